Background: an optimization exercise with open tools, aiming at small area. Do not read the settings as production practice. RTL that was checked went through simulation tests only; none was proved equivalent to the original. The runs stand in the order in which they began. Some may have run side by side, so a run need not build on the results above it, and the first need not be the original design. Some runs may be left out. An edit can pass the tests and still lose a function that they never use. Only the layout flow was run in runs 3 to 9; the RTL was not checked for function there. The clock port is modelled as an ideal driver; clocking choices that lean on that would not hold on a real chip.

## config.mk

```make
export PLATFORM = sky130hd
export DESIGN_NAME = cpu
export DESIGN_NICKNAME = cpu
export VERILOG_FILES = /design/flow/design.v
export SDC_FILE = /design/flow/constraint.sdc
export NUM_CORES = 4
export LEC_CHECK = 0
export ABC_AREA = 1
export CAP_MARGIN = 20
export CORE_MARGIN = 2
export CORE_UTILIZATION = 40
export SLEW_MARGIN = 20
```

## constraint.sdc

```tcl
create_clock -name core_clock -period 10.0 [get_ports {clock_i}]
set_input_delay 2.0000 -clock core_clock [delete_from_list [all_inputs] [get_ports {clock_i}]]
set_output_delay 2.0000 -clock core_clock [all_outputs]
set_load 0.01 [all_outputs]
```

## design.v

```verilog
module cpu #(
    parameter unsigned CLOCK_DIVIDER = 12
) (
    input logic clock_i,
    input logic reset_i,
    input logic [7:0] data_i,
    input logic data_valid_i,
    output logic [7:0] data_o,
    output logic [15:0] address_o,
    output logic bus_read_o,
    output logic bus_write_o
);
  logic [3:0] cnt;
  logic step;
  assign step = cnt[3] & cnt[2];
  always_ff @(posedge clock_i) begin
    if (reset_i) cnt <= 4'd0;
    else if (step) cnt <= 4'd1;
    else cnt <= cnt + 4'd1;
  end
  localparam logic [5:0]
    S_FETCH  = 6'd0,
    S_NOP    = 6'd1,  S_SEC   = 6'd2,  S_CLC   = 6'd3,
    S_TAX    = 6'd4,  S_TAY   = 6'd5,  S_TXA   = 6'd6,  S_TYA  = 6'd7,
    S_TXS    = 6'd8,  S_TSX   = 6'd9,
    S_LDAI   = 6'd10, S_LDXI  = 6'd11, S_LDYI  = 6'd12,
    S_ADCI   = 6'd13, S_SBCI  = 6'd14, S_CMPI  = 6'd15,
    S_ANDI   = 6'd16, S_EORI  = 6'd17, S_ORAI  = 6'd18,
    S_STA1   = 6'd19, S_STA2  = 6'd20,
    S_LDAZ1  = 6'd21, S_LDXZ1 = 6'd22, S_LDYZ1 = 6'd23,
    S_LDAZ2  = 6'd24, S_LDXZ2 = 6'd25, S_LDYZ2 = 6'd26,
    S_ZPX1   = 6'd27, S_ZPX2  = 6'd28, S_ZPX3  = 6'd29,
    S_IDX1   = 6'd30, S_IDX2  = 6'd31, S_IDX3  = 6'd32, S_IDX4 = 6'd33, S_IDX5 = 6'd34,
    S_LDAA1  = 6'd35, S_ADCA1 = 6'd36, S_SBCA1 = 6'd37, S_CMPA1 = 6'd38,
    S_ANDA1  = 6'd39, S_EORA1 = 6'd40, S_ORAA1 = 6'd41,
    S_LDAA2  = 6'd42, S_ADCA2 = 6'd43, S_SBCA2 = 6'd44, S_CMPA2 = 6'd45,
    S_ANDA2  = 6'd46, S_EORA2 = 6'd47, S_ORAA2 = 6'd48,
    S_LDAA3  = 6'd49, S_ADCA3 = 6'd50, S_SBCA3 = 6'd51, S_CMPA3 = 6'd52,
    S_ANDA3  = 6'd53, S_EORA3 = 6'd54, S_ORAA3 = 6'd55,
    S_JMP1   = 6'd56, S_JMP2  = 6'd57,
    S_STUCK  = 6'd58;
  localparam logic [2:0] OP_ADD = 3'd0, OP_AND = 3'd1, OP_EOR = 3'd2, OP_ORA = 3'd3;
  localparam logic [1:0] CI_0 = 2'd0, CI_1 = 2'd1, CI_C = 2'd2, CI_NC = 2'd3;
  logic [5:0] st;
  logic pend;   
  logic [7:0] a, x, y, sp, t, h;
  logic c;
  logic [15:0] pc;
  logic upc;   
  logic zh;   
  logic [5:0] nst;
  logic npend, ld_pend;
  logic nrd, nwr, nupc, ld_upc;
  logic pc_inc, pc_jmp;
  logic ld_a, ld_x, ld_y, ld_sp, ld_t, ld_h, ld_zh, nzh;
  logic sa_a, sa_x, sa_y, sa_sp, sa_t, sa_h;   
  logic sb_d;   
  logic binv;
  logic [2:0] op;
  logic [1:0] ci;
  logic ld_c, c_alu, c_val;
  function automatic logic [5:0] decode(input logic [7:0] o);
    case (o)
      8'hEA: decode = S_NOP;
      8'h38: decode = S_SEC;
      8'h18: decode = S_CLC;
      8'hAA: decode = S_TAX;
      8'hA8: decode = S_TAY;
      8'h8A: decode = S_TXA;
      8'h98: decode = S_TYA;
      8'h9A: decode = S_TXS;
      8'hBA: decode = S_TSX;
      8'hA9: decode = S_LDAI;
      8'hA2: decode = S_LDXI;
      8'hA0: decode = S_LDYI;
      8'h69: decode = S_ADCI;
      8'hE9: decode = S_SBCI;
      8'hC9: decode = S_CMPI;
      8'h29: decode = S_ANDI;
      8'h49: decode = S_EORI;
      8'h09: decode = S_ORAI;
      8'h85: decode = S_STA1;
      8'hA5: decode = S_LDAZ1;
      8'hA6: decode = S_LDXZ1;
      8'hA4: decode = S_LDYZ1;
      8'hB5: decode = S_ZPX1;
      8'hA1: decode = S_IDX1;
      8'hAD: decode = S_LDAA1;
      8'h6D: decode = S_ADCA1;
      8'hED: decode = S_SBCA1;
      8'hCD: decode = S_CMPA1;
      8'h2D: decode = S_ANDA1;
      8'h4D: decode = S_EORA1;
      8'h0D: decode = S_ORAA1;
      8'h4C: decode = S_JMP1;
      default: decode = S_STUCK;
    endcase
  endfunction
  logic implied;
  assign implied = (data_i == 8'hEA) | (data_i == 8'h38) | (data_i == 8'h18) |
                   (data_i == 8'hAA) | (data_i == 8'hA8) | (data_i == 8'h8A) |
                   (data_i == 8'h98) | (data_i == 8'h9A) | (data_i == 8'hBA);
  always_comb begin
    nst = st;
    npend = 1'b0; ld_pend = 1'b0;
    nrd = 1'b0; nwr = 1'b0;
    nupc = 1'b1; ld_upc = 1'b0;
    pc_inc = 1'b0; pc_jmp = 1'b0;
    ld_a = 1'b0; ld_x = 1'b0; ld_y = 1'b0; ld_sp = 1'b0; ld_t = 1'b0; ld_h = 1'b0;
    ld_zh = 1'b0; nzh = 1'b0;
    sa_a = 1'b0; sa_x = 1'b0; sa_y = 1'b0; sa_sp = 1'b0; sa_t = 1'b0; sa_h = 1'b0;
    sb_d = 1'b0; binv = 1'b0; op = OP_ORA; ci = CI_0;
    ld_c = 1'b0; c_alu = 1'b0; c_val = 1'b0;
    case (st)
      S_FETCH: begin
        if (pend) begin
          ld_a = 1'b1; sa_t = 1'b1;
        end
        if (data_valid_i) begin
          nst = decode(data_i);
          if (!implied) begin
            nrd = 1'b1; pc_inc = 1'b1; ld_upc = 1'b1;
          end
        end
      end
      S_NOP, S_SEC, S_CLC, S_TAX, S_TAY, S_TXA, S_TYA, S_TXS, S_TSX: begin
        nst = S_FETCH; ld_pend = 1'b1;
        nrd = 1'b1; pc_inc = 1'b1; ld_upc = 1'b1;
        case (st)
          S_SEC: begin ld_c = 1'b1; c_val = 1'b1; end
          S_CLC: begin ld_c = 1'b1; c_val = 1'b0; end
          S_TAX: begin ld_x = 1'b1; sa_a = 1'b1; end
          S_TAY: begin ld_y = 1'b1; sa_a = 1'b1; end
          S_TXA: begin ld_a = 1'b1; sa_x = 1'b1; end
          S_TYA: begin ld_a = 1'b1; sa_y = 1'b1; end
          S_TXS: begin ld_sp = 1'b1; sa_x = 1'b1; end
          S_TSX: begin ld_x = 1'b1; sa_sp = 1'b1; end
          default: ;
        endcase
      end
      S_LDAI, S_LDXI, S_LDYI, S_LDAZ2, S_LDXZ2, S_LDYZ2, S_ZPX3: begin
        if (data_valid_i || st == S_LDAZ2 || st == S_LDXZ2 || st == S_LDYZ2 || st == S_ZPX3) begin
          nst = S_FETCH; ld_pend = 1'b1;
          nrd = 1'b1; pc_inc = 1'b1; ld_upc = 1'b1;
          sb_d = 1'b1;
          ld_c = 1'b1; c_val = 1'b0;
          case (st)
            S_LDAI, S_LDAZ2, S_ZPX3: ld_a = 1'b1;
            S_LDXI, S_LDXZ2: ld_x = 1'b1;
            default: ld_y = 1'b1;
          endcase
        end
      end
      S_ADCI, S_SBCI, S_CMPI, S_ANDI, S_EORI, S_ORAI,
      S_ADCA3, S_SBCA3, S_CMPA3, S_ANDA3, S_EORA3, S_ORAA3: begin
        if (data_valid_i) begin
          nst = S_FETCH; ld_pend = 1'b1; npend = (st != S_CMPI);
          nrd = 1'b1; pc_inc = 1'b1; ld_upc = 1'b1;
          ld_t = 1'b1; sa_a = 1'b1; sb_d = 1'b1;
          case (st)
            S_ADCI, S_ADCA3: begin op = OP_ADD; ci = CI_C; ld_c = 1'b1; c_alu = 1'b1; end
            S_SBCI, S_SBCA3: begin op = OP_ADD; ci = CI_NC; binv = 1'b1; ld_c = 1'b1; c_alu = 1'b1; end
            S_CMPI, S_CMPA3: begin op = OP_ADD; ci = CI_1; ld_c = 1'b1; c_alu = 1'b1; end
            S_ANDI, S_ANDA3: op = OP_AND;
            S_EORI, S_EORA3: op = OP_EOR;
            default: op = OP_ORA;
          endcase
        end
      end
      S_STA1: begin
        if (data_valid_i) begin
          nst = S_STA2;
          nwr = 1'b1; ld_upc = 1'b1; nupc = 1'b0;
          ld_t = 1'b1; sb_d = 1'b1; ld_zh = 1'b1; nzh = 1'b1;
        end
      end
      S_STA2: begin
        nst = S_FETCH; ld_pend = 1'b1;
        nrd = 1'b1; pc_inc = 1'b1; ld_upc = 1'b1;
      end
      S_LDAZ1, S_LDXZ1, S_LDYZ1: begin
        if (data_valid_i) begin
          nst = st + 6'd3;
          nrd = 1'b1; ld_upc = 1'b1; nupc = 1'b0;
          ld_t = 1'b1; sb_d = 1'b1; ld_zh = 1'b1; nzh = 1'b1;
        end
      end
      S_ZPX1, S_IDX1: begin
        if (data_valid_i) begin
          nst = st + 6'd1;
          ld_t = 1'b1; sa_x = 1'b1; sb_d = 1'b1; op = OP_ADD;
        end
      end
      S_ZPX2, S_IDX2: begin
        nst = st + 6'd1;
        nrd = 1'b1; ld_upc = 1'b1; nupc = 1'b0; ld_zh = 1'b1; nzh = 1'b1;
      end
      S_IDX3: begin
        nst = S_IDX4;
        nrd = 1'b1;
        ld_t = 1'b1; sa_t = 1'b1; op = OP_ADD; ci = CI_1;
        ld_h = 1'b1;   
      end
      S_IDX4: begin
        nst = S_IDX5;
        nrd = 1'b1;
        ld_t = 1'b1; sa_h = 1'b1;
        ld_h = 1'b1; ld_zh = 1'b1; nzh = 1'b0;
      end
      S_IDX5: begin
        nst = S_FETCH; ld_pend = 1'b1;
        nrd = 1'b1; pc_inc = 1'b1; ld_upc = 1'b1;
        ld_a = 1'b1; sb_d = 1'b1;
      end
      S_LDAA1, S_ADCA1, S_SBCA1, S_CMPA1, S_ANDA1, S_EORA1, S_ORAA1: begin
        if (data_valid_i) begin
          nst = st + 6'd7;
          nrd = 1'b1; pc_inc = 1'b1; ld_upc = 1'b1;
          ld_t = 1'b1; sb_d = 1'b1;
        end
      end
      S_LDAA2, S_ADCA2, S_SBCA2, S_CMPA2, S_ANDA2, S_EORA2, S_ORAA2: begin
        if (data_valid_i) begin
          nst = st + 6'd7;
          nrd = 1'b1; ld_upc = 1'b1; nupc = 1'b0;
          ld_h = 1'b1; ld_zh = 1'b1; nzh = 1'b0;
        end
      end
      S_LDAA3: begin
        if (data_valid_i) begin
          nst = S_FETCH; ld_pend = 1'b1;
          nrd = 1'b1; pc_inc = 1'b1; ld_upc = 1'b1;
          ld_a = 1'b1; sb_d = 1'b1;
        end
      end
      S_JMP1: begin
        if (data_valid_i) begin
          nst = S_JMP2;
          nrd = 1'b1; pc_inc = 1'b1; ld_upc = 1'b1;
          ld_t = 1'b1; sb_d = 1'b1;
        end
      end
      S_JMP2: begin
        if (data_valid_i) begin
          nst = S_FETCH; ld_pend = 1'b1;
          nrd = 1'b1; pc_jmp = 1'b1; ld_upc = 1'b1;
        end
      end
      default: ;
    endcase
    if (reset_i) begin
      nst = S_JMP1;
      npend = 1'b0; ld_pend = 1'b1;
      nrd = 1'b1; nwr = 1'b0;
      nupc = 1'b1; ld_upc = 1'b1;
      pc_inc = 1'b0; pc_jmp = 1'b1;
      ld_a = 1'b1; ld_x = 1'b1; ld_y = 1'b1; ld_sp = 1'b1; ld_t = 1'b0; ld_h = 1'b0;
      ld_zh = 1'b0;
      sa_a = 1'b0; sa_x = 1'b0; sa_y = 1'b0; sa_sp = 1'b0; sa_t = 1'b0; sa_h = 1'b0;
      sb_d = 1'b0; binv = 1'b0; op = OP_ORA;
      ld_c = 1'b1; c_alu = 1'b0; c_val = 1'b0;
    end
  end
  logic pc_rst;
  assign pc_rst = reset_i;
  logic [7:0] alu_a, alu_b, alu_z;
  logic [8:0] sum;
  logic cin;
  always_comb begin
    alu_a = ({8{sa_a}} & a) | ({8{sa_x}} & x) | ({8{sa_y}} & y) | ({8{sa_sp}} & sp) |
            ({8{sa_t}} & t) | ({8{sa_h}} & h);
    alu_b = ({8{sb_d}} & data_i) ^ {8{binv}};
    case (ci)
      CI_0: cin = 1'b0;
      CI_1: cin = 1'b1;
      CI_C: cin = c;
      default: cin = ~c;
    endcase
    sum = {1'b0, alu_a} + {1'b0, alu_b} + {8'd0, cin};
    case (op)
      OP_ADD: alu_z = sum[7:0];
      OP_AND: alu_z = alu_a & alu_b;
      OP_EOR: alu_z = alu_a ^ alu_b;
      default: alu_z = alu_a | alu_b;
    endcase
  end
  logic en;
  assign en = step | reset_i;
  always_ff @(posedge clock_i) begin
    if (en) begin
      st <= nst;
      if (ld_pend) pend <= npend;
      bus_read_o <= nrd;
      bus_write_o <= nwr;
      if (ld_upc) upc <= nupc;
      if (ld_zh) zh <= nzh;
      if (ld_a) a <= alu_z;
      if (ld_x) x <= alu_z;
      if (ld_y) y <= alu_z;
      if (ld_sp) sp <= alu_z;
      if (ld_t) t <= alu_z;
      if (ld_h) h <= data_i;
      if (ld_c) c <= c_alu ? sum[8] : c_val;
      if (pc_inc) pc <= pc + 16'd1;
      else if (pc_jmp) pc <= pc_rst ? 16'hFFFC : {data_i, t};
    end
  end
  assign address_o = upc ? pc : {zh ? 8'd0 : h, t};
  assign data_o = a;
endmodule
```

## run.sh

```bash
#!/bin/bash
# synth_recipe.tcl (not shown) runs the flow's synth.tcl, then flattens the netlist and writes it again
# the make line also repeats each setting of config.mk as NAME=value (left out here)
make -C /OpenROAD-flow-scripts/flow DESIGN_CONFIG=/design/flow/config.mk WORK_HOME=/design/flow/orfs CLKGATE_MAP_FILE= SYNTH_SCRIPT=/design/flow/synth_recipe.tcl finish
```

==> results.yml, run 1 <==
timing:
  rsz0062_at_grt: "false"
  finalHoldViolations: 0
  final.setup.tns_ns: 0
  clock.fmax_mhz: 155
  setup_viol: 0
  fin_crit_sh: 0.643
  worst_slew_pin_slew_ns: 1.09
  whs_ns: 0.457
  clock_skew_ns: 0.0115
  min_period_ns: 6.43
  slew_headroom: 0.270
  drv_slew: 0
critical_path:
  crit_chain: "clkdlybuf4s50_1 > clkinv_1 > nor2_1 > nor2_1 > nand2_1 > nand2_1 > inv_1 > nand2_1 > nand2_1 > nand2_1 > fa_1 > fa_1 > o21ai_0 > a21oi_1 > o21bai_1 > xnor2_1 > inv_1 > nand4_1 > nand4_1"
  crit_path_top_delay_cell: "clkdlybuf4s50_1"
  path_buf_inv: 4
  cp.arrival_ns: 6.46
  critPathKind: "input port to flop"
  critPathLaunchType: "input port"
  crit_fanout: 16
  crit_required_ns: 10.03
  r2r_end: "a[6]"
  slowest_delay_ns: 0.80
  timing.rr.start: "st[4]"
  crit_family: "buffers and inverters"
  path_common_cell: "nand2_1"
  critPathCaptureType: "flop"
  r2r_cells: 24
  rrSetupSlack_ns: 4.82
floorplan:
  die_h_um: 134
  dieArea_um2: 18000
  ios: 37
  std_cell_rows: 47
  start_util: 0.409
  dieWidth_um: 134
  coreArea_um2: 16600
detailed_routing:
  wl_per_cell_um: 17.1
  ant_nets: 0
  wl_um: 20700
  num_vias: 6638
  drc: 0
  dr.first_iter.drc_count: 501
  via_per_inst: 5.48
  drt_pass1_iterations: 5
clock_tree:
  clk_latency_ns: 0.35
  path_clk_slew_ns: 0.06
  cts_hold_buf: 0
  cts_setup_buffers: 0
  cts_tree: "built"
  cts_root_buf: "clkbuf_16"
  cts_inserted_buffers: 9
  cts_resized: 0
  clockBufferDepth: 2
  htreeDepth: 3
  cts.sinks: 90
synth:
  yosysTopAreaCellShare: 0.336
  yosysUniqueCellTypes: 47
  yosysMostFrequentCell: "nand2_1"
  syn_nets: 983
  ys_async_sr_fraction: 0
  synth_area_um2: 6790
  synth_top_area_cell: "edfxtp_1"
  synthTopCellsByCount: "nand2_1 (286), nor2_1 (130), inv_1 (97)"
  yosysWarningCount: 1
  synthCells: 949
  yosys-top-cells-area: "edfxtp_1 (34%), nand2_1 (16%), nor2_1 (7.2%), inv_1 (5.4%), nand3_1 (4.7%)"
  ys.flop_type: "edfxtp_1"
  ys_ff_latch: 90
  avgSynthCellArea_um2: 7.16
  synth-edff-count: 76
  ys_seq_area_frac: 0.377
place:
  place_hpwl_um: 16400
  io_buffer_count: 36
  gp_congestion: 0.976
final_layout:
  drive_gt1_frac: 0.0636
  syn2layout_area_growth_pct: 13.7
  layout.nets: 1020
  antenna_cells: 0
hold_path:
  hold_class: "flop to flop"
  hp-start: "cnt[3]"
  min_to: "cnt[3]"
  holdPathStages: 2
job:
  drv_cap: 0
global_route:
  grt_usage: 0.233
  grt_overflow: 0
  grt_max_degree: 27
  grt_pass1_wl_um: 33000
  grt_pass1_vias: 6190
  antenna_found_initial: 0
status:
  outcome: "finished clean"
==> metal layers <==
metal / vias to the layer above / track usage / share of wire
met1: 3109 / 0.343 / 0.47
met2: 251 / 0.358 / 0.45
met4: 0 / 0.0678 / 0.019
met3: 27 / 0.0325 / 0.064
met5: - / 0 / 0
li1: 3251 / - / -
==> metrics by stage <==
stage / instances / instance area, um^2 / utilization / worst slack (ns)
after global placement: 1195 / 7400 / 0.446 / 3.53
after floorplan: 949 / 6790 / - / 4.60
after CTS: 1211 / 7720 / 0.466 / 3.71
after global routing: 1211 / 7720 / 0.466 / 3.15
final: 1211 / 7720 / 0.466 / 3.57
after detailed placement: 1195 / 7400 / 0.446 / 3.34
==> cells by family after synthesis <==
family,after synthesis,synth area share
AOI/OAI and AO/OA,114,0.0999
xor gates and xnor gates,23,0.0297
and+or+nand+nor,576,0.378
DFF,90,0.377
adders and majority gates,23,0.0457
buffers and inverters,123,0.0689
==> final cells by class <==
class | instances | area (um^2)
Tap cell | 220 | 275
Clock buffer | 10 | 229
Inverter | 109 | 409
Sequential cell | 90 | 2560
Clock inverter | 6 | 96.3
Multi-Input combinational cell | 736 | 3760
Fill cell | 1718 | 8860
Timing Repair Buffer | 40 | 390
==> layout by cell type (no fill, tap or decap), types with 15 or more instances in the layout <==
| cell | Yosys | final |
|---|---|---|
| xor2_1 | 15 | 15 |
| nand4_1 | 39 | 39 |
| inv_1 | 97 | 97 |
| nand3_1 | 64 | 64 |
| clkdlybuf4s50_1 | 0 | 36 |
| edfxtp_1 | 76 | 76 |
| nor2_1 | 130 | 130 |
| ha_1 | 20 | 20 |
| nand2_1 | 286 | 286 |
| a21oi_1 | 20 | 20 |
| o21ai_0 | 56 | 56 |
==> how the worst max path moves through the flow <==
stage | cells past startpoint | start | end | slack (ns)
final | 19 | data_valid_i | a[6] | 3.57
after global placement | 19 | data_valid_i | sp[6] | 3.53
after CTS | 19 | data_valid_i | a[6] | 3.71
after floorplan | 19 | data_valid_i | a[6] | 4.60
after global routing | 19 | data_valid_i | a[6] | 3.15
after detailed placement | 19 | data_valid_i | sp[6] | 3.34
==> worst register-to-register path: cells and delay by family (launching register included) <==
kind            cells  cell delay, ns
compound gates      3            0.67
xor+xnor            1            0.14
fa+ha+maj           2            0.88
simple gates       14            2.40
buf+inv             4            0.32
flops               1            0.45
Power of run 1 is not shown: the default activity estimate is doubtful for this run.
==> run 2, diff against run 1 <==
==> design.v (replaced) <==
module cpu #(
    parameter unsigned CLOCK_DIVIDER = 12
) (
    input logic clock_i,
    input logic reset_i,
    input logic [7:0] data_i,
    input logic data_valid_i,
    output logic [7:0] data_o,
    output logic [15:0] address_o,
    output logic bus_read_o,
    output logic bus_write_o
);
  logic [3:0] cnt;
  logic step, shift, first, last;
  assign step  = (cnt == 4'd3);
  assign shift = cnt[3];
  assign first = (cnt == 4'd8);
  assign last  = (cnt == 4'd15);
  always_ff @(posedge clock_i) begin
    if (reset_i) cnt <= 4'd7;
    else if (step) cnt <= 4'd8;
    else cnt <= cnt + 4'd1;
  end
  localparam logic [3:0]
    Q_F0    = 4'd0,    
    Q_F1    = 4'd1,    
    Q_EXD   = 4'd2,    
    Q_EXN   = 4'd3,    
    Q_ZP1   = 4'd4,    
    Q_ZX1   = 4'd5,    
    Q_ZX2   = 4'd6,    
    Q_I3    = 4'd7,    
    Q_I4    = 4'd8,    
    Q_AB1   = 4'd9,    
    Q_AB2   = 4'd10,   
    Q_RST   = 4'd11,   
    Q_STUCK = 4'd12;   
  logic [3:0] q;
  logic [7:0] ir;
  logic [7:0] a, x, y, sp, t, h;
  logic c, cy;
  logic [15:0] pc;
  logic upc;   
  logic zh;   
  function automatic logic [3:0] decode(input logic [7:0] o);
    if (o == 8'hEA || o == 8'h38 || o == 8'h18 || o == 8'hAA || o == 8'hA8 || o == 8'h8A ||
        o == 8'h98 || o == 8'h9A || o == 8'hBA)
      decode = Q_EXN;
    else if (o == 8'hA9 || o == 8'hA2 || o == 8'hA0 || o == 8'h69 || o == 8'hE9 ||
             o == 8'hC9 || o == 8'h29 || o == 8'h49 || o == 8'h09)
      decode = Q_EXD;
    else if (o == 8'h85 || o == 8'hA5 || o == 8'hA6 || o == 8'hA4)
      decode = Q_ZP1;
    else if (o == 8'hB5 || o == 8'hA1)
      decode = Q_ZX1;
    else if (o == 8'hAD || o == 8'h6D || o == 8'hED || o == 8'hCD || o == 8'h2D ||
             o == 8'h4D || o == 8'h0D || o == 8'h4C)
      decode = Q_AB1;
    else
      decode = Q_STUCK;
  endfunction
  logic implied;
  assign implied = (data_i == 8'hEA) | (data_i == 8'h38) | (data_i == 8'h18) |
                   (data_i == 8'hAA) | (data_i == 8'hA8) | (data_i == 8'h8A) |
                   (data_i == 8'h98) | (data_i == 8'h9A) | (data_i == 8'hBA);
  logic [3:0] nq;
  logic nrd, nwr, set_upc, clr_upc, set_zh, clr_zh;
  logic pc_inc, pc_jmp;
  logic ld_ir, t_d, t_h, h_d;
  logic c_ld, c_v;
  logic clr_c_op;   
  assign clr_c_op = (ir == 8'hA9) | (ir == 8'hA2) | (ir == 8'hA0) | (ir == 8'hA5) |
                    (ir == 8'hA6) | (ir == 8'hA4) | (ir == 8'hB5);
  always_comb begin
    nq = q;
    nrd = 1'b0;
    nwr = 1'b0;
    set_upc = 1'b0; clr_upc = 1'b0; set_zh = 1'b0; clr_zh = 1'b0;
    pc_inc = 1'b0; pc_jmp = 1'b0;
    ld_ir = 1'b0; t_d = 1'b0; t_h = 1'b0; h_d = 1'b0;
    c_ld = 1'b0; c_v = 1'b0;
    case (q)
      Q_F0, Q_F1: begin
        nq = Q_F0;
        if (data_valid_i) begin
          ld_ir = 1'b1;
          nq = decode(data_i);
          if (!implied) begin
            nrd = 1'b1; pc_inc = 1'b1;
          end
        end
      end
      Q_EXD, Q_EXN: begin
        if (data_valid_i || q == Q_EXN) begin
          nq = Q_F1;
          t_d = 1'b1;
          nrd = 1'b1; pc_inc = 1'b1; set_upc = 1'b1;
          if (clr_c_op) begin c_ld = 1'b1; c_v = 1'b0; end
          if (ir == 8'h38) begin c_ld = 1'b1; c_v = 1'b1; end
          if (ir == 8'h18) begin c_ld = 1'b1; c_v = 1'b0; end
        end
      end
      Q_ZP1: begin
        if (data_valid_i) begin
          nq = Q_EXN;
          t_d = 1'b1; clr_upc = 1'b1; set_zh = 1'b1;
          if (ir == 8'h85) nwr = 1'b1;
          else nrd = 1'b1;
        end
      end
      Q_ZX1: begin
        if (data_valid_i) begin
          nq = Q_ZX2;
          t_d = 1'b1;
        end
      end
      Q_ZX2: begin
        nq = (ir == 8'hA1) ? Q_I3 : Q_EXN;
        nrd = 1'b1; clr_upc = 1'b1; set_zh = 1'b1;
      end
      Q_I3: begin
        nq = Q_I4;
        nrd = 1'b1; t_h = 1'b1; h_d = 1'b1;
      end
      Q_I4: begin
        nq = Q_EXN;
        nrd = 1'b1; t_h = 1'b1; h_d = 1'b1; clr_zh = 1'b1;
      end
      Q_AB1, Q_RST: begin
        if (data_valid_i) begin
          nq = Q_AB2;
          t_d = 1'b1; nrd = 1'b1; pc_inc = 1'b1;
        end
      end
      Q_AB2: begin
        if (data_valid_i) begin
          nrd = 1'b1;
          if (!ir[0]) begin   
            nq = Q_F0;
            pc_jmp = 1'b1;
          end else begin
            nq = Q_EXD;
            h_d = 1'b1; clr_upc = 1'b1; clr_zh = 1'b1;
          end
        end
      end
      default: ;
    endcase
  end
  localparam logic [1:0] OP_ADD = 2'd0, OP_AND = 2'd1, OP_EOR = 2'd2, OP_ORA = 2'd3;
  logic sa_a, sa_x, sa_y, sa_sp, sa_h, sb_t, binv;
  logic [1:0] op;
  logic cin;
  logic d_a, d_x, d_y, d_sp, d_t, d_h;   
  logic r_a, r_x;   
  logic upd_c;
  always_comb begin
    sa_a = 1'b0; sa_x = 1'b0; sa_y = 1'b0; sa_sp = 1'b0; sa_h = 1'b0; sb_t = 1'b0;
    binv = 1'b0; op = OP_ORA; cin = 1'b0;
    d_a = 1'b0; d_x = 1'b0; d_y = 1'b0; d_sp = 1'b0; d_t = 1'b0; d_h = 1'b0;
    r_a = 1'b0; r_x = 1'b0;
    upd_c = 1'b0;
    case (q)
      Q_F1: begin
        case (ir)
          8'hA9, 8'hA5, 8'hB5, 8'hAD, 8'hA1: begin sb_t = 1'b1; d_t = 1'b1; d_a = 1'b1; end
          8'hA2, 8'hA6: begin sb_t = 1'b1; d_t = 1'b1; d_x = 1'b1; end
          8'hA0, 8'hA4: begin sb_t = 1'b1; d_t = 1'b1; d_y = 1'b1; end
          8'h69, 8'h6D: begin
            sa_a = 1'b1; sb_t = 1'b1; d_a = 1'b1; d_t = 1'b1;
            op = OP_ADD; cin = c; upd_c = 1'b1;
          end
          8'hE9, 8'hED: begin
            sa_a = 1'b1; sb_t = 1'b1; binv = 1'b1; d_a = 1'b1; d_t = 1'b1;
            op = OP_ADD; cin = ~c; upd_c = 1'b1;
          end
          8'hCD: begin
            sa_a = 1'b1; sb_t = 1'b1; d_a = 1'b1; d_t = 1'b1;
            op = OP_ADD; cin = 1'b1; upd_c = 1'b1;
          end
          8'hC9: begin
            sa_a = 1'b1; sb_t = 1'b1; r_a = 1'b1; d_t = 1'b1;
            op = OP_ADD; cin = 1'b1; upd_c = 1'b1;
          end
          8'h29, 8'h2D: begin sa_a = 1'b1; sb_t = 1'b1; d_a = 1'b1; d_t = 1'b1; op = OP_AND; end
          8'h49, 8'h4D: begin sa_a = 1'b1; sb_t = 1'b1; d_a = 1'b1; d_t = 1'b1; op = OP_EOR; end
          8'h09, 8'h0D: begin sa_a = 1'b1; sb_t = 1'b1; d_a = 1'b1; d_t = 1'b1; op = OP_ORA; end
          8'hAA: begin sa_a = 1'b1; d_a = 1'b1; d_x = 1'b1; end
          8'hA8: begin sa_a = 1'b1; d_a = 1'b1; d_y = 1'b1; end
          8'h8A: begin sa_x = 1'b1; d_x = 1'b1; d_a = 1'b1; end
          8'h98: begin sa_y = 1'b1; d_y = 1'b1; d_a = 1'b1; end
          8'h9A: begin sa_x = 1'b1; d_x = 1'b1; d_sp = 1'b1; end
          8'hBA: begin sa_sp = 1'b1; d_sp = 1'b1; d_x = 1'b1; end
          default: ;
        endcase
      end
      Q_ZX2: begin
        sa_x = 1'b1; r_x = 1'b1; sb_t = 1'b1; d_t = 1'b1; d_h = 1'b1; op = OP_ADD; cin = 1'b0;
      end
      Q_I3: begin
        sa_h = 1'b1; d_h = 1'b1; op = OP_ADD; cin = 1'b1;
      end
      Q_RST: begin
        d_a = 1'b1; d_x = 1'b1; d_y = 1'b1; d_sp = 1'b1;
      end
      default: ;
    endcase
  end
  logic ab, bb, z, ci, co;
  always_comb begin
    ab = (sa_a & a[0]) | (sa_x & x[0]) | (sa_y & y[0]) | (sa_sp & sp[0]) | (sa_h & h[0]);
    bb = (sb_t & t[0]) ^ binv;
    ci = first ? cin : cy;
    co = (ab & bb) | (ab & ci) | (bb & ci);
    case (op)
      OP_ADD: z = ab ^ bb ^ ci;
      OP_AND: z = ab & bb;
      OP_EOR: z = ab ^ bb;
      default: z = ab | bb;
    endcase
  end
  logic sh_a, sh_x, sh_y, sh_sp, sh_t, sh_h;
  assign sh_a  = shift & (d_a | r_a);
  assign sh_x  = shift & (d_x | r_x);
  assign sh_y  = shift & d_y;
  assign sh_sp = shift & d_sp;
  assign sh_t  = shift & d_t;
  assign sh_h  = shift & d_h;
  always_ff @(posedge clock_i) begin
    if (sh_a) a <= {r_a ? a[0] : z, a[7:1]};
    if (sh_x) x <= {r_x ? x[0] : z, x[7:1]};
    if (sh_y) y <= {z, y[7:1]};
    if (sh_sp) sp <= {z, sp[7:1]};
    if (shift) cy <= co;
    if (sh_t) t <= {z, t[7:1]};
    else if (step & t_d) t <= data_i;
    else if (step & t_h) t <= h;
    if (sh_h) h <= {z, h[7:1]};
    else if (step & h_d) h <= data_i;
  end
  always_ff @(posedge clock_i) begin
    if (reset_i) begin
      q <= Q_RST;
      ir[0] <= 1'b0;
      bus_read_o <= 1'b1;
      bus_write_o <= 1'b0;
      c <= 1'b0;
      pc <= 16'hFFFC;
      upc <= 1'b1;
    end else begin
      if (shift & last & upd_c) c <= co;
      if (step) begin
        q <= nq;
        if (ld_ir) ir <= data_i;
        bus_read_o <= nrd;
        bus_write_o <= nwr;
        if (set_upc) upc <= 1'b1;
        else if (clr_upc) upc <= 1'b0;
        if (set_zh) zh <= 1'b1;
        else if (clr_zh) zh <= 1'b0;
        if (c_ld) c <= c_v;
        if (pc_inc) pc <= pc + 16'd1;
        else if (pc_jmp) pc <= {data_i, t};
      end
    end
  end
  assign address_o = upc ? pc : {zh ? 8'd0 : h, t};
  assign data_o = a;
endmodule
--- a/config.mk
+++ b/config.mk
@@ -7,3 +7,2 @@
 export LEC_CHECK = 0
-export ABC_AREA = 1
 export CAP_MARGIN = 20
==> run 2 against run 1 <==
  * Still clean on timing, DRC and antenna
  * Die area decreased by 23%
  * Wire length decreased by 33%
  * Critical path depth decreased by 12
  * Synthesized area decreased by 24%
  * Worst hold slack got worse by 0.036 ns
==> results.yml, run 2 <==
final_layout:
  largest_reg_flops: 16
  stdcell_area_um2: 5890
  drive_gt1_frac: 0.115
  regMostFlops: "pc"
  antenna_cells: 0
  mostFrequentLayoutCell: "edfxtp_1"
  layout.nets: 560
  final.fill_count: 1202
  mostFrequentLayoutCells: "edfxtp_1 (57), nand2_1 (53), nor2_1 (37), clkdlybuf4s50_1 (36), o21ai_0 (32)"
  syn2layout_area_growth_pct: 14.1
synth:
  avgSynthCellArea_um2: 9.73
  synth_top_area_cell: "edfxtp_1"
  synth-edff-count: 57
  ys_async_sr_fraction: 0
  yosysWarningCount: 1
  synthCells: 530
  yosysMostFrequentCell: "edfxtp_1"
  yosys-top-cells-area: "edfxtp_1 (33%), dfxtp_1 (11%), nand2_1 (3.9%), mux2i_1 (3.5%), mux2_2 (3.3%)"
  ys.flop_type: "edfxtp_1"
  syn_nets: 547
  yosysTopAreaCellShare: 0.332
  ys_seq_area_frac: 0.444
  synthTopCellsByCount: "edfxtp_1 (57), nand2_1 (53), nor2_1 (37)"
  synth_area_um2: 5160
  ys_ff_latch: 86
  yosysUniqueCellTypes: 78
detailed_routing:
  drt_pass1_iterations: 6
  ant_nets: 0
  wl_um: 13900
  dr.first_iter.drc_count: 382
  wl_per_cell_um: 19.4
  via_per_inst: 5.90
  drc: 0
  num_vias: 4245
critical_path:
  crit_start: "data_i[4]"
  critPathKind: "input port to flop"
  slowest_delay_ns: 0.73
  critPathCaptureType: "flop"
  rrSetupSlack_ns: 6.15
  crit_chain: "clkdlybuf4s50_1 > nor2b_1 > o211ai_1 > a31oi_4 > a21oi_2 > mux2i_1 > a221oi_2"
  r2r_cells: 12
  cp.arrival_ns: 4.62
  critPathLaunchType: "input port"
  timing.rr.start: "q[1]"
  crit_family: "compound AO/OA/AOI/OAI gates"
  crit_required_ns: 10.25
  path_buf_inv: 1
  crit_fanout: 12
  r2r_end: "t[7]"
  crit_path_top_delay_cell: "clkdlybuf4s50_1"
floorplan:
  dieWidth_um: 118
  start_util: 0.409
  coreArea_um2: 12600
  ios: 37
  std_cell_rows: 41
  die_h_um: 118
  dieArea_um2: 13800
global_route:
  grt_max_degree: 29
  grt_pass1_wl_um: 22300
  grt_usage: 0.202
  grt_pass1_vias: 4013
  antenna_found_initial: 0
  grt_overflow: 0
place:
  gp_congestion: 0.915
  place_hpwl_um: 9800
  dpl_worst_slack_ns: 5.33
  io_buffer_count: 36
  postPlaceCellArea_um2: 5570
clock_tree:
  cts.sinks: 86
  cts_resized: 0
  clk_latency_ns: 0.35
  cts_hold_buf: 0
  htreeDepth: 3
  path_clk_slew_ns: 0.07
  cts_tree: "built"
  cts_root_buf: "clkbuf_16"
  cts_setup_buffers: 0
  clockBufferDepth: 2
  cts_inserted_buffers: 9
hold_path:
  hp-start: "x[7]"
  hold_class: "flop to flop"
  holdPathStages: 0
  min_to: "x[6]"
timing:
  slew_headroom: 0.392
  rsz0062_at_grt: "false"
  worst_slew_pin_slew_ns: 0.911
  drv_slew: 0
  fin_crit_sh: 0.436
  final.setup.tns_ns: 0
  setup_slack_ns: 5.64
  min_period_ns: 4.36
  setup_viol: 0
  finalHoldViolations: 0
  clock.fmax_mhz: 229
  clock_skew_ns: 0.00716
status:
  outcome: "finished clean"
job:
  drv_cap: 0
-- run 2: cell types whose count changed after synthesis, moves of 18 or more --
cell      before  now
edfxtp_1      76   57
inv_1         97   18
mux2i_1        0   18
nand2_1      286   53
nand3_1       64   12
nand4_1       39   10
nor2_1       130   37
o21ai_0       56   33
-- run 2: worst reg2reg max path, delay by kind of cell, from the launching register on --
family,cells,cell delay [ns]
and+or+nand+nor,3,1.01
AOI/OAI and AO/OA,4,0.98
DFF,1,0.80
adders and majority gates,1,0.28
xor gates and xnor gates,1,0.24
buffers and inverters,2,0.16
muxes,1,0.12
-- run 2: final cells by class --
class,count,area (um^2),share of cell area
inverter,19,71.3,0.0121
clock buffer,9,225,0.0383
clock inverter,7,92.6,0.0157
timing repair buffer,38,375,0.0638
multi-input combinational,389,2620,0.444
sequential,86,2290,0.389
tap,172,215,0.0366
-- run 2: how the worst max path moves through the flow --
stage | endpoint | slack (ns) | cells past startpoint
2_1_floorplan | t[7] | 6.45 | 7
3_3_place_gp | pc[2] | 5.47 | 7
5_1_grt | pc[2] | 5.47 | 7
6_report | pc[2] | 5.64 | 7
4_1_cts | pc[2] | 5.67 | 7
3_5_place_dp | pc[2] | 5.33 | 7
-- run 2: cell families after synthesis --
| family | count (synthesis) | synth area share |
|---|---|---|
| mux | 33 | 0.0677 |
| buf+inv | 55 | 0.0485 |
| compound gates | 153 | 0.216 |
| flops | 86 | 0.444 |
| fa+ha+maj | 7 | 0.0180 |
| xor+xnor | 4 | 0.00679 |
| simple gates | 192 | 0.198 |
-- run 2: per-layer routing --
| metal | vias to the layer above | global-route usage | wire (um) |
|---|---|---|---|
| met4 | 0 | 0.0678 | 237 |
| met2 | 204 | 0.279 | 6100 |
| met1 | 2018 | 0.309 | 6370 |
| met5 | - | 0 | 0 |
| met3 | 14 | 0.0446 | 1240 |
| li1 | 2009 | - | - |
-- run 2: per-stage QoR --
step           std cells  hold WS [ns]  utilization
3_3_place_gp         704         0.405        0.441
6_report             720         0.421        0.466
2_1_floorplan        530         0.400            -
3_5_place_dp         704         0.405        0.441
4_1_cts              720         0.422        0.466
5_1_grt              720         0.428        0.466
Power of run 2 is not shown: the default activity estimate is doubtful for this run.
==> run 3, diff against run 2 <==
--- a/design.v
+++ b/design.v
@@ -13,7 +13,4 @@
   logic [3:0] cnt;
-  logic step, shift, first, last;
-  assign step  = (cnt == 4'd3);
-  assign shift = cnt[3];
-  assign first = (cnt == 4'd8);
-  assign last  = (cnt == 4'd15);
+  logic step;
+  assign step = (cnt == 4'd3);
   always_ff @(posedge clock_i) begin
@@ -22,2 +19,20 @@
     else cnt <= cnt + 4'd1;
+  end
+  logic par;
+  always_ff @(posedge clock_i) begin
+    if (reset_i) par <= 1'b0;
+    else if (step) par <= ~par;
+  end
+  logic late;   
+  logic shift, first, last;
+  always_comb begin
+    if (late) begin
+      shift = (cnt[3] & cnt[2]) | (~cnt[3] & ~cnt[2]);
+      first = (cnt == 4'd12);
+      last  = (cnt == 4'd3);
+    end else begin
+      shift = cnt[3];
+      first = (cnt == 4'd8);
+      last  = (cnt == 4'd15);
+    end
   end
@@ -70,5 +85,23 @@
   logic c_ld, c_v;
-  logic clr_c_op;   
-  assign clr_c_op = (ir == 8'hA9) | (ir == 8'hA2) | (ir == 8'hA0) | (ir == 8'hA5) |
-                    (ir == 8'hA6) | (ir == 8'hA4) | (ir == 8'hB5);
+  logic f_sa_a, f_sa_x, f_sa_y, f_sa_sp, f_sb_t, f_binv, f_op0, f_op1, f_k1, f_kc, f_d_a, f_d_x, f_d_y, f_d_sp, f_d_t, f_upd_c, f_c_ld, f_c_v, f_is_sta, f_is_idx;
+  assign f_sa_a = (~ir[7]) | (ir[6]) | (ir[5] & ~ir[4] & ir[3] & ~ir[0]);
+  assign f_sa_x = (~ir[5] & ir[1]);
+  assign f_sa_y = (~ir[5] & ~ir[1] & ~ir[0]);
+  assign f_sa_sp = (ir[5] & ir[4] & ir[3]);
+  assign f_sb_t = (~ir[3]) | (ir[0]);
+  assign f_binv = (ir[7] & ir[6] & ir[5]);
+  assign f_op0 = (~ir[7] & ~ir[6]);
+  assign f_op1 = (~ir[7] & ~ir[5]);
+  assign f_k1 = (ir[7] & ~ir[5] & ir[0]);
+  assign f_kc = (ir[6] & ir[5]);
+  assign f_d_a = (ir[5] & ir[0]) | (~ir[7] & ir[0]) | (ir[6] & ir[2] & ir[0]) | (ir[7] & ir[4] & ~ir[1]) | (~ir[6] & ~ir[4] & ir[3]);
+  assign f_d_x = (~ir[6] & ir[1]);
+  assign f_d_y = (ir[7] & ~ir[1] & ~ir[0]);
+  assign f_d_sp = (ir[4] & ir[1]);
+  assign f_d_t = 1'b1;
+  assign f_upd_c = (ir[6] & ir[5] & ~ir[1]) | (ir[7] & ir[6] & ~ir[5]);
+  assign f_c_ld = (~ir[3] & ~ir[0]) | (ir[5] & ~ir[3] & ir[2]) | (ir[7] & ~ir[6] & ir[3] & ~ir[2] & ir[0]) | (~ir[7] & ir[4]);
+  assign f_c_v = (~ir[7] & ir[5]);
+  assign f_is_sta = (~ir[5]);
+  assign f_is_idx = (~ir[2]);
   always_comb begin
@@ -97,5 +130,3 @@
           nrd = 1'b1; pc_inc = 1'b1; set_upc = 1'b1;
-          if (clr_c_op) begin c_ld = 1'b1; c_v = 1'b0; end
-          if (ir == 8'h38) begin c_ld = 1'b1; c_v = 1'b1; end
-          if (ir == 8'h18) begin c_ld = 1'b1; c_v = 1'b0; end
+          c_ld = f_c_ld; c_v = f_c_v;
         end
@@ -106,3 +137,3 @@
           t_d = 1'b1; clr_upc = 1'b1; set_zh = 1'b1;
-          if (ir == 8'h85) nwr = 1'b1;
+          if (f_is_sta) nwr = 1'b1;
           else nrd = 1'b1;
@@ -117,3 +148,3 @@
       Q_ZX2: begin
-        nq = (ir == 8'hA1) ? Q_I3 : Q_EXN;
+        nq = f_is_idx ? Q_I3 : Q_EXN;
         nrd = 1'b1; clr_upc = 1'b1; set_zh = 1'b1;
@@ -154,3 +185,3 @@
   logic d_a, d_x, d_y, d_sp, d_t, d_h;   
-  logic r_a, r_x;   
+  logic r_x;   
   logic upd_c;
@@ -160,3 +191,3 @@
     d_a = 1'b0; d_x = 1'b0; d_y = 1'b0; d_sp = 1'b0; d_t = 1'b0; d_h = 1'b0;
-    r_a = 1'b0; r_x = 1'b0;
+    r_x = 1'b0;
     upd_c = 1'b0;
@@ -164,33 +195,9 @@
       Q_F1: begin
-        case (ir)
-          8'hA9, 8'hA5, 8'hB5, 8'hAD, 8'hA1: begin sb_t = 1'b1; d_t = 1'b1; d_a = 1'b1; end
-          8'hA2, 8'hA6: begin sb_t = 1'b1; d_t = 1'b1; d_x = 1'b1; end
-          8'hA0, 8'hA4: begin sb_t = 1'b1; d_t = 1'b1; d_y = 1'b1; end
-          8'h69, 8'h6D: begin
-            sa_a = 1'b1; sb_t = 1'b1; d_a = 1'b1; d_t = 1'b1;
-            op = OP_ADD; cin = c; upd_c = 1'b1;
-          end
-          8'hE9, 8'hED: begin
-            sa_a = 1'b1; sb_t = 1'b1; binv = 1'b1; d_a = 1'b1; d_t = 1'b1;
-            op = OP_ADD; cin = ~c; upd_c = 1'b1;
-          end
-          8'hCD: begin
-            sa_a = 1'b1; sb_t = 1'b1; d_a = 1'b1; d_t = 1'b1;
-            op = OP_ADD; cin = 1'b1; upd_c = 1'b1;
-          end
-          8'hC9: begin
-            sa_a = 1'b1; sb_t = 1'b1; r_a = 1'b1; d_t = 1'b1;
-            op = OP_ADD; cin = 1'b1; upd_c = 1'b1;
-          end
-          8'h29, 8'h2D: begin sa_a = 1'b1; sb_t = 1'b1; d_a = 1'b1; d_t = 1'b1; op = OP_AND; end
-          8'h49, 8'h4D: begin sa_a = 1'b1; sb_t = 1'b1; d_a = 1'b1; d_t = 1'b1; op = OP_EOR; end
-          8'h09, 8'h0D: begin sa_a = 1'b1; sb_t = 1'b1; d_a = 1'b1; d_t = 1'b1; op = OP_ORA; end
-          8'hAA: begin sa_a = 1'b1; d_a = 1'b1; d_x = 1'b1; end
-          8'hA8: begin sa_a = 1'b1; d_a = 1'b1; d_y = 1'b1; end
-          8'h8A: begin sa_x = 1'b1; d_x = 1'b1; d_a = 1'b1; end
-          8'h98: begin sa_y = 1'b1; d_y = 1'b1; d_a = 1'b1; end
-          8'h9A: begin sa_x = 1'b1; d_x = 1'b1; d_sp = 1'b1; end
-          8'hBA: begin sa_sp = 1'b1; d_sp = 1'b1; d_x = 1'b1; end
-          default: ;
-        endcase
+        sa_a = f_sa_a; sa_x = f_sa_x; sa_y = f_sa_y; sa_sp = f_sa_sp; sb_t = f_sb_t;
+        binv = f_binv; op = {f_op1, f_op0}; cin = f_k1 | (f_kc & (c ^ f_binv));
+        d_a = f_d_a; d_x = f_d_x; d_y = f_d_y; d_sp = f_d_sp; d_t = f_d_t;
+        upd_c = f_upd_c;
+      end
+      Q_ZP1: begin   
+        sa_a = 1'b1; d_h = 1'b1;
       end
@@ -221,7 +228,4 @@
   end
-  logic sh_a, sh_x, sh_y, sh_sp, sh_t, sh_h;
-  assign sh_a  = shift & (d_a | r_a);
-  assign sh_x  = shift & (d_x | r_x);
-  assign sh_y  = shift & d_y;
-  assign sh_sp = shift & d_sp;
+  assign late = par & (q != Q_I3);
+  logic sh_t, sh_h;
   assign sh_t  = shift & d_t;
@@ -229,6 +233,6 @@
   always_ff @(posedge clock_i) begin
-    if (sh_a) a <= {r_a ? a[0] : z, a[7:1]};
-    if (sh_x) x <= {r_x ? x[0] : z, x[7:1]};
-    if (sh_y) y <= {z, y[7:1]};
-    if (sh_sp) sp <= {z, sp[7:1]};
+    a <= {(shift & d_a) ? z : a[0], a[7:1]};
+    x <= {(shift & d_x & ~r_x) ? z : x[0], x[7:1]};
+    y <= {(shift & d_y) ? z : y[0], y[7:1]};
+    sp <= {(shift & d_sp) ? z : sp[0], sp[7:1]};
     if (shift) cy <= co;
@@ -267,3 +271,3 @@
   assign address_o = upc ? pc : {zh ? 8'd0 : h, t};
-  assign data_o = a;
+  assign data_o = h;
 endmodule
--- a/config.mk
+++ b/config.mk
@@ -10,2 +10,5 @@
 export CORE_UTILIZATION = 40
+export CTS_BUF_LIST = sky130_fd_sc_hd__clkbuf_8
+export CTS_CLUSTER_DIAMETER = 200
+export CTS_CLUSTER_SIZE = 50
 export SLEW_MARGIN = 20
==> run 3 against run 2 <==
  * Still clean
  * Wire length fell by 13%
  * Non-clock buffer count grew 1
  * Die area is 8.7% lower
  * Clock skew increased by 0.0056 ns
  * Global-route usage is 0.11 points lower
  * Synthesized cell count decreased by 4.5%
  * Core utilization fell by 0.28 points
  * Cell count fell by 6.5%
  * Worst setup slack gained 0.18 ns
  * Worst hold slack got worse by 0.091 ns
  * Flip-flop and latch count is 1 higher
  * Critical path type is now flop to output port
  * Critical endpoint is now address_o[7]
  * Largest cell class unchanged
==> results.yml, run 3 <==
status:
  outcome: "finished clean"
synth:
  ys_seq_area_frac: 0.424
  ys.flop_type: "dfxtp_1"
  yosysUniqueCellTypes: 81
  ys_ff_latch: 87
  yosysMostFrequentCell: "dfxtp_1"
  yosys-top-cells-area: "dfxtp_1 (26%), edfxtp_1 (16%), nand2_1 (3.8%), a21oi_1 (3.1%), nor2_1 (3.0%)"
  yosysTopAreaCellShare: 0.264
  syn_nets: 525
  synthCells: 506
  synth-edff-count: 25
  synth_area_um2: 4690
  yosysWarningCount: 1
  ys_async_sr_fraction: 0
  synth_top_area_cell: "dfxtp_1"
  synthTopCellsByCount: "dfxtp_1 (62), nand2_1 (47), nor2_1 (38)"
  avgSynthCellArea_um2: 9.28
final_layout:
  drive_gt1_frac: 0.102
  final.fill_count: 1134
  final_cells: 673
  finish.utilization: 0.464
  antenna_cells: 0
  largest_reg_flops: 16
  regMostFlops: "pc"
  syn2layout_area_growth_pct: 12.8
  mostFrequentLayoutCell: "dfxtp_1"
  layout.nets: 544
  mostFrequentLayoutCells: "dfxtp_1 (62), nand2_1 (47), nor2_1 (38), clkdlybuf4s50_1 (36), a21oi_1 (29)"
clock_tree:
  clockBufferDepth: 2
  cts_setup_buffers: 0
  cts_root_buf: "clkbuf_8"
  cts_resized: 0
  cts_tree: "built"
  cts_hold_buf: 0
  cts.sinks: 87
  path_clk_slew_ns: 0.10
  htreeDepth: 3
  clk_latency_ns: 0.39
  cts_inserted_buffers: 9
detailed_routing:
  drt_pass1_iterations: 5
  wl_um: 12200
  via_per_inst: 5.79
  num_vias: 3895
  drc: 0
  ant_nets: 0
  dr.first_iter.drc_count: 272
  wl_per_cell_um: 18.1
place:
  gp_congestion: 0.863
  place_hpwl_um: 8340
  dp_cells: 657
  io_buffer_count: 36
hold_path:
  hold_class: "flop to flop"
  hp-start: "x[1]"
  holdPathStages: 0
  min_to: "x[0]"
timing:
  setup_viol: 0
  final.setup.tns_ns: 0
  clock_skew_ns: 0.0128
  fin_crit_sh: 0.418
  finalHoldViolations: 0
  slew_headroom: 0.381
  whs_ns: 0.330
  clock.fmax_mhz: 239
  min_period_ns: 4.18
  drv_slew: 0
  worst_slew_pin_slew_ns: 0.921
  rsz0062_at_grt: "false"
global_route:
  grt_max_degree: 31
  grt_overflow: 0
  grt_usage: 0.201
  grt_pass1_wl_um: 19900
  antenna_found_initial: 0
  grt_pass1_vias: 3638
floorplan:
  coreArea_um2: 11400
  dieWidth_um: 112
  ios: 37
  start_util: 0.411
  die_h_um: 112
  std_cell_rows: 39
  dieArea_um2: 12600
critical_path:
  critPathLaunchType: "flop"
  crit_required_ns: 8.00
  critPathCaptureType: "output port"
  cp.arrival_ns: 2.18
  critPathKind: "flop to output port"
  crit_fanout: 25
  rrSetupSlack_ns: 6.41
  r2r_cells: 10
  timing.rr.start: "q[2]"
  r2r_end: "x[7]"
job:
  drv_cap: 0
==> run 3: cell types whose count changed after synthesis, moves of 7 or more <==
| cell | change |
|---|---|
| mux2_1 | +9 |
| o21ai_0 | -11 |
| nand4_1 | -7 |
| dfxtp_1 | +33 |
| edfxtp_1 | -32 |
| or3_1 | +7 |
| a21oi_1 | +9 |
==> run 3: worst max-delay path, cell delays in order, from the launching register on <==
cell and delay (ns):
dfxtp_1 0.90, mux2_2 0.41, clkdlybuf4s50_1 0.48
==> run 3: how the worst max path moves through the flow <==
stage	depth (start not counted)	slack, ns	start	endpoint
after global placement	5	5.57	data_valid_i	t[0]
final	2	5.82	upc	address_o[7]
after global routing	7	5.68	data_valid_i	pc[12]
after CTS	2	5.79	upc	address_o[1]
after detailed placement	5	5.49	data_valid_i	t[2]
after floorplan	4	6.47	data_valid_i	t[0]
==> run 3: per-stage QoR <==
step | instance area (um^2) | setup slack, ns
3_3_place_gp | 5110 | 5.57
2_1_floorplan | 4690 | 6.47
3_5_place_dp | 5110 | 5.49
6_report | 5300 | 5.82
4_1_cts | 5300 | 5.79
5_1_grt | 5300 | 5.68
==> run 3: cells by family after synthesis <==
group                      Yosys count  synth area share
adders and majority gates            9            0.0251
muxes                               33            0.0760
DFF                                 87             0.424
AOI/OAI and AO/OA                  139             0.209
and+or+nand+nor                    186             0.213
xor gates and xnor gates             5           0.00933
buffers and inverters               47            0.0432
==> run 3: layer usage <==
| metal | share of wire | vias up | GRT usage |
|---|---|---|---|
| met5 | 0 | - | 0 |
| met4 | 0.018 | 0 | 0.0724 |
| met3 | 0.063 | 14 | 0.0470 |
| met2 | 0.43 | 119 | 0.292 |
| met1 | 0.49 | 1852 | 0.291 |
| li1 | - | 1910 | - |
==> run 3: area by class of cell <==
cell class                      count  area (um^2)  share of cell area
Tap cell                          143          179              0.0338
Multi-Input combinational cell    372         2500               0.472
Clock inverter                      7         58.8              0.0111
Clock buffer                        9          124              0.0234
Sequential cell                    87         1990               0.376
Inverter                           16         60.1              0.0113
Timing Repair Buffer               39          383              0.0723
Power of run 3 is not shown: the default activity estimate is doubtful for this run.
==> run 4, diff against run 3 <==
==> flow/run.sh (new file) <==
#!/bin/bash
# The standard layout, with the smallest buffer on the ports and a clock
# tree built without dummy loads. The whole ORFS output goes to standard.log
# here; each ORFS step also keeps its own log under orfs/logs/.
set -euo pipefail
export BUFFER_PORTS_ARGS="-buffer_cell sky130_fd_sc_hd__buf_1"
export CTS_ARGS="-sink_clustering_enable -repair_clock_nets -buf_list sky130_fd_sc_hd__clkbuf_8 -dont_use_dummy_load"
bash standard.sh > standard.log 2>&1
==> standard.sh (new file) <==
#!/bin/bash
# synth_recipe.tcl (not shown) runs the flow's synth.tcl, then flattens the netlist and writes it again
# the make line also repeats each setting of config.mk as NAME=value (left out here)
make -C /OpenROAD-flow-scripts/flow DESIGN_CONFIG=/design/flow/config.mk WORK_HOME=/design/flow/orfs CLKGATE_MAP_FILE= SYNTH_SCRIPT=/design/flow/synth_recipe.tcl "${@:-finish}"
--- a/config.mk
+++ b/config.mk
@@ -9,6 +9,3 @@
 export CORE_MARGIN = 2
-export CORE_UTILIZATION = 40
-export CTS_BUF_LIST = sky130_fd_sc_hd__clkbuf_8
-export CTS_CLUSTER_DIAMETER = 200
-export CTS_CLUSTER_SIZE = 50
+export CORE_UTILIZATION = 55
 export SLEW_MARGIN = 20
removed: run.sh
==> run 4 against run 3 <==
  * Still clean on timing, DRC and antenna
  * Register-to-register slack better by 0.10 ns
  * Global-route usage up 6.1 points
  * First-iteration DRC count up 5.1%
  * Clock-buffer cell count unchanged
  * Non-clock buffer count down 1
  * Synthesized area unchanged
  * Clock skew up 0.027 ns
  * Fmax up 8.5%
  * Highest routed layer unchanged
==> results.yml, run 4 <==
timing:
  finalHoldViolations: 0
  clock.fmax_mhz: 260
  fin_crit_sh: 0.385
  slew_headroom: 0.357
  rsz0062_at_grt: "false"
  worst_slew_pin_slew_ns: 0.963
  drv_slew: 0
  min_period_ns: 3.85
  clock_skew_ns: 0.0396
  setup_viol: 0
  whs_ns: 0.314
  final.setup.tns_ns: 0
clock_tree:
  clockBufferDepth: 2
  cts_hold_buf: 0
  cts_root_buf: "clkbuf_8"
  clk_latency_ns: 0.36
  htreeDepth: 3
  cts_tree: "built"
  cts_inserted_buffers: 9
  cts_resized: 0
  path_clk_slew_ns: 0.11
  cts.sinks: 87
  cts_setup_buffers: 0
synth:
  synth_area_um2: 4690
  syn_nets: 525
  ys_ff_latch: 87
  synthTopCellsByCount: "dfxtp_1 (62), nand2_1 (47), nor2_1 (38)"
  synthCells: 506
  yosysTopAreaCellShare: 0.264
  ys.flop_type: "dfxtp_1"
  yosysMostFrequentCell: "dfxtp_1"
  synth-edff-count: 25
  yosys-top-cells-area: "dfxtp_1 (26%), edfxtp_1 (16%), nand2_1 (3.8%), a21oi_1 (3.1%), nor2_1 (3.0%)"
  ys_async_sr_fraction: 0
  yosysWarningCount: 1
  yosysUniqueCellTypes: 81
  synth_top_area_cell: "dfxtp_1"
  avgSynthCellArea_um2: 9.28
  ys_seq_area_frac: 0.424
detailed_routing:
  drt_pass1_iterations: 5
  wl_per_cell_um: 18.2
  ant_nets: 0
  dr.first_iter.drc_count: 286
  wl_um: 11400
  num_vias: 3895
  via_per_inst: 6.21
  drc: 0
critical_path:
  critPathKind: "input port to flop"
  path_buf_inv: 1
  critPathLaunchType: "input port"
  crit_fanout: 16
  crit_family: "simple AND/OR/NAND/NOR gates"
  slowest_delay_ns: 0.55
  crit_required_ns: 10.26
  crit_path_top_delay_cell: "nor2_2"
  critPathCaptureType: "flop"
  cp.arrival_ns: 4.12
  crit_chain: "buf_1 > nand3b_1 > or3_1 > nor2_2 > nor2_1 > and4_1 > a211oi_1"
final_layout:
  largest_reg_flops: 16
  seq_area_um2: 1990
  mostFrequentLayoutCell: "dfxtp_1"
  mostFrequentLayoutCells: "dfxtp_1 (62), nand2_1 (47), nor2_1 (38), buf_1 (36), a21oi_1 (29)"
  multiInputGateArea_um2: 2500
  drive_gt1_frac: 0.0900
  final.fill_count: 793
  layout.nets: 543
  antenna_cells: 0
  finish.utilization: 0.600
  regMostFlops: "pc"
  syn2layout_area_growth_pct: 5.60
global_route:
  grt_pass1_vias: 3514
  grt_overflow: 0
  grt_max_degree: 31
  grt_pass1_wl_um: 18600
  grt_usage: 0.261
  antenna_found_initial: 0
place:
  place_hpwl_um: 7970
  io_buffer_count: 36
  gp_congestion: 0.902
floorplan:
  std_cell_rows: 33
  ios: 37
  dieArea_um2: 9290
  dieWidth_um: 96.4
  start_util: 0.568
  die_h_um: 96.4
  coreArea_um2: 8260
status:
  outcome: "finished clean"
job:
  drv_cap: 0
hold_path:
  hold_class: "flop to flop"
run 4: layer usage:
metal,share of wire,up-vias,global-route usage,wire [um]
li1,-,1897,-,-
met1,0.50,1878,0.403,5740
met2,0.44,110,0.385,4990
met3,0.048,10,0.0349,549
met4,0.0085,0,0.0646,97
met5,0,-,0,0
run 4: layout make-up:
cell class / instances / share of cell area
multi-input combinational: 372 / 0.504
timing repair buffer: 38 / 0.0303
tap: 105 / 0.0265
inverter: 16 / 0.0121
sequential: 87 / 0.402
clock buffer: 9 / 0.0250
run 4: worst paths after layout:
path	start	endpoint	slack (ns)	cells past startpoint
worst min register to register	sp[4]	sp[3]	0.31	0
worst min-delay path	sp[4]	sp[3]	0.31	0
worst max register to register	q[3]	x[7]	6.51	10
worst max-delay path	data_valid_i	pc[14]	6.15	7
run 4: stage by stage:
step,cell area [um^2],worst slack [ns],instances
global placement,4830,5.90,618
finish,4960,6.15,627
detailed placement,4830,5.85,618
CTS,4960,6.20,627
floorplan,4690,6.47,506
global route,4960,5.98,627
run 4: kinds of logic after synthesis:
| logic type | synth area share |
|---|---|
| and+or+nand+nor | 0.213 |
| AOI/OAI and AO/OA | 0.209 |
| adders and majority gates | 0.0251 |
| buffers and inverters | 0.0432 |
| xor gates and xnor gates | 0.00933 |
| muxes | 0.0760 |
| DFF | 0.424 |
Power of run 4 is not shown: the default activity estimate is doubtful for this run.
==> run 5, diff against run 4 <==
--- a/config.mk
+++ b/config.mk
@@ -9,3 +9,3 @@
 export CORE_MARGIN = 2
-export CORE_UTILIZATION = 55
+export CORE_UTILIZATION = 40
 export SLEW_MARGIN = 20
==> run 5 against run 4 <==
  * Fmax is 0.76% lower
  * Synthesized cell count is the same
  * Flip-flop and latch count unchanged
  * Core utilization down 16 points
  * Worst setup slack worse by 0.030 ns
  * Worst hold slack lost 0.0059 ns
  * Via count is 0.18% lower
  * Critical path type unchanged
==> results.yml, run 5 <==
final_layout:
  drive_gt1_frac: 0.0900
  antenna_cells: 0
  finish.utilization: 0.438
  layout.nets: 543
  final.fill_count: 1146
  largest_reg_flops: 16
  multiInputGateArea_um2: 2500
  regMostFlops: "pc"
  seq_area_um2: 1990
  mostFrequentLayoutCells: "dfxtp_1 (62), nand2_1 (47), nor2_1 (38), buf_1 (36), a21oi_1 (29)"
  stdcell_area_um2: 5000
  mostFrequentLayoutCell: "dfxtp_1"
  syn2layout_area_growth_pct: 6.61
critical_path:
  slowest_delay_ns: 0.56
  crit_chain: "buf_1 > nand3b_1 > or3_1 > nor2_2 > nor2_1 > and4_1 > a211oi_1"
  critPathCaptureType: "flop"
  cp.arrival_ns: 4.16
  crit_required_ns: 10.28
  crit_path_top_delay_cell: "nor2_2"
  critPathLaunchType: "input port"
  crit_fanout: 16
  critPathKind: "input port to flop"
synth:
  synth_top_family_by_area: "simple AND/OR/NAND/NOR gates"
  yosys.area_share.xor_xnor: 0.00933
  syn_nets: 525
  ys_seq_area_frac: 0.424
  synth_fa_ha_area_frac: 0.0251
  synth_area_um2: 4690
  ys_async_sr_fraction: 0
  yosysWarningCount: 1
  synth-edff-count: 25
  yosys-top-cells-area: "dfxtp_1 (26%), edfxtp_1 (16%), nand2_1 (3.8%), a21oi_1 (3.1%), nor2_1 (3.0%)"
  avgSynthCellArea_um2: 9.28
  synthCells: 506
  yosysTopAreaCellShare: 0.264
  synthSimpleGateAreaFrac: 0.213
  ys_ff_latch: 87
  synth_top_area_cell: "dfxtp_1"
  yosysMostFrequentCell: "dfxtp_1"
  synthMuxAreaShare: 0.0760
  synthTopCellsByCount: "dfxtp_1 (62), nand2_1 (47), nor2_1 (38)"
  yosysUniqueCellTypes: 81
  synth_compound_area_frac: 0.209
  ys.flop_type: "dfxtp_1"
place:
  postPlaceCellArea_um2: 4880
  place_hpwl_um: 8150
  dpl_worst_slack_ns: 5.80
  io_buffer_count: 36
  gp_congestion: 0.851
timing:
  clock.fmax_mhz: 258
  min_period_ns: 3.88
  setup_viol: 0
  setup_slack_ns: 6.12
  fin_crit_sh: 0.388
  clock_skew_ns: 0.0265
  drv_slew: 0
  slew_headroom: 0.334
  worst_slew_pin_slew_ns: 0.998
  rsz0062_at_grt: "false"
  finalHoldViolations: 0
  final.setup.tns_ns: 0
detailed_routing:
  num_vias: 3888
  via_per_inst: 5.85
  dr.first_iter.drc_count: 244
  drc: 0
  drt_pass1_iterations: 5
  wl_um: 11700
  wl_per_cell_um: 17.6
  ant_nets: 0
global_route:
  grt_usage: 0.191
  grt_overflow: 0
  grt_max_degree: 31
  grt_pass1_vias: 3586
  grt_pass1_wl_um: 18900
  antenna_found_initial: 0
floorplan:
  dieWidth_um: 112
  coreArea_um2: 11400
  ios: 37
  start_util: 0.411
  die_h_um: 112
  dieArea_um2: 12600
  std_cell_rows: 39
clock_tree:
  clk_latency_ns: 0.38
  cts_tree: "built"
  cts_setup_buffers: 0
  clockBufferDepth: 2
  cts_inserted_buffers: 9
  cts_root_buf: "clkbuf_8"
  path_clk_slew_ns: 0.09
  htreeDepth: 3
  cts_resized: 0
  cts.sinks: 87
  cts_hold_buf: 0
job:
  drv_cap: 0
status:
  outcome: "finished clean"
hold_path:
  hold_class: "flop to flop"
run 5: cell counts after synthesis:
Identical to the previous run, type by type.
run 5: metal layers:
layer | routed length (um) | vias up | track usage
li1 | - | 1895 | -
met1 | 5550 | 1845 | 0.269
met2 | 5090 | 125 | 0.278
met3 | 750 | 23 | 0.0518
met4 | 284 | 0 | 0.0748
met5 | 0 | - | 0
run 5: kinds of logic after synthesis:
kind of cell | after synthesis
simple gates | 186
compound gates | 139
flops | 87
buf+inv | 47
mux | 33
fa+ha+maj | 9
xor+xnor | 5
run 5: through the flow:
stage                     instances  hold slack, ns
after detailed placement        656           0.312
final                           665           0.308
after global routing            665           0.310
after floorplan                 506           0.310
after global placement          656           0.311
after CTS                       665           0.313
run 5: layout make-up:
class,instances,area share
repair buffers,38,0.0300
flip-flops and latches,87,0.398
inverters,16,0.0120
well taps,143,0.0358
multi-input cells,372,0.499
clock buffers,9,0.0248
run 5: worst paths after layout:
path                start     end  slack [ns]  cells after the start
min reg2reg          x[2]    x[1]        0.31                      0
min                  x[2]    x[1]        0.31                      0
max reg2reg          q[0]    x[7]        6.48                     10
max          data_valid_i  pc[14]        6.12                      7
run 5: worst max-delay path, delay by kind of cell:
family / cells / cell delay, ns
AO/OA/AOI/OAI: 1 / 0.21
AND/OR/NAND/NOR: 5 / 1.50
buffers and inverters: 1 / 0.45
Power of run 5 is not shown: the default activity estimate is doubtful for this run.
==> run 6, diff against run 5 <==
==> flow/run.sh (replaced) <==
#!/bin/bash
# The standard layout (standard.sh) with three changes that only make the
# layout smaller: the smallest buffer on every port, a clock tree of clkbuf_8
# without dummy loads, and, after the floorplan, gates on paths with positive
# slack sized down (repair_timing -recover_power). Each tool's full output goes
# to a log of its own here; ORFS also keeps per-step logs under orfs/logs/.
set -euo pipefail
export BUFFER_PORTS_ARGS="-buffer_cell sky130_fd_sc_hd__buf_1"
export CTS_ARGS="-sink_clustering_enable -repair_clock_nets -buf_list sky130_fd_sc_hd__clkbuf_8 -dont_use_dummy_load"
bash standard.sh synth floorplan > standard_floorplan.log 2>&1
openroad -no_init -exit flow/downsize.tcl > downsize.log 2>&1
bash standard.sh > standard_finish.log 2>&1
==> flow/downsize.tcl (new file) <==
# Size down gates that have slack to spare, in the floorplan's database.
set res orfs/results/$::env(FLOW_PLATFORM)/cpu/base
read_db $res/2_floorplan.odb
read_liberty $::env(FLOW_HOME)/platforms/sky130hd/lib/sky130_fd_sc_hd__tt_025C_1v80.lib
read_sdc $res/2_floorplan.sdc
source $::env(FLOW_HOME)/platforms/sky130hd/setRC.tcl
report_design_area
report_worst_slack -max
repair_timing -recover_power 100 -verbose
report_design_area
report_worst_slack -max
write_db $res/2_floorplan.odb
--- a/config.mk
+++ b/config.mk
@@ -9,3 +9,3 @@
 export CORE_MARGIN = 2
-export CORE_UTILIZATION = 40
+export CORE_UTILIZATION = 55
 export SLEW_MARGIN = 20
==> run 6 against run 5 <==
  * Critical path depth did not move
  * Synthesized cell count did not move
  * Worst setup slack got worse by 0.47 ns
  * Sequential share of layout area rose by 0.81 points
  * Worst hold slack got worse by 0.00080 ns
  * Via count rose by 2.0%
  * Die area fell by 26%
  * Flip-flop and latch count did not move
  * Critical path type unchanged
  * Largest cell class unchanged
==> results.yml, run 6 <==
final_layout:
  drive_gt1_frac: 0.0593
  antenna_cells: 0
  mostFrequentLayoutCells: "dfxtp_1 (62), nand2_1 (47), nor2_1 (38), buf_1 (36), o21ai_0 (33)"
  layout.nets: 544
  mostFrequentLayoutCell: "dfxtp_1"
  regMostFlops: "pc"
  largest_reg_flops: 16
  stdcell_area_um2: 4900
  syn2layout_area_growth_pct: 4.48
clock_tree:
  clk_latency_ns: 0.37
  htreeDepth: 3
  cts_resized: 0
  cts.sinks: 87
  cts_hold_buf: 0
  clockBufferDepth: 2
  cts_root_buf: "clkbuf_8"
  cts_setup_buffers: 0
  cts_inserted_buffers: 9
  path_clk_slew_ns: 0.09
  cts_tree: "built"
floorplan:
  dieArea_um2: 9290
  dieWidth_um: 96.4
  coreArea_um2: 8260
  std_cell_rows: 33
  die_h_um: 96.4
  start_util: 0.568
  ios: 37
global_route:
  grt_use_met3: 0.0582
  met2_usage: 0.406
  grt_max_degree: 31
  grt_usage: 0.270
  grt_overflow: 0
  grt_pass1_wl_um: 19000
  groute.layer.met1.usage: 0.401
  grt_pass1_vias: 3565
  antenna_found_initial: 0
  grt.busiest_layer: "met2"
timing:
  slew_headroom: 0.325
  fin_crit_sh: 0.435
  setup_viol: 0
  clock.fmax_mhz: 230
  clock_skew_ns: 0.0408
  final.setup.tns_ns: 0
  finalHoldViolations: 0
  worst_slew_pin_slew_ns: 1.00
  setup_slack_ns: 5.65
  min_period_ns: 4.35
  rsz0062_at_grt: "false"
  drv_slew: 0
synth:
  yosysWarningCount: 1
  yosysMostFrequentCell: "dfxtp_1"
  ys_ff_latch: 87
  ys.flop_type: "dfxtp_1"
  yosysUniqueCellTypes: 81
  synth_area_um2: 4690
  ys_async_sr_fraction: 0
  yosys-top-cells-area: "dfxtp_1 (26%), edfxtp_1 (16%), nand2_1 (3.8%), a21oi_1 (3.1%), nor2_1 (3.0%)"
  synth-edff-count: 25
  syn_nets: 525
  ys_seq_area_frac: 0.424
  avgSynthCellArea_um2: 9.28
  synthCells: 506
  yosysTopAreaCellShare: 0.264
  synth_top_area_cell: "dfxtp_1"
  synthTopCellsByCount: "dfxtp_1 (62), nand2_1 (47), nor2_1 (38)"
critical_path:
  crit_fanout: 14
  cp.arrival_ns: 4.56
  crit_required_ns: 10.20
  critPathKind: "input port to flop"
  critPathCaptureType: "flop"
  critPathLaunchType: "input port"
detailed_routing:
  wl_per_cell_um: 18.7
  via_per_inst: 6.32
  dr.first_iter.drc_count: 239
  drc: 0
  num_vias: 3966
  wl_um: 11800
  drt_pass1_iterations: 5
  ant_nets: 0
job:
  drv_cap: 0
hold_path:
  hold_class: "flop to flop"
status:
  outcome: "finished clean"
place:
  gp_congestion: 0.871
  io_buffer_count: 36
  dpl_worst_slack_ns: 5.39
  postPlaceCellArea_um2: 4780
  place_hpwl_um: 8210
[run 6: cell counts after synthesis]
Identical to the previous run, type by type.
[run 6: layer usage]
layer	part of all wire	wire length (um)	vias up
met2	0.44	5160	147
met3	0.072	843	10
met5	0	0	-
met4	0.0093	109	0
met1	0.48	5660	1914
li1	-	-	1895
[run 6: cells by family after synthesis]
group | after synthesis | share of synthesized area
AOI/OAI and AO/OA | 139 | 0.209
xor gates and xnor gates | 5 | 0.00933
adders and majority gates | 9 | 0.0251
buffers and inverters | 47 | 0.0432
DFF | 87 | 0.424
muxes | 33 | 0.0760
and+or+nand+nor | 186 | 0.213
[run 6: through the flow]
step,cells,hold WS (ns),util
5_1_grt,628,0.309,0.594
3_5_place_dp,619,0.312,0.579
2_1_floorplan,506,0.310,-
4_1_cts,628,0.304,0.594
6_report,628,0.307,0.594
3_3_place_gp,619,0.311,0.579
[run 6: layout make-up]
cell class                      instances  area [um^2]
Inverter                               16         60.1
Timing Repair Buffer                   39          158
Multi-Input combinational cell        372         2440
Sequential cell                        87         1990
Clock buffer                            9          124
Tap cell                              105          131
Fill cell                             767         3350
[run 6: worst paths after layout]
path | from | end | slack [ns] | cells after the start
worst max register to register | q[0] | x[7] | 6.49 | 10
worst min register to register | a[1] | a[0] | 0.31 | 0
worst min-delay path | a[1] | a[0] | 0.31 | 0
worst max-delay path | data_valid_i | pc[10] | 5.65 | 7
[run 6: critical path, stage by stage]
cell and delay, ns:
buf_1 0.42, nor2b_1 0.37, nand2_4 0.11, nor4_1 0.84, o211ai_1 0.39, o211ai_1 0.26, o311ai_0 0.15
Power of run 6 is not shown: the default activity estimate is doubtful for this run.
==> run 7, diff against run 6 <==
--- a/flow/run.sh
+++ b/flow/run.sh
@@ -8,3 +8,3 @@
 export BUFFER_PORTS_ARGS="-buffer_cell sky130_fd_sc_hd__buf_1"
-export CTS_ARGS="-sink_clustering_enable -repair_clock_nets -buf_list sky130_fd_sc_hd__clkbuf_8 -dont_use_dummy_load"
+export CTS_ARGS="-sink_clustering_enable -repair_clock_nets -buf_list sky130_fd_sc_hd__clkbuf_16 -sink_clustering_size 100 -sink_clustering_max_diameter 500 -dont_use_dummy_load"
 bash standard.sh synth floorplan > standard_floorplan.log 2>&1
==> run 7 against run 6 <==
  * Still clean
  * Core utilization grew 1.2 points
  * Wire length grew 0.29%
  * Largest cell class unchanged
  * Register-to-register slack got worse by 0.07 ns
  * Global-route usage about the same
  * Sequential share of layout area shrank 0.82 points
  * Via count hardly changed
  * Synthesized area unchanged
  * Die area is the same
  * Fmax up 0.39%
==> results.yml, run 7 <==
status:
  outcome: "finished clean"
synth:
  ys_seq_area_frac: 0.424
  ys_ff_latch: 87
  synth_area_um2: 4690
  avgSynthCellArea_um2: 9.28
  yosysMostFrequentCell: "dfxtp_1"
  synth_top_area_cell: "dfxtp_1"
  syn_nets: 525
  yosys-top-cells-area: "dfxtp_1 (26%), edfxtp_1 (16%), nand2_1 (3.8%), a21oi_1 (3.1%), nor2_1 (3.0%)"
  yosysWarningCount: 1
  ys.flop_type: "dfxtp_1"
  ys_async_sr_fraction: 0
  synthTopCellsByCount: "dfxtp_1 (62), nand2_1 (47), nor2_1 (38)"
  synthCells: 506
  yosysUniqueCellTypes: 81
  synth-edff-count: 25
  yosysTopAreaCellShare: 0.264
final_layout:
  final.fill_count: 760
  mostFrequentLayoutCell: "dfxtp_1"
  syn2layout_area_growth_pct: 6.64
  mostFrequentLayoutCells: "dfxtp_1 (62), nand2_1 (47), nor2_1 (38), buf_1 (36), o21ai_0 (33)"
  antenna_cells: 0
  regMostFlops: "pc"
  seq_area_um2: 1990
  drive_gt1_frac: 0.0593
  largest_reg_flops: 16
  layout.nets: 544
  multiInputGateArea_um2: 2440
floorplan:
  dieArea_um2: 9290
  coreArea_um2: 8260
  die_h_um: 96.4
  std_cell_rows: 33
  start_util: 0.568
  dieWidth_um: 96.4
  ios: 37
critical_path:
  crit_family: "simple AND/OR/NAND/NOR gates"
  crit_fanout: 14
  cp.arrival_ns: 4.52
  critPathLaunchType: "input port"
  slowest_delay_ns: 0.84
  critPathCaptureType: "flop"
  path_common_cell: "o211ai_1"
  crit_path_top_delay_cell: "nor4_1"
  crit_required_ns: 10.19
  path_buf_inv: 1
  critPathKind: "input port to flop"
  crit_chain: "buf_1 > nor2b_1 > nand2_4 > nor4_1 > o211ai_1 > o211ai_1 > o311ai_0"
timing:
  slew_headroom: 0.329
  finalHoldViolations: 0
  whs_ns: 0.310
  final.setup.tns_ns: 0
  clock_skew_ns: 0.0266
  fin_crit_sh: 0.434
  min_period_ns: 4.34
  worst_slew_pin_slew_ns: 0.999
  clock.fmax_mhz: 231
  drv_slew: 0
  setup_viol: 0
  rsz0062_at_grt: "false"
place:
  place_hpwl_um: 8210
  io_buffer_count: 36
  gp_congestion: 0.871
job:
  drv_cap: 0
clock_tree:
  clk_latency_ns: 0.34
  clockBufferDepth: 2
  cts_resized: 0
  cts_inserted_buffers: 9
  htreeDepth: 3
  cts_hold_buf: 0
  cts_tree: "built"
  cts_root_buf: "clkbuf_16"
  cts.sinks: 87
  cts_setup_buffers: 0
  path_clk_slew_ns: 0.07
global_route:
  grt_overflow: 0
  grt_pass1_wl_um: 19000
  grt_usage: 0.270
  antenna_found_initial: 0
  grt_max_degree: 31
  grt_pass1_vias: 3600
detailed_routing:
  num_vias: 3968
  via_per_inst: 6.32
  dr.first_iter.drc_count: 200
  wl_per_cell_um: 18.8
  drc: 0
  ant_nets: 0
  drt_pass1_iterations: 7
  wl_um: 11800
hold_path:
  hold_class: "flop to flop"
[run 7: changes by cell type in the layout (fill, tap and decap cells not counted)]
cell | previous run | this run
clkbuf_8 | 9 | 0
clkbuf_16 | 0 | 9
[run 7: final cells by class]
class,instances,share of cell area
clock buffers,9,0.0450
inverters,16,0.0120
well taps,105,0.0263
multi-input cells,372,0.487
repair buffers,39,0.0315
flip-flops and latches,87,0.398
[run 7: path summary, 6_finish.rpt]
| path | start | endpoint | slack (ns) | depth (start not counted) |
|---|---|---|---|---|
| worst min-delay path | a[1] | a[0] | 0.31 | 0 |
| worst max register to register | q[0] | x[7] | 6.42 | 10 |
| worst max-delay path | data_valid_i | pc[10] | 5.66 | 7 |
| worst min register to register | a[1] | a[0] | 0.31 | 0 |
[run 7: logic make-up after synthesis]
group | Yosys count | synth area share
compound gates | 139 | 0.209
xor+xnor | 5 | 0.00933
fa+ha+maj | 9 | 0.0251
buf+inv | 47 | 0.0432
flops | 87 | 0.424
mux | 33 | 0.0760
simple gates | 186 | 0.213
[run 7: per-layer routing]
| metal | GRT usage | vias to the layer above | share of wire |
|---|---|---|---|
| met5 | 0 | - | 0 |
| li1 | - | 1896 | - |
| met4 | 0.0728 | 0 | 0.011 |
| met2 | 0.406 | 163 | 0.44 |
| met1 | 0.402 | 1896 | 0.48 |
| met3 | 0.0465 | 13 | 0.072 |
[run 7: stage by stage]
stage / utilization / cells / cell area, um^2 / setup slack (ns)
floorplan: - / 506 / 4690 / 6.47
global placement: 0.579 / 619 / 4780 / 5.55
detailed placement: 0.579 / 619 / 4780 / 5.39
CTS: 0.606 / 628 / 5000 / 5.71
global route: 0.606 / 628 / 5000 / 5.31
finish: 0.606 / 628 / 5000 / 5.66
Power of run 7 is not shown: the default activity estimate is doubtful for this run.
==> run 8, diff against run 7 <==
--- a/flow/run.sh
+++ b/flow/run.sh
@@ -8,3 +8,3 @@
 export BUFFER_PORTS_ARGS="-buffer_cell sky130_fd_sc_hd__buf_1"
-export CTS_ARGS="-sink_clustering_enable -repair_clock_nets -buf_list sky130_fd_sc_hd__clkbuf_16 -sink_clustering_size 100 -sink_clustering_max_diameter 500 -dont_use_dummy_load"
+export CTS_ARGS="-sink_clustering_enable -repair_clock_nets -root_buf sky130_fd_sc_hd__clkbuf_8 -buf_list sky130_fd_sc_hd__clkbuf_4 -dont_use_dummy_load"
 bash standard.sh synth floorplan > standard_floorplan.log 2>&1
==> run 8 against run 7 <==
  * Synthesized cell count is the same
  * Via count is essentially flat
  * Clock skew grew 0.014 ns
  * Flip-flop and latch count is the same
  * Clock-buffer cell count is the same
  * Synthesized area is the same
  * Core utilization shrank 1.2 points
  * Wire length shrank 0.29%
  * Worst hold slack lost 0.0033 ns
  * Sequential share of layout area grew 0.82 points
  * Design area shrank 2.0%
  * Cell count is the same
  * Critical path type unchanged
==> results.yml, run 8 <==
place:
  dpl_worst_slack_ns: 5.39
  postPlaceCellArea_um2: 4780
  gp_congestion: 0.871
  dp_cells: 619
  place_hpwl_um: 8210
  io_buffer_count: 36
synth:
  yosys.area_share.xor_xnor: 0.00933
  synth_compound_area_frac: 0.209
  synthTopCellsByCount: "dfxtp_1 (62), nand2_1 (47), nor2_1 (38)"
  yosys-top-cells-area: "dfxtp_1 (26%), edfxtp_1 (16%), nand2_1 (3.8%), a21oi_1 (3.1%), nor2_1 (3.0%)"
  synthSimpleGateAreaFrac: 0.213
  yosysMostFrequentCell: "dfxtp_1"
  ys_ff_latch: 87
  synth_top_area_cell: "dfxtp_1"
  avgSynthCellArea_um2: 9.28
  synthCells: 506
  synth-edff-count: 25
  synthMuxAreaShare: 0.0760
  yosysUniqueCellTypes: 81
  ys_async_sr_fraction: 0
  synth_area_um2: 4690
  ys.flop_type: "dfxtp_1"
  synth_fa_ha_area_frac: 0.0251
  syn_nets: 525
  yosysWarningCount: 1
  ys_seq_area_frac: 0.424
  synth_top_family_by_area: "simple AND/OR/NAND/NOR gates"
  yosysTopAreaCellShare: 0.264
clock_tree:
  cts.sinks: 87
  clk_latency_ns: 0.37
  cts_inserted_buffers: 9
  cts_resized: 0
  clockBufferDepth: 2
  path_clk_slew_ns: 0.09
  cts_hold_buf: 0
  cts_setup_buffers: 0
  htreeDepth: 3
  cts_tree: "built"
  cts_root_buf: "clkbuf_8"
final_layout:
  regMostFlops: "pc"
  layout.nets: 544
  antenna_cells: 0
  final.fill_count: 767
  final_cells: 628
  syn2layout_area_growth_pct: 4.48
  mostFrequentLayoutCells: "dfxtp_1 (62), nand2_1 (47), nor2_1 (38), buf_1 (36), o21ai_0 (33)"
  stdcell_area_um2: 4900
  drive_gt1_frac: 0.0593
  largest_reg_flops: 16
  mostFrequentLayoutCell: "dfxtp_1"
detailed_routing:
  via_per_inst: 6.32
  ant_nets: 0
  drc: 0
  drt_pass1_iterations: 5
  wl_per_cell_um: 18.7
  num_vias: 3966
  wl_um: 11800
  dr.first_iter.drc_count: 239
critical_path:
  crit_required_ns: 10.20
  cp.arrival_ns: 4.56
  critPathKind: "input port to flop"
  crit_start: "data_valid_i"
  crit_fanout: 14
  critPathLaunchType: "input port"
  critPathCaptureType: "flop"
  timing.rr.start: "q[0]"
floorplan:
  die_h_um: 96.4
  coreArea_um2: 8260
  dieArea_um2: 9290
  dieWidth_um: 96.4
  std_cell_rows: 33
  ios: 37
  start_util: 0.568
job:
  drv_cap: 0
hold_path:
  hold_class: "flop to flop"
  hp-start: "a[1]"
global_route:
  met2_usage: 0.406
  grt_overflow: 0
  groute.layer.met1.usage: 0.401
  grt_max_degree: 31
  grt.busiest_layer: "met2"
  antenna_found_initial: 0
  grt_use_met3: 0.0582
  grt_usage: 0.270
  grt_pass1_vias: 3565
  grt_pass1_wl_um: 19000
timing:
  drv_slew: 0
  rsz0062_at_grt: "false"
  clock_skew_ns: 0.0408
  fin_crit_sh: 0.435
  worst_slew_pin_slew_ns: 1.00
  setup_slack_ns: 5.65
  clock.fmax_mhz: 230
  final.setup.tns_ns: 0
  min_period_ns: 4.35
  slew_headroom: 0.325
  finalHoldViolations: 0
  setup_viol: 0
status:
  outcome: "finished clean"
==> run 8: cell counts after synthesis <==
Identical to the previous run, type by type.
==> run 8: final timing paths <==
check | endpoint | slack, ns | cells past startpoint
hold reg to reg | a[0] | 0.31 | 0
setup / recovery | pc[10] | 5.65 | 7
hold / removal | a[0] | 0.31 | 0
setup reg to reg | x[7] | 6.49 | 10
==> run 8: per-layer routing <==
metal  wire [um]  vias to the layer above
met4         109                        0
met3         843                       10
met5           0                        -
met2        5160                      147
met1        5660                     1914
li1            -                     1895
==> run 8: area by class of cell <==
cell class	instances	area, um^2	area share
inverters	16	60.1	0.0122
well taps	105	131	0.0268
multi-input cells	372	2440	0.497
flip-flops and latches	87	1990	0.406
repair buffers	39	158	0.0322
clock buffers	9	124	0.0253
==> run 8: cells by family (layout without fill, tap and decap cells) <==
group	Yosys count	in the layout
AOI/OAI and AO/OA	139	139
xor gates and xnor gates	5	5
adders and majority gates	9	9
buffers and inverters	47	64
DFF	87	87
muxes	33	33
and+or+nand+nor	186	186
==> run 8: per-stage QoR <==
stage	hold WS, ns	util
detailed placement	0.312	0.579
CTS	0.304	0.594
global placement	0.311	0.579
finish	0.307	0.594
global route	0.309	0.594
floorplan	0.310	-
==> run 8: critical path, cell delays in order <==
cell and delay, ns:
buf_1 0.42, nor2b_1 0.37, nand2_4 0.11, nor4_1 0.84
o211ai_1 0.39, o211ai_1 0.26, o311ai_0 0.15
Power of run 8 is not shown: the default activity estimate is doubtful for this run.
==> run 9, diff against run 8 <==
--- a/flow/run.sh
+++ b/flow/run.sh
@@ -8,3 +8,3 @@
 export BUFFER_PORTS_ARGS="-buffer_cell sky130_fd_sc_hd__buf_1"
-export CTS_ARGS="-sink_clustering_enable -repair_clock_nets -root_buf sky130_fd_sc_hd__clkbuf_8 -buf_list sky130_fd_sc_hd__clkbuf_4 -dont_use_dummy_load"
+export CTS_ARGS="-sink_clustering_enable -repair_clock_nets -root_buf sky130_fd_sc_hd__clkbuf_16 -buf_list sky130_fd_sc_hd__clkbuf_4 -dont_use_dummy_load"
 bash standard.sh synth floorplan > standard_floorplan.log 2>&1
==> run 9 against run 8 <==
  * Still clean on timing, DRC and antenna
  * First-iteration DRC count down 16%
  * Critical path depth unchanged
  * Register-to-register slack got worse by 0.07 ns
  * Flip-flop and latch count stayed put
  * Die area unchanged
  * Fmax up 0.39%
  * Synthesized area unchanged
  * Clock skew down 0.014 ns
  * Sequential share of layout area fell by 0.82 points
  * Synthesized cell count unchanged
  * Via count barely moved
  * Largest cell class unchanged
  * Highest routed layer unchanged
==> results.yml, run 9 <==
final_layout:
  antenna_cells: 0
  layout.nets: 544
  syn2layout_area_growth_pct: 6.64
  drive_gt1_frac: 0.0593
  mostFrequentLayoutCells: "dfxtp_1 (62), nand2_1 (47), nor2_1 (38), buf_1 (36), o21ai_0 (33)"
  regMostFlops: "pc"
  final.fill_count: 760
  largest_reg_flops: 16
  mostFrequentLayoutCell: "dfxtp_1"
timing:
  slew_headroom: 0.329
  final.setup.tns_ns: 0
  rsz0062_at_grt: "false"
  min_period_ns: 4.34
  fin_crit_sh: 0.434
  worst_slew_pin_slew_ns: 0.999
  setup_viol: 0
  drv_slew: 0
  finalHoldViolations: 0
  clock_skew_ns: 0.0266
  clock.fmax_mhz: 231
synth:
  synthCells: 506
  yosysMostFrequentCell: "dfxtp_1"
  synthTopCellsByCount: "dfxtp_1 (62), nand2_1 (47), nor2_1 (38)"
  synth-edff-count: 25
  ys_async_sr_fraction: 0
  yosysWarningCount: 1
  syn_nets: 525
  ys_ff_latch: 87
  yosys-top-cells-area: "dfxtp_1 (26%), edfxtp_1 (16%), nand2_1 (3.8%), a21oi_1 (3.1%), nor2_1 (3.0%)"
  synth_top_area_cell: "dfxtp_1"
  synth_area_um2: 4690
  yosysTopAreaCellShare: 0.264
  yosysUniqueCellTypes: 81
  ys.flop_type: "dfxtp_1"
  avgSynthCellArea_um2: 9.28
  ys_seq_area_frac: 0.424
critical_path:
  crit_start: "data_valid_i"
  crit_required_ns: 10.19
  r2r_cells: 10
  crit_path_top_delay_cell: "nor4_1"
  critPathKind: "input port to flop"
  path_common_cell: "o211ai_1"
  cp.arrival_ns: 4.52
  rrSetupSlack_ns: 6.42
  critPathCaptureType: "flop"
  timing.rr.start: "q[0]"
  crit_fanout: 14
  slowest_delay_ns: 0.84
  r2r_end: "x[7]"
  crit_chain: "buf_1 > nor2b_1 > nand2_4 > nor4_1 > o211ai_1 > o211ai_1 > o311ai_0"
  critPathLaunchType: "input port"
global_route:
  grt_max_degree: 31
  grt_usage: 0.270
  grt_pass1_wl_um: 19000
  grt_overflow: 0
  grt_pass1_vias: 3600
  antenna_found_initial: 0
clock_tree:
  cts_root_buf: "clkbuf_16"
  cts_inserted_buffers: 9
  path_clk_slew_ns: 0.07
  clockBufferDepth: 2
  clk_latency_ns: 0.34
  htreeDepth: 3
  cts_tree: "built"
  cts.sinks: 87
  cts_resized: 0
  cts_setup_buffers: 0
  cts_hold_buf: 0
hold_path:
  hp-start: "a[1]"
  min_to: "a[0]"
  hold_class: "flop to flop"
  holdPathStages: 0
detailed_routing:
  wl_um: 11800
  drt_pass1_iterations: 7
  num_vias: 3968
  dr.first_iter.drc_count: 200
  via_per_inst: 6.32
  ant_nets: 0
  wl_per_cell_um: 18.8
  drc: 0
place:
  gp_congestion: 0.871
  place_hpwl_um: 8210
  io_buffer_count: 36
floorplan:
  dieWidth_um: 96.4
  dieArea_um2: 9290
  start_util: 0.568
  die_h_um: 96.4
  ios: 37
  std_cell_rows: 33
  coreArea_um2: 8260
status:
  outcome: "finished clean"
job:
  drv_cap: 0
[run 9: how the worst max path moves through the flow]
stage | end | slack [ns]
3_5_place_dp | pc[10] | 5.39
3_3_place_gp | pc[10] | 5.55
6_report | pc[10] | 5.66
5_1_grt | pc[10] | 5.31
4_1_cts | pc[10] | 5.71
2_1_floorplan | t[0] | 6.47
[run 9: cell families after synthesis]
| logic type | share of synthesized area |
|---|---|
| simple gates | 0.213 |
| compound gates | 0.209 |
| flops | 0.424 |
| buf+inv | 0.0432 |
| mux | 0.0760 |
| fa+ha+maj | 0.0251 |
| xor+xnor | 0.00933 |
[run 9: worst max-delay path: cells and delay by family]
| kind | cells | cell delay (ns) |
|---|---|---|
| buffers and inverters | 1 | 0.41 |
| AO/OA/AOI/OAI | 3 | 0.79 |
| AND/OR/NAND/NOR | 3 | 1.32 |
[run 9: final cells by class]
cell class	count	area [um^2]	share of cell area
inverter	16	60.1	0.0120
timing repair buffer	39	158	0.0315
sequential	87	1990	0.398
multi-input combinational	372	2440	0.487
clock buffer	9	225	0.0450
tap	105	131	0.0263
[run 9: metal layers]
layer  vias to the layer above  GRT usage  part of all wire
li1                       1896          -                 -
met1                      1896      0.402              0.48
met2                       163      0.406              0.44
met3                        13     0.0465             0.072
met4                         0     0.0728             0.011
met5                         -          0                 0
[run 9: through the flow]
step / setup WS (ns) / hold WS, ns / instances / area (um^2) / utilization
after global routing: 5.31 / 0.320 / 628 / 5000 / 0.606
after global placement: 5.55 / 0.311 / 619 / 4780 / 0.579
after detailed placement: 5.39 / 0.312 / 619 / 4780 / 0.579
after CTS: 5.71 / 0.313 / 628 / 5000 / 0.606
after floorplan: 6.47 / 0.310 / 506 / 4690 / -
final: 5.66 / 0.310 / 628 / 5000 / 0.606
Power of run 9 is not shown: the default activity estimate is doubtful for this run.
==> run 10, diff against run 9 <==
--- a/design.v
+++ b/design.v
@@ -39,15 +39,15 @@
   localparam logic [3:0]
-    Q_F0    = 4'd0,    
-    Q_F1    = 4'd1,    
-    Q_EXD   = 4'd2,    
-    Q_EXN   = 4'd3,    
-    Q_ZP1   = 4'd4,    
-    Q_ZX1   = 4'd5,    
-    Q_ZX2   = 4'd6,    
-    Q_I3    = 4'd7,    
-    Q_I4    = 4'd8,    
-    Q_AB1   = 4'd9,    
-    Q_AB2   = 4'd10,   
-    Q_RST   = 4'd11,   
-    Q_STUCK = 4'd12;   
+    Q_F0    = 4'd3,   
+    Q_F1    = 4'd7,   
+    Q_EXD   = 4'd1,   
+    Q_EXN   = 4'd6,   
+    Q_ZP1   = 4'd12,   
+    Q_ZX1   = 4'd9,   
+    Q_ZX2   = 4'd13,   
+    Q_I3    = 4'd14,   
+    Q_I4    = 4'd4,   
+    Q_AB1   = 4'd5,   
+    Q_AB2   = 4'd0,   
+    Q_RST   = 4'd8,   
+    Q_STUCK = 4'd10;   
   logic [3:0] q;
--- a/flow/run.sh
+++ b/flow/run.sh
@@ -8,3 +8,3 @@
 export BUFFER_PORTS_ARGS="-buffer_cell sky130_fd_sc_hd__buf_1"
-export CTS_ARGS="-sink_clustering_enable -repair_clock_nets -root_buf sky130_fd_sc_hd__clkbuf_16 -buf_list sky130_fd_sc_hd__clkbuf_4 -dont_use_dummy_load"
+export CTS_ARGS="-sink_clustering_enable -repair_clock_nets -buf_list sky130_fd_sc_hd__clkbuf_8 -dont_use_dummy_load"
 bash standard.sh synth floorplan > standard_floorplan.log 2>&1
==> run 10 against run 9 <==
  * Flip-flop and latch count unchanged
  * Register-to-register slack got worse by 0.09 ns
  * Sequential share of layout area up 1.3 points
  * Worst setup slack gained 0.23 ns
  * Fmax is 5.7% higher
  * First-iteration DRC count rose by 96%
  * Critical endpoint is now t[7]
==> results.yml, run 10 <==
timing:
  rsz0062_at_grt: "false"
  slew_headroom: 0.332
  clock_skew_ns: 0.0358
  worst_slew_pin_slew_ns: 0.977
  finalHoldViolations: 0
  whs_ns: 0.310
  clock.fmax_mhz: 244
  fin_crit_sh: 0.410
  min_period_ns: 4.10
  setup_viol: 0
  drv_slew: 0
  final.setup.tns_ns: 0
clock_tree:
  clockBufferDepth: 2
  cts.sinks: 87
  cts_tree: "built"
  htreeDepth: 3
  clk_latency_ns: 0.37
  cts_setup_buffers: 0
  path_clk_slew_ns: 0.10
  cts_resized: 0
  cts_hold_buf: 0
  cts_inserted_buffers: 9
  cts_root_buf: "clkbuf_8"
synth:
  syn_nets: 522
  ys_seq_area_frac: 0.436
  yosysTopAreaCellShare: 0.272
  ys.flop_type: "dfxtp_1"
  yosysUniqueCellTypes: 70
  ys_async_sr_fraction: 0
  synth_top_area_cell: "dfxtp_1"
  avgSynthCellArea_um2: 9.07
  yosysMostFrequentCell: "nand2_1"
  yosys-top-cells-area: "dfxtp_1 (27%), edfxtp_1 (16%), o21ai_0 (5.6%), nand2_1 (5.4%), mux2_2 (5.4%)"
  synth-edff-count: 25
  synthTopCellsByCount: "nand2_1 (66), dfxtp_1 (62), o21ai_0 (51)"
  synth_area_um2: 4560
  synthCells: 503
  ys_ff_latch: 87
  yosysWarningCount: 1
final_layout:
  antenna_cells: 0
  syn2layout_area_growth_pct: 6.06
  largest_reg_flops: 16
  mostFrequentLayoutCell: "nand2_1"
  finish.utilization: 0.595
  regMostFlops: "pc"
  drive_gt1_frac: 0.0741
  mostFrequentLayoutCells: "nand2_1 (66), dfxtp_1 (62), o21ai_0 (53), nor2_1 (38), buf_1 (36)"
  layout.nets: 547
place:
  io_buffer_count: 36
  gp_congestion: 0.929
  place_hpwl_um: 8290
detailed_routing:
  ant_nets: 0
  wl_per_cell_um: 18.7
  drc: 0
  drt_pass1_iterations: 5
  wl_um: 11800
  dr.first_iter.drc_count: 391
  via_per_inst: 6.18
  num_vias: 3901
global_route:
  grt_usage: 0.272
  grt_max_degree: 30
  grt.busiest_layer: "met1"
  groute.layer.met1.usage: 0.422
  antenna_found_initial: 0
  grt_pass1_vias: 3397
  grt_overflow: 0
  grt_pass1_wl_um: 18600
  grt_use_met3: 0.0482
  met2_usage: 0.384
critical_path:
  critPathKind: "input port to flop"
  cp.arrival_ns: 4.19
  crit_required_ns: 10.09
  critPathCaptureType: "flop"
  crit_fanout: 12
  critPathLaunchType: "input port"
floorplan:
  std_cell_rows: 33
  start_util: 0.561
  dieWidth_um: 95.1
  ios: 37
  coreArea_um2: 8130
  dieArea_um2: 9040
  die_h_um: 95.1
hold_path:
  hold_class: "flop to flop"
status:
  outcome: "finished clean"
job:
  drv_cap: 0
-- run 10: worst max-delay path, cell delays in order --
cell	delay, ns
buf_1	0.45
nand2b_1	0.23
o21a_1	0.24
nor2_1	0.60
mux2_2	0.41
mux2_2	0.26
-- run 10: layout make-up --
type	count	area, um^2
Fill cell	746	3290
Inverter	18	67.6
Tap cell	105	131
Multi-Input combinational cell	373	2370
Timing Repair Buffer	39	155
Clock buffer	9	124
Sequential cell	87	1990
-- run 10: kinds of logic after synthesis --
logic type               share of synthesized area
AND/OR/NAND/NOR                              0.207
AO/OA/AOI/OAI                                0.214
flip-flops                                   0.436
buffers and inverters                       0.0397
multiplexers                                0.0740
adder cells (fa/ha/maj)                     0.0236
XOR/XNOR                                   0.00576
-- run 10: worst paths after layout --
| path | from | endpoint | slack, ns | depth (start not counted) |
|---|---|---|---|---|
| max | data_valid_i | t[7] | 5.90 | 6 |
| min | x[5] | x[4] | 0.31 | 0 |
| max reg2reg | q[3] | t[7] | 6.33 | 11 |
| min reg2reg | x[5] | x[4] | 0.31 | 0 |
-- run 10: stage by stage --
step	instance area [um^2]	setup slack, ns	std cells
floorplan	4560	6.43	503
global placement	4710	5.65	621
detailed placement	4710	5.56	621
CTS	4840	5.91	630
global route	4840	5.76	631
finish	4840	5.90	631
-- run 10: per-layer routing --
metal,share of wire,up-vias
li1,-,1888
met1,0.50,1847
met2,0.42,156
met3,0.075,10
met4,0.0090,0
met5,0,-
Power of run 10 is not shown: the default activity estimate is doubtful for this run.
==> run 11, diff against run 10 <==
==> flow/run.sh (replaced) <==
#!/bin/bash
# The standard layout (standard.sh) with changes that only make the layout
# smaller: the smallest buffer on every port; gates with slack to spare sized
# down after the floorplan (repair_timing -recover_power); and a clock net
# buffered by a single clkbuf_16 at the registers' centroid instead of an
# H-tree. Each tool's full output goes to a log of its own here; ORFS also keeps
# per-step logs under orfs/logs/.
set -euo pipefail
export BUFFER_PORTS_ARGS="-buffer_cell sky130_fd_sc_hd__buf_1"
export POST_FLOORPLAN_TCL="$PWD/flow/downsize_hook.tcl"
export PRE_CTS_TCL="$PWD/flow/clock.tcl"
bash standard.sh > standard.log 2>&1
==> flow/clock.tcl (new file) <==
# PRE_CTS hook: drive every register's clock pin from one clkbuf_16 placed at
# the registers' centroid; the clock port then feeds only that buffer.
set block [ord::get_db_block]
set clknet [$block findNet clock_i]
set master [[ord::get_db] findMaster sky130_fd_sc_hd__clkbuf_16]
set buf [odb::dbInst_create $block $master clkroot]
set net [odb::dbNet_create $block clkroot_net]
$net setSigType CLOCK
set sx 0
set sy 0
set n 0
foreach it [$clknet getITerms] {
  set inst [$it getInst]
  if { [$inst getName] eq "clkroot" } { continue }
  set b [$inst getBBox]
  set sx [expr {$sx + ([$b xMin] + [$b xMax]) / 2}]
  set sy [expr {$sy + ([$b yMin] + [$b yMax]) / 2}]
  incr n
  $it disconnect
  $it connect $net
}
[$buf findITerm A] connect $clknet
[$buf findITerm X] connect $net
$buf setLocation [expr {$sx / $n}] [expr {$sy / $n}]
$buf setPlacementStatus PLACED
puts "clock.tcl: clkroot drives $n clock pins"
==> flow/downsize_hook.tcl (new file) <==
# POST_FLOORPLAN hook: size down gates that have slack to spare.
repair_timing -recover_power 100 -verbose
removed: flow/downsize.tcl
==> run 11 against run 10 <==
  * Critical path depth did not move
  * Flip-flop and latch count did not move
  * Core utilization rose by 1.4 points
  * Global-route usage fell by 0.22 points
  * Via count rose by 1.3%
  * Worst setup slack improved by 0.15 ns
  * Design area rose by 2.4%
  * Die area did not move
  * Synthesized area did not move
  * Highest routed layer unchanged
==> results.yml, run 11 <==
place:
  gp_congestion: 0.929
  io_buffer_count: 36
  dpl_worst_slack_ns: 5.56
  postPlaceCellArea_um2: 4710
  place_hpwl_um: 8290
timing:
  fin_crit_sh: 0.395
  clock_skew_ns: 0.0191
  setup_viol: 0
  clock.fmax_mhz: 253
  slew_headroom: 0.337
  rsz0062_at_grt: "false"
  setup_slack_ns: 6.05
  drv_slew: 0
  worst_slew_pin_slew_ns: 0.970
  min_period_ns: 3.95
  finalHoldViolations: 0
  final.setup.tns_ns: 0
final_layout:
  mostFrequentLayoutCells: "nand2_1 (66), dfxtp_1 (62), o21ai_0 (53), nor2_1 (38), buf_1 (36)"
  mostFrequentLayoutCell: "nand2_1"
  stdcell_area_um2: 4950
  finish.utilization: 0.609
  largest_reg_flops: 16
  antenna_cells: 0
  regMostFlops: "pc"
  layout.nets: 548
  drive_gt1_frac: 0.0880
  syn2layout_area_growth_pct: 8.55
floorplan:
  coreArea_um2: 8130
  ios: 37
  die_h_um: 95.1
  dieWidth_um: 95.1
  start_util: 0.561
  std_cell_rows: 33
  dieArea_um2: 9040
synth:
  avgSynthCellArea_um2: 9.07
  ys_ff_latch: 87
  synth_top_area_cell: "dfxtp_1"
  synth_area_um2: 4560
  yosysTopAreaCellShare: 0.272
  synth-edff-count: 25
  syn_nets: 522
  yosysUniqueCellTypes: 70
  synthTopCellsByCount: "nand2_1 (66), dfxtp_1 (62), o21ai_0 (51)"
  ys_seq_area_frac: 0.436
  ys_async_sr_fraction: 0
  ys.flop_type: "dfxtp_1"
  yosys-top-cells-area: "dfxtp_1 (27%), edfxtp_1 (16%), o21ai_0 (5.6%), nand2_1 (5.4%), mux2_2 (5.4%)"
  yosysMostFrequentCell: "nand2_1"
  synthCells: 503
  yosysWarningCount: 1
critical_path:
  endpoint: "t[7]"
  timing.rr.start: "q[1]"
  critPathKind: "input port to flop"
  crit_start: "data_valid_i"
  critPathCaptureType: "flop"
  r2r_cells: 10
  crit_fanout: 12
  cp.arrival_ns: 4.18
  rrSetupSlack_ns: 6.31
  critPathLaunchType: "input port"
  crit_required_ns: 10.23
  r2r_end: "t[7]"
clock_tree:
  cts_tree: "built"
  cts_inserted_buffers: 9
  cts.sinks: 87
  clk_latency_ns: 0.48
  cts_resized: 0
  cts_setup_buffers: 0
  cts_hold_buf: 0
  path_clk_slew_ns: 0.11
global_route:
  antenna_found_initial: 0
  grt_max_degree: 30
  grt_pass1_wl_um: 18600
  grt_overflow: 0
  grt_pass1_vias: 3428
  grt_usage: 0.270
hold_path:
  hp-start: "a[6]"
  hold_class: "flop to flop"
detailed_routing:
  drt_pass1_iterations: 5
  met2_length_um: 5070
  ant_nets: 0
  top_layer: "met4"
  wl_um: 11900
  wl_met3_um: 878
  drc: 0
  num_vias: 3951
  wl_met1_um: 5800
  wl_per_cell_um: 18.6
  via_per_inst: 6.18
  dr.first_iter.drc_count: 318
job:
  drv_cap: 0
status:
  outcome: "finished clean"
==> run 11: cell families after synthesis <==
family	synth area share
buffers and inverters	0.0397
muxes	0.0740
and+or+nand+nor	0.207
xor gates and xnor gates	0.00576
DFF	0.436
AOI/OAI and AO/OA	0.214
adders and majority gates	0.0236
==> run 11: final cells by class, without the clock buffers <==
type                       instances  area [um^2]
sequential                        87         1990
timing repair buffer              39          155
fill                             735         3180
buffer                             1         25.0
multi-input combinational        373         2370
inverter                          18         67.6
clock inverter                     7         88.8
tap                              105          131
==> run 11: through the flow <==
stage | hold slack (ns) | cells
2_1_floorplan | 0.310 | 503
3_3_place_gp | 0.310 | 621
3_5_place_dp | 0.314 | 621
4_1_cts | 0.324 | 638
5_1_grt | 0.328 | 639
6_report | 0.323 | 639
==> run 11: worst min path at each step <==
stage / endpoint / slack [ns] / depth (start not counted)
floorplan: a[0] / 0.31 / 0
global placement: a[0] / 0.31 / 0
detailed placement: y[2] / 0.31 / 0
CTS: x[1] / 0.32 / 0
global route: x[1] / 0.33 / 0
finish: a[5] / 0.32 / 0
==> run 11: layer usage <==
layer | up-vias | global-route usage
met5 | - | 0
met4 | 0 | 0.0700
met3 | 10 | 0.0411
met2 | 173 | 0.387
met1 | 1867 | 0.421
li1 | 1901 | -
==> run 11: worst max-delay path: stages <==
cell	delay, ns
buf_1	0.43
nand2b_1	0.23
o21a_1	0.24
nor2_1	0.60
mux2_2	0.42
mux2_2	0.26
Power of run 11 is not shown: the default activity estimate is doubtful for this run.
==> run 12, diff against run 11 <==
--- a/design.v
+++ b/design.v
@@ -39,15 +39,13 @@
   localparam logic [3:0]
-    Q_F0    = 4'd3,   
-    Q_F1    = 4'd7,   
-    Q_EXD   = 4'd1,   
-    Q_EXN   = 4'd6,   
-    Q_ZP1   = 4'd12,   
-    Q_ZX1   = 4'd9,   
-    Q_ZX2   = 4'd13,   
-    Q_I3    = 4'd14,   
-    Q_I4    = 4'd4,   
+    Q_F0    = 4'd15,   
+    Q_F1    = 4'd1,   
+    Q_EXN   = 4'd14,   
+    Q_ZP1   = 4'd4,   
+    Q_ZX2   = 4'd0,   
+    Q_I3    = 4'd6,   
+    Q_I4    = 4'd2,   
     Q_AB1   = 4'd5,   
-    Q_AB2   = 4'd0,   
-    Q_RST   = 4'd8,   
-    Q_STUCK = 4'd10;   
+    Q_AB2   = 4'd9,   
+    Q_RST   = 4'd3,   
+    Q_STUCK = 4'd12;   
   logic [3:0] q;
@@ -65,7 +63,5 @@
              o == 8'hC9 || o == 8'h29 || o == 8'h49 || o == 8'h09)
-      decode = Q_EXD;
-    else if (o == 8'h85 || o == 8'hA5 || o == 8'hA6 || o == 8'hA4)
+      decode = Q_EXN;
+    else if (o == 8'h85 || o == 8'hA5 || o == 8'hA6 || o == 8'hA4 || o == 8'hB5 || o == 8'hA1)
       decode = Q_ZP1;
-    else if (o == 8'hB5 || o == 8'hA1)
-      decode = Q_ZX1;
     else if (o == 8'hAD || o == 8'h6D || o == 8'hED || o == 8'hCD || o == 8'h2D ||
@@ -106,2 +102,6 @@
   assign f_is_idx = (~ir[2]);
+  logic f_is_zx;   
+  assign f_is_zx = ir[4] | ~ir[2];
+  logic f_needdv;   
+  assign f_needdv = (~ir[3] & ~ir[2] & ~ir[0]) | (ir[3] & ir[0]);
   always_comb begin
@@ -125,4 +125,4 @@
       end
-      Q_EXD, Q_EXN: begin
-        if (data_valid_i || q == Q_EXN) begin
+      Q_EXN: begin
+        if (data_valid_i || !f_needdv) begin
           nq = Q_F1;
@@ -135,12 +135,11 @@
         if (data_valid_i) begin
-          nq = Q_EXN;
-          t_d = 1'b1; clr_upc = 1'b1; set_zh = 1'b1;
-          if (f_is_sta) nwr = 1'b1;
-          else nrd = 1'b1;
-        end
-      end
-      Q_ZX1: begin
-        if (data_valid_i) begin
-          nq = Q_ZX2;
           t_d = 1'b1;
+          if (f_is_zx) begin   
+            nq = Q_ZX2;
+          end else begin
+            nq = Q_EXN;
+            clr_upc = 1'b1; set_zh = 1'b1;
+            if (f_is_sta) nwr = 1'b1;
+            else nrd = 1'b1;
+          end
         end
@@ -172,3 +171,3 @@
           end else begin
-            nq = Q_EXD;
+            nq = Q_EXN;
             h_d = 1'b1; clr_upc = 1'b1; clr_zh = 1'b1;
==> flow/run.sh (replaced) <==
#!/bin/bash
# The standard layout (standard.sh) with three changes that only make the
# layout smaller: the smallest buffer on every port, a clock tree of clkbuf_8
# without dummy loads, and, after the floorplan, gates on paths with positive
# slack sized down (repair_timing -recover_power). Each tool's full output goes
# to a log of its own here; ORFS also keeps per-step logs under orfs/logs/.
set -euo pipefail
export BUFFER_PORTS_ARGS="-buffer_cell sky130_fd_sc_hd__buf_1"
export CTS_ARGS="-sink_clustering_enable -repair_clock_nets -buf_list sky130_fd_sc_hd__clkbuf_8 -dont_use_dummy_load"
bash standard.sh synth floorplan > standard_floorplan.log 2>&1
openroad -no_init -exit flow/downsize.tcl > downsize.log 2>&1
bash standard.sh > standard_finish.log 2>&1
==> flow/downsize.tcl (new file) <==
# Size down gates that have slack to spare, in the floorplan's database.
set res orfs/results/$::env(FLOW_PLATFORM)/cpu/base
read_db $res/2_floorplan.odb
read_liberty $::env(FLOW_HOME)/platforms/sky130hd/lib/sky130_fd_sc_hd__tt_025C_1v80.lib
read_sdc $res/2_floorplan.sdc
source $::env(FLOW_HOME)/platforms/sky130hd/setRC.tcl
report_design_area
report_worst_slack -max
repair_timing -recover_power 100 -verbose
report_design_area
report_worst_slack -max
write_db $res/2_floorplan.odb
removed: flow/clock.tcl
removed: flow/downsize_hook.tcl
==> run 12 against run 11 <==
  * Still clean on timing, DRC and antenna
  * Fmax decreased by 13%
  * Global-route usage increased by 0.13 points
  * Register-to-register slack improved by 0.05 ns
  * Critical path depth increased by 2
  * Die area decreased by 2.8%
  * Cell count decreased by 4.1%
  * Synthesized cell count decreased by 3.2%
  * Flip-flop and latch count unchanged
  * First-iteration DRC count increased by 22%
  * Worst setup slack got worse by 0.58 ns
  * Critical path type unchanged
  * Critical endpoint is now pc[6]
==> results.yml, run 12 <==
timing:
  fin_crit_sh: 0.454
  worst_slew_pin_slew_ns: 1.00
  clock.fmax_mhz: 220
  final.setup.tns_ns: 0
  min_period_ns: 4.54
  slew_headroom: 0.331
  clock_skew_ns: 0.0394
  setup_viol: 0
  finalHoldViolations: 0
  rsz0062_at_grt: "false"
  drv_slew: 0
  whs_ns: 0.305
final_layout:
  antenna_cells: 0
  layout.nets: 532
  syn2layout_area_growth_pct: 5.51
  final.fill_count: 723
  mostFrequentLayoutCells: "dfxtp_1 (62), nand2_1 (54), o21ai_0 (45), nor2_1 (41), buf_1 (36)"
  drive_gt1_frac: 0.0509
  regMostFlops: "pc"
  mostFrequentLayoutCell: "dfxtp_1"
  largest_reg_flops: 16
detailed_routing:
  drc: 0
  ant_nets: 0
  num_vias: 3795
  drt_pass1_iterations: 5
  wl_per_cell_um: 18.3
  wl_um: 11200
  dr.first_iter.drc_count: 389
  via_per_inst: 6.19
global_route:
  antenna_found_initial: 0
  grt_usage: 0.271
  grt_overflow: 0
  grt_pass1_vias: 3477
  grt_pass1_wl_um: 18400
  grt_max_degree: 26
status:
  outcome: "finished clean"
hold_path:
  hold_class: "flop to flop"
place:
  io_buffer_count: 36
  place_hpwl_um: 8000
  gp_congestion: 0.930
synth:
  synthSimpleGateAreaFrac: 0.185
  ys_async_sr_fraction: 0
  ys.flop_type: "dfxtp_1"
  yosysTopAreaCellShare: 0.280
  synth_compound_area_frac: 0.211
  synth_top_family_by_area: "compound AO/OA/AOI/OAI gates"
  syn_nets: 506
  yosysMostFrequentCell: "dfxtp_1"
  synthCells: 487
  yosysWarningCount: 1
  synth_area_um2: 4430
  yosysUniqueCellTypes: 69
  yosys-top-cells-area: "dfxtp_1 (28%), edfxtp_1 (17%), o21ai_0 (4.6%), nand2_1 (4.6%), mux2_2 (4.3%)"
  synth-edff-count: 25
  ys_seq_area_frac: 0.449
  synth_fa_ha_area_frac: 0.0265
  synth_top_area_cell: "dfxtp_1"
  ys_ff_latch: 87
  synthTopCellsByCount: "dfxtp_1 (62), nand2_1 (54), o21ai_0 (41)"
  avgSynthCellArea_um2: 9.10
  synthMuxAreaShare: 0.0703
  yosys.area_share.xor_xnor: 0.00988
clock_tree:
  cts_inserted_buffers: 9
  cts.sinks: 87
  htreeDepth: 3
  cts_setup_buffers: 0
  clockBufferDepth: 2
  cts_root_buf: "clkbuf_8"
  cts_tree: "built"
  clk_latency_ns: 0.37
  cts_hold_buf: 0
  cts_resized: 0
  path_clk_slew_ns: 0.11
floorplan:
  std_cell_rows: 32
  coreArea_um2: 7770
  dieArea_um2: 8790
  dieWidth_um: 93.8
  ios: 37
  die_h_um: 93.8
  start_util: 0.571
critical_path:
  critPathCaptureType: "flop"
  critPathKind: "input port to flop"
  crit_chain: "buf_1 > inv_1 > a2111oi_1 > o311ai_0 > a21oi_2 > nor2_1 > a311oi_1 > a21oi_1"
  critPathLaunchType: "input port"
  crit_family: "compound AO/OA/AOI/OAI gates"
  slowest_delay_ns: 0.85
  cp.arrival_ns: 4.74
  path_buf_inv: 2
  crit_fanout: 20
  crit_required_ns: 10.21
  crit_path_top_delay_cell: "a21oi_2"
job:
  drv_cap: 0
[run 12: cell count changes after synthesis, sizes merged, moves of 6 or more]
cell    change
a21oi      +14
a311oi      +6
nand2      -12
nor3        -7
o21ai       -7
[run 12: per-stage QoR]
step | util | instance area [um^2] | cells | setup slack, ns
2_1_floorplan | - | 4430 | 487 | 6.50
3_3_place_gp | 0.586 | 4550 | 604 | 5.20
3_5_place_dp | 0.586 | 4550 | 604 | 5.11
4_1_cts | 0.602 | 4680 | 613 | 5.47
5_1_grt | 0.602 | 4680 | 613 | 5.07
6_report | 0.602 | 4680 | 613 | 5.46
[run 12: final timing paths]
kind,from,slack (ns),endpoint,cells after the start
worst max-delay path,data_i[5],5.46,pc[6],8
worst min register to register,y[1],0.31,y[0],0
worst max register to register,q[2],6.36,t[7],11
worst min-delay path,y[1],0.31,y[0],0
[run 12: kinds of logic (layout without fill, tap and decap cells)]
| family | count (synthesis) | count (layout) |
|---|---|---|
| mux | 29 | 29 |
| xor+xnor | 5 | 5 |
| fa+ha+maj | 9 | 9 |
| compound gates | 144 | 144 |
| simple gates | 167 | 167 |
| buf+inv | 46 | 70 |
| flops | 87 | 87 |
[run 12: area by class of cell]
cell class / count / area [um^2] / share of cell area
timing repair buffer: 40 / 165 / 0.0353
multi-input combinational: 354 / 2190 / 0.468
sequential: 87 / 1990 / 0.426
tap: 102 / 128 / 0.0273
inverter: 21 / 78.8 / 0.0169
clock buffer: 9 / 124 / 0.0265
[run 12: per-layer routing]
| metal | global-route usage | up-vias | wire length, um |
|---|---|---|---|
| met2 | 0.386 | 145 | 4870 |
| met3 | 0.0433 | 11 | 807 |
| met5 | 0 | - | 0 |
| met1 | 0.428 | 1817 | 5460 |
| li1 | - | 1822 | - |
| met4 | 0.0628 | 0 | 104 |
Power of run 12 is not shown: the default activity estimate is doubtful for this run.
==> run 13, diff against run 12 <==
--- a/flow/run.sh
+++ b/flow/run.sh
@@ -11,2 +11,3 @@
 openroad -no_init -exit flow/downsize.tcl > downsize.log 2>&1
+export POST_CTS_TCL="$PWD/flow/post_cts.tcl"
 bash standard.sh > standard_finish.log 2>&1
==> flow/post_cts.tcl (new file) <==
# POST_CTS hook: size down gates that still have slack to spare, then legalize.
repair_timing -recover_power 100 -verbose
detailed_placement
check_placement -verbose
==> run 13 against run 12 <==
  * Non-clock buffer count is 1 higher
  * Critical path depth stayed put
  * Critical path type unchanged
  * Highest routed layer unchanged
  * Global-route usage hardly changed
  * Register-to-register slack better by 0.02 ns
  * Clock skew is 0.0016 ns lower
==> results.yml, run 13 <==
critical_path:
  path_buf_inv: 1
  crit_chain: "clkbuf_1 > or2b_1 > a21oi_1 > o311ai_0 > a21oi_2 > nor3_1 > a311oi_1 > a211oi_1"
  crit_path_top_delay_cell: "o311ai_0"
  crit_fanout: 9
  slowest_delay_ns: 0.73
  critPathKind: "input port to flop"
  crit_required_ns: 10.26
  critPathCaptureType: "flop"
  critPathLaunchType: "input port"
  cp.arrival_ns: 4.52
  crit_family: "compound AO/OA/AOI/OAI gates"
detailed_routing:
  num_vias: 3776
  wl_per_cell_um: 18.3
  via_per_inst: 6.15
  drt_pass1_iterations: 5
  dr.first_iter.drc_count: 384
  drc: 0
  ant_nets: 0
  wl_um: 11200
final_layout:
  mostFrequentLayoutCell: "dfxtp_1"
  regMostFlops: "pc"
  stdcell_area_um2: 4670
  syn2layout_area_growth_pct: 5.36
  largest_reg_flops: 16
  mostFrequentLayoutCells: "dfxtp_1 (62), nand2_1 (54), o21ai_0 (46), nor2_1 (41), a21oi_1 (32)"
  drive_gt1_frac: 0.0449
  layout.nets: 533
  antenna_cells: 0
synth:
  yosys-top-cells-area: "dfxtp_1 (28%), edfxtp_1 (17%), o21ai_0 (4.6%), nand2_1 (4.6%), mux2_2 (4.3%)"
  yosysUniqueCellTypes: 69
  syn_nets: 506
  ys_seq_area_frac: 0.449
  synthCells: 487
  ys.flop_type: "dfxtp_1"
  yosysMostFrequentCell: "dfxtp_1"
  synth_top_area_cell: "dfxtp_1"
  synthTopCellsByCount: "dfxtp_1 (62), nand2_1 (54), o21ai_0 (41)"
  yosysTopAreaCellShare: 0.280
  synth_area_um2: 4430
  ys_ff_latch: 87
  ys_async_sr_fraction: 0
  yosysWarningCount: 1
  synth-edff-count: 25
  avgSynthCellArea_um2: 9.10
status:
  outcome: "finished clean"
place:
  place_hpwl_um: 8000
  io_buffer_count: 36
  postPlaceCellArea_um2: 4550
  gp_congestion: 0.930
timing:
  setup_viol: 0
  final.setup.tns_ns: 0
  finalHoldViolations: 0
  rsz0062_at_grt: "false"
  worst_slew_pin_slew_ns: 0.910
  slew_headroom: 0.392
  fin_crit_sh: 0.427
  clock.fmax_mhz: 234
  drv_slew: 0
  clock_skew_ns: 0.0378
  min_period_ns: 4.27
global_route:
  groute.layer.met1.usage: 0.430
  met2_usage: 0.386
  grt_usage: 0.271
  antenna_found_initial: 0
  grt_pass1_vias: 3467
  grt_use_met3: 0.0433
  grt_pass1_wl_um: 18400
  grt.busiest_layer: "met1"
  grt_overflow: 0
  grt_max_degree: 26
clock_tree:
  clk_latency_ns: 0.37
  cts_tree: "built"
  path_clk_slew_ns: 0.10
  cts.sinks: 87
floorplan:
  die_h_um: 93.8
  start_util: 0.571
  coreArea_um2: 7770
  std_cell_rows: 32
  dieArea_um2: 8790
  ios: 37
  dieWidth_um: 93.8
hold_path:
  hold_class: "flop to flop"
job:
  drv_cap: 0
## run 13: cell counts after synthesis
No cell type changed its count.
## run 13: stage by stage
| stage | hold slack [ns] | util | std cells | setup slack, ns |
|---|---|---|---|---|
| after floorplan | 0.310 | - | 487 | 6.50 |
| after global placement | 0.311 | 0.586 | 604 | 5.20 |
| after detailed placement | 0.313 | 0.586 | 604 | 5.11 |
| after global routing | 0.311 | 0.601 | 614 | 5.47 |
| final | 0.305 | 0.601 | 614 | 5.73 |
## run 13: area by class of cell
cell class / instances / area [um^2]
tap: 102 / 128
multi-input combinational: 354 / 2180
fill: 725 / 3100
sequential: 87 / 1990
inverter: 21 / 78.8
timing repair buffer: 41 / 169
clock buffer: 9 / 124
## run 13: cells by family (layout without fill, tap and decap cells)
logic type                 Yosys count  count (layout)  synth area share
DFF                                 87              87             0.449
muxes                               29              29            0.0703
and+or+nand+nor                    167             167             0.185
xor gates and xnor gates             5               5           0.00988
buffers and inverters               46              71            0.0480
AOI/OAI and AO/OA                  144             144             0.211
adders and majority gates            9               9            0.0265
## run 13: worst register-to-register path, delay by kind of cell (launching register included)
family | cells | cell delay, ns
DFF | 1 | 0.88
adders and majority gates | 1 | 0.43
xor gates and xnor gates | 1 | 0.17
AOI/OAI and AO/OA | 6 | 1.50
and+or+nand+nor | 3 | 0.45
## run 13: layer usage
metal	wire (um)	vias to the layer above
met5	0	-
li1	-	1819
met4	104	0
met1	5460	1801
met2	4860	145
met3	819	11
## run 13: path summary, 6_finish.rpt
check / startpoint / to / slack, ns / depth (start not counted)
max: data_i[6] / pc[10] / 5.73 / 8
min: y[1] / y[0] / 0.30 / 0
max reg2reg: q[2] / h[7] / 6.38 / 11
min reg2reg: y[1] / y[0] / 0.30 / 0
Power of run 13 is not shown: the default activity estimate is doubtful for this run.
==> run 14, diff against run 13 <==
--- a/design.v
+++ b/design.v
@@ -40,12 +40,12 @@
     Q_F0    = 4'd15,   
-    Q_F1    = 4'd1,   
-    Q_EXN   = 4'd14,   
-    Q_ZP1   = 4'd4,   
-    Q_ZX2   = 4'd0,   
-    Q_I3    = 4'd6,   
-    Q_I4    = 4'd2,   
-    Q_AB1   = 4'd5,   
-    Q_AB2   = 4'd9,   
-    Q_RST   = 4'd3,   
-    Q_STUCK = 4'd12;   
+    Q_F1    = 4'd0,   
+    Q_EXN   = 4'd9,   
+    Q_ZP1   = 4'd12,   
+    Q_ZX2   = 4'd5,   
+    Q_I3    = 4'd7,   
+    Q_I4    = 4'd6,   
+    Q_AB1   = 4'd3,   
+    Q_AB2   = 4'd4,   
+    Q_RST   = 4'd2,   
+    Q_STUCK = 4'd11;   
   logic [3:0] q;
@@ -77,3 +77,3 @@
   logic [3:0] nq;
-  logic nrd, nwr, set_upc, clr_upc, set_zh, clr_zh;
+  logic nrd;
   logic pc_inc, pc_jmp;
@@ -109,4 +109,2 @@
     nrd = 1'b0;
-    nwr = 1'b0;
-    set_upc = 1'b0; clr_upc = 1'b0; set_zh = 1'b0; clr_zh = 1'b0;
     pc_inc = 1'b0; pc_jmp = 1'b0;
@@ -129,3 +127,3 @@
           t_d = 1'b1;
-          nrd = 1'b1; pc_inc = 1'b1; set_upc = 1'b1;
+          nrd = 1'b1; pc_inc = 1'b1;
           c_ld = f_c_ld; c_v = f_c_v;
@@ -140,5 +138,3 @@
             nq = Q_EXN;
-            clr_upc = 1'b1; set_zh = 1'b1;
-            if (f_is_sta) nwr = 1'b1;
-            else nrd = 1'b1;
+            if (!f_is_sta) nrd = 1'b1;
           end
@@ -148,3 +144,3 @@
         nq = f_is_idx ? Q_I3 : Q_EXN;
-        nrd = 1'b1; clr_upc = 1'b1; set_zh = 1'b1;
+        nrd = 1'b1;
       end
@@ -156,3 +152,3 @@
         nq = Q_EXN;
-        nrd = 1'b1; t_h = 1'b1; h_d = 1'b1; clr_zh = 1'b1;
+        nrd = 1'b1; t_h = 1'b1; h_d = 1'b1;
       end
@@ -172,3 +168,3 @@
             nq = Q_EXN;
-            h_d = 1'b1; clr_upc = 1'b1; clr_zh = 1'b1;
+            h_d = 1'b1;
           end
@@ -248,6 +244,4 @@
       bus_read_o <= 1'b1;
-      bus_write_o <= 1'b0;
       c <= 1'b0;
       pc <= 16'hFFFC;
-      upc <= 1'b1;
     end else begin
@@ -258,7 +252,2 @@
         bus_read_o <= nrd;
-        bus_write_o <= nwr;
-        if (set_upc) upc <= 1'b1;
-        else if (clr_upc) upc <= 1'b0;
-        if (set_zh) zh <= 1'b1;
-        else if (clr_zh) zh <= 1'b0;
         if (c_ld) c <= c_v;
@@ -269,2 +258,9 @@
   end
+  logic f_mem, f_zp, f_is_sta_s;
+  assign f_is_sta_s = ~ir[5] & ~ir[3];   
+  assign f_mem = (~ir[3] & ir[0]) | ir[2];   
+  assign f_zp = ~ir[3] & ir[2];   
+  assign upc = ~((q == Q_I3) | (q == Q_I4) | ((q == Q_EXN) & f_mem));
+  assign zh = (q == Q_I3) | (q == Q_I4) | ((q == Q_EXN) & f_zp);
+  assign bus_write_o = (q == Q_EXN) & f_is_sta_s;
   assign address_o = upc ? pc : {zh ? 8'd0 : h, t};
--- a/flow/run.sh
+++ b/flow/run.sh
@@ -11,3 +11,2 @@
 openroad -no_init -exit flow/downsize.tcl > downsize.log 2>&1
-export POST_CTS_TCL="$PWD/flow/post_cts.tcl"
 bash standard.sh > standard_finish.log 2>&1
removed: flow/post_cts.tcl
==> run 14 against run 13 <==
  * Still clean
  * Sequential share of layout area shrank 0.69 points
  * Register-to-register slack lost 0.11 ns
  * Worst hold slack gained 0.0079 ns
  * Synthesized cell count is the same
  * Core utilization shrank 0.55 points
  * Clock skew shrank 0.0063 ns
  * Critical path type is now flop to output port
  * Highest routed layer unchanged
==> results.yml, run 14 <==
status:
  outcome: "finished clean"
detailed_routing:
  drt_pass1_iterations: 5
  drc: 0
  wl_per_cell_um: 19.1
  num_vias: 3883
  ant_nets: 0
  via_per_inst: 6.39
  wl_um: 11600
  dr.first_iter.drc_count: 401
global_route:
  grt.busiest_layer: "met2"
  met2_usage: 0.431
  grt_max_degree: 26
  grt_usage: 0.282
  antenna_found_initial: 0
  grt_overflow: 0
  grt_use_met3: 0.0483
  grt_pass1_vias: 3566
  groute.layer.met1.usage: 0.407
  grt_pass1_wl_um: 19000
synth:
  yosysWarningCount: 1
  ys_seq_area_frac: 0.441
  yosys-top-cells-area: "dfxtp_1 (28%), edfxtp_1 (17%), nand2_1 (4.6%), o21ai_0 (4.0%), mux2_2 (3.4%)"
  synthMuxAreaShare: 0.0506
  yosysMostFrequentCell: "dfxtp_1"
  synth_compound_area_frac: 0.244
  synthSimpleGateAreaFrac: 0.171
  synthTopCellsByCount: "dfxtp_1 (60), nand2_1 (53), nor2_1 (37)"
  avgSynthCellArea_um2: 8.94
  ys_async_sr_fraction: 0
  synth_fa_ha_area_frac: 0.0270
  synth_top_family_by_area: "compound AO/OA/AOI/OAI gates"
  ys_ff_latch: 84
  ys.flop_type: "dfxtp_1"
  synth-edff-count: 24
  yosysUniqueCellTypes: 74
  yosysTopAreaCellShare: 0.276
  yosys.area_share.xor_xnor: 0.0101
  synthCells: 487
  syn_nets: 506
  synth_top_area_cell: "dfxtp_1"
  synth_area_um2: 4360
clock_tree:
  cts_inserted_buffers: 9
  cts_hold_buf: 0
  htreeDepth: 3
  cts_setup_buffers: 0
  cts_root_buf: "clkbuf_8"
  clk_latency_ns: 0.35
  path_clk_slew_ns: 0.07
  cts_resized: 0
  cts_tree: "built"
  cts.sinks: 84
  clockBufferDepth: 2
critical_path:
  crit_required_ns: 8.00
  crit_start: "q[3]"
  cp.arrival_ns: 2.86
  rrSetupSlack_ns: 6.27
  r2r_end: "h[7]"
  endpoint: "address_o[3]"
  r2r_cells: 10
  critPathKind: "flop to output port"
  critPathLaunchType: "flop"
  critPathCaptureType: "output port"
  crit_fanout: 25
  timing.rr.start: "q[1]"
floorplan:
  dieArea_um2: 8650
  coreArea_um2: 7690
  ios: 37
  dieWidth_um: 93.0
  start_util: 0.567
  die_h_um: 93.0
  std_cell_rows: 32
timing:
  min_period_ns: 4.86
  worst_slew_pin_slew_ns: 1.01
  setup_viol: 0
  slew_headroom: 0.328
  whs_ns: 0.313
  rsz0062_at_grt: "false"
  clock_skew_ns: 0.0315
  final.setup.tns_ns: 0
  finalHoldViolations: 0
  fin_crit_sh: 0.486
  clock.fmax_mhz: 206
  drv_slew: 0
place:
  gp_congestion: 1.00
  io_buffer_count: 36
  dp_cells: 599
  place_hpwl_um: 8350
final_layout:
  regMostFlops: "pc"
  finish.utilization: 0.596
  largest_reg_flops: 16
  syn2layout_area_growth_pct: 5.14
  mostFrequentLayoutCell: "dfxtp_1"
  final_cells: 608
  mostFrequentLayoutCells: "dfxtp_1 (60), nand2_1 (53), o21ai_0 (38), nor2_1 (37), buf_1 (36)"
  antenna_cells: 0
  layout.nets: 527
  drive_gt1_frac: 0.0494
hold_path:
  hold_class: "flop to flop"
  hp-start: "sp[1]"
job:
  drv_cap: 0
## run 14: cell count changes after synthesis, moves of 4 or more
cell | previous run | this run
a31oi_1 | 1 | 14
nand2b_1 | 16 | 3
inv_1 | 19 | 31
nand3_1 | 9 | 18
clkbuf_1 | 9 | 17
mux2i_1 | 12 | 4
buf_2 | 10 | 4
o21ai_0 | 41 | 35
a211oi_1 | 6 | 1
nand4_1 | 7 | 2
mux2_2 | 17 | 13
o32a_1 | 1 | 5
## run 14: stage by stage
stage | instance area, um^2 | worst slack, ns
after detailed placement | 4460 | 5.55
after CTS | 4580 | 5.17
after global routing | 4580 | 4.85
after floorplan | 4360 | 6.18
final | 4580 | 5.14
after global placement | 4460 | 5.62
## run 14: worst min-delay path by stage
stage | slack [ns] | to | cells after the start
after floorplan | 0.31 | a[0] | 0
after global placement | 0.31 | sp[3] | 0
after detailed placement | 0.31 | a[0] | 0
after CTS | 0.31 | sp[0] | 0
after global routing | 0.31 | sp[0] | 0
final | 0.31 | sp[0] | 0
## run 14: worst max-delay path, cell delays in order, from the launching register on
cell	delay (ns)
dfxtp_1	0.80
nand4bb_1	0.30
o21ai_2	0.87
mux2_2	0.41
buf_1	0.12
## run 14: per-layer routing
layer,up-vias,share of wire
met2,197,0.46
met5,-,0
met1,1838,0.44
li1,1820,-
met3,28,0.075
met4,0,0.025
## run 14: area by class of cell
cell class / count / area [um^2]
Clock buffer: 9 / 124
Fill cell: 714 / 3110
Inverter: 31 / 116
Multi-Input combinational cell: 345 / 2150
Sequential cell: 84 / 1920
Tap cell: 102 / 128
Timing Repair Buffer: 37 / 143
## run 14: cells by family after synthesis
group | after synthesis
buffers and inverters | 58
XOR/XNOR | 5
multiplexers | 20
AO/OA/AOI/OAI | 155
AND/OR/NAND/NOR | 156
adder cells (fa/ha/maj) | 9
flip-flops | 84
Power of run 14 is not shown: the default activity estimate is doubtful for this run.

static timing again, ports no longer ideal:
In the flow no input, the clock included, has a driving cell. The finished layouts below were timed again as built, in two steps.
Step 1 (the two cells are an assumption about what drives the block):
set clk [get_ports {clock_i}]
set_driving_cell -lib_cell sky130_fd_sc_hd__clkbuf_16 $clk
set_driving_cell -lib_cell sky130_fd_sc_hd__buf_2 [delete_from_list [all_inputs] $clk]
Step 2, shift: input delay + t, output delay - t, t = (earliest + latest rising clock arrival at the registers) / 2. This alone moves slack from input paths to output paths.
a / b / c = ideal ports / drivers / drivers and shift; a / b = the first two.
run | shift t [ns] | slack for setup (ns) | worst setup path after step 2
run 1 | 0.390 | 3.568 / 3.561 / 3.171 | input to register
run 2 | 0.383 | 5.639 / 5.656 / 5.273 | input to register
run 3 | 0.413 | 5.818 / 5.786 / 5.467 | input to register
run 4 | 0.375 | 6.147 / 6.156 / 5.781 | input to register
run 5 | 0.404 | 6.117 / 6.128 / 5.723 | input to register
run 6 | 0.385 | 5.648 / 5.656 / 5.271 | input to register
run 7 | 0.369 | 5.665 / 5.677 / 5.308 | input to register
run 8 | 0.385 | 5.648 / 5.656 / 5.271 | input to register
run 9 | 0.369 | 5.665 / 5.677 / 5.308 | input to register
run 10 | 0.386 | 5.899 / 5.908 / 5.522 | input to register
run 11 | 0.512 | 6.047 / 6.032 / 5.548 | input to register
run 12 | 0.381 | 5.464 / 5.471 / 5.090 | input to register
run 13 | 0.379 | 5.735 / 5.742 / 5.363 | input to register
run 14 | 0.371 | 5.144 / 5.112 / 5.483 | register to output
After both steps every run listed still meets setup and hold. The setup slack of run 11, which loses most, moves by -0.015 ns with the drivers and by -0.499 ns with both steps.
